From an optimization exercise on the open Yosys and OpenROAD flow, aimed at small area, a short achievable clock period and few clock cycles per item; shortcuts taken in it are not production practice.
Where RTL was checked, it was by simulation tests only, not by an equivalence proof against the original.
Order is by start time. A run may have started before the one above it ended, and the first run may already hold edits.
Not every run is shown, and edits may drop behaviour that the tests do not exercise.
No functional check of the RTL was part of runs 1 to 4.

===== design.v =====
module shift_add(x_i, y_i, z_i, value, x, y, z);
    parameter STAGE = 16;
    input wire [31:0] x_i, y_i, z_i, value;
    output reg [31:0] x, y, z;
  wire [31:0] x_shift, y_shift;
  assign x_shift = {x_i[31],(x_i[30:0] >> STAGE)};
  assign y_shift = {y_i[31],(y_i[30:0] >> STAGE)};
  reg [31:0] x_p, y_p;
    always @(*) begin
        if (y_i[31]) begin    
            if (x_i[31]) begin 
                x = {1'b1, (x_i[30:0] + y_shift[30:0])};
                y = {1'b1, (y_i[30:0] + x_shift[30:0])}; 
            end else begin
                x = (x_i[29:0] > y_shift[29:0]) ? {2'b00, (x_i[29:0] - y_shift[29:0])} : {2'b10, (y_shift[29:0] - x_i[29:0])};
                y = (y_i[29:0] < x_shift[29:0]) ? {2'b00, (x_shift[29:0] - y_i[29:0])} : {2'b10, (y_i[29:0] - x_shift[29:0])};
            end
        end else begin  
            if (x_i[31]) begin  
              x = {1'b1, (x_i[30:0] + y_shift[30:0])};
              y = {1'b0,(y_i[30:0] + x_shift[30:0]) };
            end else begin
                 x = (x_i[29:0] > y_shift[29:0]) ? {2'b00, (x_i[29:0] - y_shift[29:0])} : {2'b10, (y_shift[29:0] - x_i[29:0])};
                y = (y_i[29:0] > x_shift[29:0]) ? {2'b00, (-x_shift[29:0] + y_i[29:0])} : {2'b10, (-y_i[29:0] + x_shift[29:0])};
            end
        end
    end
    always @(*) begin
        if (y_i[31]) begin
            if (z_i[31]) begin
                z = {1'b1, (z_i[30:0] + value[30:0])};
            end else begin
              z = (z_i[29:0] > value[29:0]) ? (z_i - value) : {1'b1, (value[30:0] - z_i[30:0])};
            end
        end else begin
            if (z_i[31]) begin
                z = (z_i[29:0] > value[29:0]) ? {2'b10, (z_i[29:0] - value[29:0])} : {2'b00, (value[29:0] - z_i[29:0])};
            end else begin
              z = {1'b0, (z_i[30:0] + value[30:0])};
            end
        end
    end
endmodule
module thv_cordic(x,y,clk,x_o,y_o,z_o);
input wire[31:0] x,y;
input wire clk;
output reg [31:0] x_o,y_o,z_o;
wire [31:0] x_1_2_in,x_2_3_in,x_3_4_in,x_4_5_in,x_5_6_in,x_6_7_in,x_7_8_in,x_8_9_in,x_9_10_in,x_10_11_in,x_11_12_in,x_12_13_in,x_13_14_in,x_14_15_in,x_15_16_in,x_16_17_in,x_17_18_in,x_18_out;
reg [31:0] x_0_1_out,x_1_2_out,x_2_3_out,x_3_4_out,x_4_5_out,x_5_6_out,x_6_7_out,x_7_8_out,x_8_9_out,x_9_10_out,x_10_11_out,x_11_12_out,x_12_13_out,x_13_14_out,x_14_15_out,x_15_16_out,x_16_17_out,x_17_18_out;
wire [31:0] y_1_2_in,y_2_3_in,y_3_4_in,y_4_5_in,y_5_6_in,y_6_7_in,y_7_8_in,y_8_9_in,y_9_10_in,y_10_11_in,y_11_12_in,y_12_13_in,y_13_14_in,y_14_15_in,y_15_16_in,y_16_17_in,y_17_18_in,y_18_out;
  reg [31:0] y_0_1_out,y_1_2_out,y_2_3_out,y_3_4_out,y_4_5_out,y_5_6_out,y_6_7_out,y_7_8_out,y_8_9_out,y_9_10_out,y_10_11_out,y_11_12_out,y_12_13_out,y_13_14_out,y_14_15_out,y_15_16_out,y_16_17_out,y_17_18_out;
wire [31:0] z_1_2_in,z_2_3_in,z_3_4_in,z_4_5_in,z_5_6_in,z_6_7_in,z_7_8_in,z_8_9_in,z_9_10_in,z_10_11_in,z_11_12_in,z_12_13_in,z_13_14_in,z_14_15_in,z_15_16_in,z_16_17_in,z_17_18_in,z_18_out;
reg [31:0] z_0_1_out,z_1_2_out,z_2_3_out,z_3_4_out,z_4_5_out,z_5_6_out,z_6_7_out,z_7_8_out,z_8_9_out,z_9_10_out,z_10_11_out,z_11_12_out,z_12_13_out,z_13_14_out,z_14_15_out,z_15_16_out,z_16_17_out,z_17_18_out;
wire [31:0] value_0,value_1,value_2,value_3,value_4,value_5,value_6,value_7,value_8,value_9,value_10,value_11,value_12,value_13,value_14,value_15;
assign value_0 = 32'b00000001100101011100000000100000;
assign value_1 = 32'b00000000101111001010100111000000;
assign value_2 = 32'b00000000010111001101000101100000;
assign value_3 = 32'b00000000001011100011101000000000;
assign value_4 = 32'b00000000000101110001011101000000;
assign value_5 = 32'b00000000000010111000101011100000;
assign value_6 = 32'b00000000000001011100010101100000;
assign value_7 = 32'b00000000000000101110001010100000;
assign value_8 = 32'b00000000000000010111000101100000;
assign value_9 = 32'b00000000000000001011100010100000;
assign value_10= 32'b00000000000000000101110001100000;
assign value_11= 32'b00000000000000000010111000100000;
assign value_12= 32'b00000000000000000001011100100000;
assign value_13= 32'b00000000000000000000101110000000;
assign value_14= 32'b00000000000000000000010111000000;
assign value_15= 32'b00000000000000000000001011100000;
shift_add #(1) stage_1 (.x_i(x_0_1_out), .y_i(y_0_1_out), .z_i(z_0_1_out), .value(value_0), .x(x_1_2_in), .y(y_1_2_in), .z(z_1_2_in));
shift_add #(2) stage_2 (.x_i(x_1_2_out), .y_i(y_1_2_out), .z_i(z_1_2_out), .value(value_1), .x(x_2_3_in), .y(y_2_3_in), .z(z_2_3_in));
shift_add #(3) stage_3 (.x_i(x_2_3_out), .y_i(y_2_3_out), .z_i(z_2_3_out), .value(value_2), .x(x_3_4_in), .y(y_3_4_in), .z(z_3_4_in));
shift_add #(4) stage_4 (.x_i(x_3_4_out), .y_i(y_3_4_out), .z_i(z_3_4_out), .value(value_3), .x(x_4_5_in), .y(y_4_5_in), .z(z_4_5_in));
shift_add #(4) stage_5 (.x_i(x_4_5_out), .y_i(y_4_5_out), .z_i(z_4_5_out), .value(value_3), .x(x_5_6_in), .y(y_5_6_in), .z(z_5_6_in));
shift_add #(5) stage_6 (.x_i(x_5_6_out), .y_i(y_5_6_out), .z_i(z_5_6_out), .value(value_4), .x(x_6_7_in), .y(y_6_7_in), .z(z_6_7_in));
shift_add #(6) stage_7 (.x_i(x_6_7_out), .y_i(y_6_7_out), .z_i(z_6_7_out), .value(value_5), .x(x_7_8_in), .y(y_7_8_in), .z(z_7_8_in));
shift_add #(7) stage_8 (.x_i(x_7_8_out), .y_i(y_7_8_out), .z_i(z_7_8_out), .value(value_6), .x(x_8_9_in), .y(y_8_9_in), .z(z_8_9_in));
shift_add #(8) stage_9 (.x_i(x_8_9_out), .y_i(y_8_9_out), .z_i(z_8_9_out), .value(value_7), .x(x_9_10_in), .y(y_9_10_in), .z(z_9_10_in));
shift_add #(9) stage_10 (.x_i(x_9_10_out), .y_i(y_9_10_out), .z_i(z_9_10_out), .value(value_8), .x(x_10_11_in), .y(y_10_11_in), .z(z_10_11_in));
shift_add #(10) stage_11 (.x_i(x_10_11_out), .y_i(y_10_11_out), .z_i(z_10_11_out), .value(value_9), .x(x_11_12_in), .y(y_11_12_in), .z(z_11_12_in));
shift_add #(11) stage_12 (.x_i(x_11_12_out), .y_i(y_11_12_out), .z_i(z_11_12_out), .value(value_10), .x(x_12_13_in), .y(y_12_13_in), .z(z_12_13_in));
shift_add #(12) stage_13 (.x_i(x_12_13_out), .y_i(y_12_13_out), .z_i(z_12_13_out), .value(value_11), .x(x_13_14_in), .y(y_13_14_in), .z(z_13_14_in));
shift_add #(13) stage_14 (.x_i(x_13_14_out), .y_i(y_13_14_out), .z_i(z_13_14_out), .value(value_12), .x(x_14_15_in), .y(y_14_15_in), .z(z_14_15_in));
shift_add #(13) stage_15 (.x_i(x_14_15_out), .y_i(y_14_15_out), .z_i(z_14_15_out), .value(value_12), .x(x_15_16_in), .y(y_15_16_in), .z(z_15_16_in));
shift_add #(14) stage_16 (.x_i(x_15_16_out), .y_i(y_15_16_out), .z_i(z_15_16_out), .value(value_13), .x(x_16_17_in), .y(y_16_17_in), .z(z_16_17_in));
shift_add #(15) stage_17 (.x_i(x_16_17_out), .y_i(y_16_17_out), .z_i(z_16_17_out), .value(value_14), .x(x_17_18_in), .y(y_17_18_in), .z(z_17_18_in));
shift_add #(16) stage_18 (.x_i(x_17_18_out), .y_i(y_17_18_out), .z_i(z_17_18_out), .value(value_15), .x(x_18_out), .y(y_18_out), .z(z_18_out));
always @(posedge clk)
begin
x_0_1_out <= x;
y_0_1_out <= y;
z_0_1_out <= 32'b0;
x_1_2_out <= x_1_2_in;
y_1_2_out <= y_1_2_in;
z_1_2_out <= z_1_2_in;
x_2_3_out <= x_2_3_in;
y_2_3_out <= y_2_3_in;
z_2_3_out <= z_2_3_in;
x_3_4_out <= x_3_4_in;
y_3_4_out <= y_3_4_in;
z_3_4_out <= z_3_4_in;
x_4_5_out <= x_4_5_in;
y_4_5_out <= y_4_5_in;
z_4_5_out <= z_4_5_in;
x_5_6_out <= x_5_6_in;
y_5_6_out <= y_5_6_in;
z_5_6_out <= z_5_6_in;
x_6_7_out <= x_6_7_in;
y_6_7_out <= y_6_7_in;
z_6_7_out <= z_6_7_in;
x_7_8_out <= x_7_8_in;
y_7_8_out <= y_7_8_in;
z_7_8_out <= z_7_8_in;
x_8_9_out <= x_8_9_in;
y_8_9_out <= y_8_9_in;
z_8_9_out <= z_8_9_in;
x_9_10_out <= x_9_10_in;
y_9_10_out <= y_9_10_in;
z_9_10_out <= z_9_10_in;
x_10_11_out <= x_10_11_in;
y_10_11_out <= y_10_11_in;
z_10_11_out <= z_10_11_in;
x_11_12_out <= x_11_12_in;
y_11_12_out <= y_11_12_in;
z_11_12_out <= z_11_12_in;
x_12_13_out <= x_12_13_in;
y_12_13_out <= y_12_13_in;
z_12_13_out <= z_12_13_in;
x_13_14_out <= x_13_14_in;
y_13_14_out <= y_13_14_in;
z_13_14_out <= z_13_14_in;
x_14_15_out <= x_14_15_in;
y_14_15_out <= y_14_15_in;
z_14_15_out <= z_14_15_in;
x_15_16_out <= x_15_16_in;
y_15_16_out <= y_15_16_in;
z_15_16_out <= z_15_16_in;
x_16_17_out <= x_16_17_in;
y_16_17_out <= y_16_17_in;
z_16_17_out <= z_16_17_in;
x_17_18_out <= x_17_18_in;
y_17_18_out <= y_17_18_in;
z_17_18_out <= z_17_18_in;
x_o <= x_18_out;
y_o <= y_18_out;
z_o <= {z_18_out[31], z_18_out[29:0], 1'b0};
end
endmodule
module is_valid(fp,x,y,exponent,clk,reset,valid);
input wire [31:0] fp;
input wire clk,reset;
output reg [31:0] x,y;
output reg [7:0] exponent;
output reg valid;
always @(posedge clk, posedge reset)
begin
    if(reset)
        begin
        x<= 32'b0;
        y<= 32'b0;
        exponent <= 8'b0;
        valid <= 1'b0;
        end
    else
        begin
        if((fp[31]==0)&&(fp[22:0]!=23'b0)&&(fp[30:23]!=8'd0)&&(fp[30:23]!=8'd255))
            begin
            x <= {(7'b0000010),fp[22:0],2'b0};
            y <= {7'b0,fp[22:0],2'b0};
            exponent <= (fp[30:23]>=7'd127)?(fp[30:23]-7'd127):({1'b1,7'd127-fp[29:23]});
            valid <= 1'b1;
            end
        else
            begin
            x <= x;
            y <= y;
            exponent <= exponent;
            valid <= 1'b0;
            end
        end
end
endmodule
module delay_unit(
    input wire [7:0] exponent,
    input wire valid,
    input wire clk,
    input wire reset,
    output reg [7:0] exponent_out,
    output wire valid_out
);
reg [7:0] exp_0_1_out, exp_1_2_out, exp_2_3_out, exp_3_4_out, exp_4_5_out, 
          exp_5_6_out, exp_6_7_out, exp_7_8_out, exp_8_9_out, exp_9_10_out, 
          exp_10_11_out, exp_11_12_out, exp_12_13_out, exp_13_14_out, 
          exp_14_15_out, exp_15_16_out, exp_16_17_out, exp_17_18_out;
reg [18:0] valid_sr;
assign valid_out = valid_sr[18];
always @(posedge clk, posedge reset) begin
    if (reset)
        valid_sr <= 19'b0;
    else
        valid_sr <= {valid_sr[17:0], valid};
end
always @(posedge clk) begin
    exp_0_1_out  <= exponent;
    exp_1_2_out  <= exp_0_1_out;
    exp_2_3_out  <= exp_1_2_out;
    exp_3_4_out  <= exp_2_3_out;
    exp_4_5_out  <= exp_3_4_out;
    exp_5_6_out  <= exp_4_5_out;
    exp_6_7_out  <= exp_5_6_out;
    exp_7_8_out  <= exp_6_7_out;
    exp_8_9_out  <= exp_7_8_out;
    exp_9_10_out <= exp_8_9_out;
    exp_10_11_out <= exp_9_10_out;
    exp_11_12_out <= exp_10_11_out;
    exp_12_13_out <= exp_11_12_out;
    exp_13_14_out <= exp_12_13_out;
    exp_14_15_out <= exp_13_14_out;
    exp_15_16_out <= exp_14_15_out;
    exp_16_17_out <= exp_15_16_out;
    exp_17_18_out <= exp_16_17_out;
    exponent_out  <= exp_17_18_out;
end
endmodule
module au(clk,value,exponent,log_value,reset,valid_in,valid);
input wire clk,reset;
input wire [7:0] exponent;
input wire [31:0] value;
input wire valid_in;
output reg [32:0] log_value;
output reg valid;
wire [24:0] frac;
assign frac = value[31] ? 25'b0 : ((value[30:25] != 6'b0) ? {25{1'b1}} : value[24:0]);
always @(posedge clk,posedge reset)
begin
   if(reset)
       begin
       log_value <= 33'b0;
       valid <= 1'b0;
       end
   else
       begin
           valid <= valid_in;
           if(exponent[7]==0)
               log_value <= {exponent,frac};
           else
               begin
                log_value <= {1'b1,({exponent[6:0],25'b0}-{7'b0,frac})};
               end
       end
end
endmodule
module thv_top(clk,reset,valid,fp_value,log_value);
input wire clk,reset;
input wire [31:0] fp_value;
output wire [32:0] log_value;
output wire valid;
wire [31:0] x,y;
wire [7:0] exponent_in,exponent_out;
wire [31:0] v_1,v_2,value;
wire valid_in,valid_d;
is_valid is_valid_inst(.fp(fp_value),.clk(clk),.reset(reset),.x(x),.y(y),.exponent(exponent_in),.valid(valid_in));
delay_unit delay_unit_inst(.exponent(exponent_in),.valid(valid_in),.clk(clk),.reset(reset),.exponent_out(exponent_out),.valid_out(valid_d));
thv_cordic thv_cordic_inst(.x(x),.y(y),.clk(clk),.x_o(v_1),.y_o(v_2),.z_o(value));
au au_inst(.clk(clk),.value(value),.reset(reset),.exponent(exponent_out),.log_value(log_value),.valid_in(valid_d),.valid(valid));
endmodule

===== run.sh =====
#!/bin/bash
# synth_recipe.tcl (not shown) runs the flow's synth.tcl, then flattens the netlist and writes it again
# the make line also repeats each setting of config.mk as NAME=value (left out here)
make -C /OpenROAD-flow-scripts/flow DESIGN_CONFIG=/design/flow/config.mk WORK_HOME=/design/flow/orfs CLKGATE_MAP_FILE= SYNTH_SCRIPT=/design/flow/synth_recipe.tcl finish

===== config.mk =====
export PLATFORM = sky130hd
export DESIGN_NAME = thv_top
export DESIGN_NICKNAME = thv_top
export VERILOG_FILES = /design/flow/design.v
export SDC_FILE = /design/flow/constraint.sdc
export NUM_CORES = 8
export LEC_CHECK = 0
export CAP_MARGIN = 20
export CORE_MARGIN = 2
export CORE_UTILIZATION = 40
export SLEW_MARGIN = 20

===== constraint.sdc =====
create_clock -name core_clock -period 5.5 [get_ports {clk}]
set_input_delay 1.1000 -clock core_clock [delete_from_list [all_inputs] [get_ports {clk}]]
set_output_delay 1.1000 -clock core_clock [all_outputs]
set_load 0.01 [all_outputs]

==> summary.txt, run 1 <==
Max Clk Rate=roughly 0.19 GHz; clock transition at the registers of the reported paths=roughly 0.060 ns; gr usage total=approximately 28%; num rows=about 240; Synth Area in Compound Gates=27.62%; #FFs+latches synth=1671; CTS tree=done; aggregate global routing overflow=0; sequential fraction of the synthesis area=20.22%; crit path kind=reg -> reg; global-route wire length before repair=950600 um; HPWL after detailed placement=between 500000 and 600000 um; 1st-iter DRT viols=about 19000; slew margin rel.=between 20% and 30%; Slew @ Worst Pin=between 1 and 1.5 ns; crit end category=register; Clock Skew=~0.11 ns; final WL=630200 um; Ys Warns=20; Hold/Removal Path Class=reg -> reg; DRC=0; # nets final=24270; CTS buffer count=roughly 210; status=no timing/DRC/antenna violations; multi-input logic area=around 120000 sq um; RSZ-0062 raised after global routing=no; Synth Instances=approximately 22000; Syn Area/Cell=approximately 7.5 sq um; largest fanout on the critical path=18; die area=423800 sq um; latest clock arrival within the worst-skew pair=between 0.9 and 1 ns; Post-synth EDFFs=0; crit path time final=a little over 5 ns; routed vias/inst=around 6.0; IO Port Bufs=67; Post-CTS Hold Buffers=0; layout cells sized above 1=between 4 and 5%; Initial DRT Pass Iterations=7; fin crit share=between 90% and 100%; Final GP Congestion=approximately 1.0; Final Hold Viols=0; library cells used by synthesis=~120; antenna violations before repair=25; Max Slew Vio Count=0; Core ar.=roughly 420000 sq um; mapped cell area=between 150000 and 200000 sq um; mux share of post-synthesis cell area=2.438%; Critical Path Start Type=register; Async SR Flop Fraction=4.847%; Antenna Nets Post-Route=0; main combinational cell family by area after synthesis=compound AO/OA/AOI/OAI gates; fillers=around 43000; depth of the CTS H-tree=4; CP Data Required Time=about 6.3 ns; Root Driver=clkbuf_16; max_cap viols=0; sequential cell area=around 34000 sq um; area share of fa/ha/maj cells after synthesis=17.98%; Post-Synth Simple-Gate Area=18.12%; Die Width=between 600 and 700 um; setup TNS=0 ns; routed length per placed instance=22.85 um; endpoints failing setup=0; synthesis-to-layout area growth=8.010%; vias in the first global route=about 150k; Clock Sinks=1671; area share of xor/xnor cells in the synthesized design=between 6 and 7%; largest net degree at the start of global routing=87; io pins=68; vias=165600; initial core utilization=about two fifths; DIE HEIGHT=between 600 and 700 um; Clock Path Buffers=4; Post-CTS Setup Bufs=0; r2r setup slk=roughly 0.33 ns; post-cts sizing count=0; Most used DFF post-synth=dfxtp_1; arrival time worst endpoint=5.94 ns
## worst max-delay path: stages (launching register included)
cell	delay, ns
dfxtp_1	0.74
inv_1	0.20
ha_1	0.57
and3_1	0.27
nand2_1	0.12
nor4_1	0.46
nand3b_1	0.23
nand2_1	0.13
a31oi_1	0.05
nor2_1	0.11
buf_4	0.17
nand2_1	0.52
mux2_2	0.41
o21ai_0	0.10
xnor2_1	0.85
## layout by cell type (no fill, tap or decap), types with 562 or more instances in the layout
cell,instances
a21o_1,562
a21oi_1,2458
dfxtp_1,1576
ha_1,2265
inv_1,1874
nand2_1,1423
nor2_1,2044
nor3_1,579
o21ai_0,1477
xnor2_1,1029
## path summary, 6_finish.rpt
| check | end | cells past startpoint | from |
|---|---|---|---|
| setup reg to reg | thv_cordic_inst.y_13_14_out[13] | 14 | thv_cordic_inst.x_12_13_out[21] |
| min in group asynchronous | is_valid_inst.exponent[0] | 2 | reset |
| hold / removal | delay_unit_inst.exp_1_2_out[3] | 0 | delay_unit_inst.exp_0_1_out[3] |
| max in group asynchronous | au_inst.log_value[6] | 3 | reset |
| hold reg to reg | delay_unit_inst.exp_1_2_out[3] | 0 | delay_unit_inst.exp_0_1_out[3] |
| setup / recovery | thv_cordic_inst.y_13_14_out[13] | 14 | thv_cordic_inst.x_12_13_out[21] |
## per-stage QoR
| stage | setup WS (ns) | instances | instance area (sq um) | utilization [%] | hold WS (ns) |
|---|---|---|---|---|---|
| detailed placement | 0.5712 | 27170 | 173200 | 41.56 | 0.3121 |
| floorplan | 1.715 | 22400 | 167400 | - | 0.3096 |
| global route | 0.1765 | 27570 | 180800 | 43.40 | 0.2451 |
| CTS | 0.5050 | 27560 | 180800 | 43.39 | 0.2435 |
| finish | 0.3259 | 27580 | 180800 | 43.41 | 0.2682 |
| global placement | 0.5429 | 27170 | 173200 | 41.56 | 0.3097 |
## area by class of cell
class	count	share of cell area, %
antenna	12	0.01660
timing repair buffer	379	1.673
tap	5497	3.803
multi-input combinational	17730	67.63
clock buffer	263	3.201
inverter	1892	3.928
clock inverter	132	1.016
sequential	1671	18.73
## kinds of logic after synthesis
family / Yosys count
xor+xnor: 1296
mux: 391
compound gates: 7336
simple gates: 6352
fa+ha+maj: 2354
flops: 1671
other cells: 1
buf+inv: 2999
## metal layers
| metal | GRT usage, % | up-vias | routed length [um] |
|---|---|---|---|
| li1 | - | 78410 | - |
| met1 | 40.51 | 78760 | 291600 |
| met2 | 41.85 | 7371 | 260800 |
| met3 | 5.140 | 1039 | 55800 |
| met4 | 8.885 | 8 | 21990 |
| met5 | 0 | - | 53 |
## Yosys cell counts (72+ instances only)
| master | number | share of area (%) |
|---|---|---|
| a211oi_1 | 287 | 1.3 |
| a21o_1 | 562 | 2.5 |
| a21oi_1 | 2461 | 7.4 |
| a221oi_1 | 76 | 0.40 |
| a311oi_1 | 95 | 0.50 |
| a31oi_1 | 297 | 1.1 |
| and2_1 | 112 | 0.42 |
| and3_1 | 175 | 0.65 |
| buf_2 | 85 | 0.25 |
| clkbuf_1 | 939 | 2.1 |
| dfrtp_1 | 81 | 1.2 |
| dfxtp_1 | 1590 | 19 |
| fa_1 | 88 | 1.1 |
| ha_1 | 2265 | 17 |
| inv_1 | 1877 | 4.2 |
| mux2_2 | 126 | 0.85 |
| mux2i_1 | 256 | 1.5 |
| nand2_1 | 1423 | 3.2 |
| nand2b_1 | 276 | 1.0 |
| nand3_1 | 417 | 1.2 |
| nand4_1 | 292 | 1.1 |
| nor2_1 | 2045 | 4.6 |
| nor2b_1 | 267 | 1.0 |
| nor3_1 | 580 | 1.7 |
| nor4_1 | 190 | 0.71 |
| o211ai_1 | 178 | 0.80 |
| o21a_1 | 155 | 0.69 |
| o21ai_0 | 1478 | 4.4 |
| o21ai_1 | 77 | 0.23 |
| o21bai_1 | 446 | 2.0 |
| o22ai_1 | 91 | 0.34 |
| o31ai_1 | 189 | 0.85 |
| o41ai_1 | 72 | 0.38 |
| or2_2 | 84 | 0.31 |
| or3_1 | 202 | 0.75 |
| or4_1 | 73 | 0.33 |
| xnor2_1 | 1033 | 5.4 |
| xor2_1 | 263 | 1.4 |
Power of run 1 is not shown: default switching activity piles up to over one toggle a cycle in this logic, so the estimate is an artifact.
==> run 2, diff against run 1 <==
==> design.v (replaced) <==
module thv_top(clk, reset, valid, fp_value, log_value);
input  wire        clk, reset;
input  wire [31:0] fp_value;
output wire [32:0] log_value;
output wire        valid;
wire acc_in = ~fp_value[31] & (|fp_value[22:0]) & (|fp_value[30:23]) & ~(&fp_value[30:23]);
reg [8:0] v;             
always @(posedge clk, posedge reset)
    if (reset) v <= {(8+1){1'b0}};
    else       v <= {v[8-1:0], acc_in};
reg [7:0]  e0;
reg [16:0] dl0;
always @(posedge clk) begin
    e0  <= fp_value[30:23];
    dl0 <= ~fp_value[22:6];
end
wire signed [18:0] t1 = $signed({2'b00, dl0}) + $signed({2'b00, dl0 >> 1}) - $signed(19'd131072);
wire acc1 = ~t1[18];
reg [16:0] dl1;
reg [7:0] e1;
reg [0:0] d1;
always @(posedge clk) begin
    dl1 <= acc1 ? t1[16:0] : dl0[16:0];
    e1  <= e0;
    d1  <= acc1;
end
wire signed [18:0] t2 = $signed({2'b00, dl1}) + $signed({2'b00, dl1 >> 2}) - $signed(19'd65536);
wire acc2 = ~t2[18];
reg [15:0] dl2;
reg [7:0] e2;
reg [1:0] d2;
always @(posedge clk) begin
    dl2 <= acc2 ? t2[15:0] : dl1[15:0];
    e2  <= e1;
    d2  <= {d1, acc2};
end
wire signed [17:0] t3 = $signed({2'b00, dl2}) + $signed({2'b00, dl2 >> 3}) - $signed(18'd32768);
wire acc3 = ~t3[17];
reg [14:0] dl3;
reg [7:0] e3;
reg [2:0] d3;
always @(posedge clk) begin
    dl3 <= acc3 ? t3[14:0] : dl2[14:0];
    e3  <= e2;
    d3  <= {d2, acc3};
end
wire signed [16:0] t4 = $signed({2'b00, dl3}) + $signed({2'b00, dl3 >> 4}) - $signed(17'd16384);
wire acc4 = ~t4[16];
reg [13:0] dl4;
reg [7:0] e4;
reg [3:0] d4;
always @(posedge clk) begin
    dl4 <= acc4 ? t4[13:0] : dl3[13:0];
    e4  <= e3;
    d4  <= {d3, acc4};
end
wire signed [15:0] t5 = $signed({2'b00, dl4}) + $signed({2'b00, dl4 >> 5}) - $signed(16'd8192);
wire acc5 = ~t5[15];
reg [12:0] dl5;
reg [7:0] e5;
reg [4:0] d5;
always @(posedge clk) begin
    dl5 <= acc5 ? t5[12:0] : dl4[12:0];
    e5  <= e4;
    d5  <= {d4, acc5};
end
wire signed [14:0] t6 = $signed({2'b00, dl5}) + $signed({2'b00, dl5 >> 6}) - $signed(15'd4096);
wire acc6 = ~t6[14];
reg [11:0] dl6;
reg [7:0] e6;
reg [5:0] d6;
always @(posedge clk) begin
    dl6 <= acc6 ? t6[11:0] : dl5[11:0];
    e6  <= e5;
    d6  <= {d5, acc6};
end
wire signed [13:0] t7 = $signed({2'b00, dl6}) + $signed({2'b00, dl6 >> 7}) - $signed(14'd2048);
wire acc7 = ~t7[13];
reg [10:0] dl7;
reg [7:0] e7;
reg [6:0] d7;
always @(posedge clk) begin
    dl7 <= acc7 ? t7[10:0] : dl6[10:0];
    e7  <= e6;
    d7  <= {d6, acc7};
end
reg [17:0] tab_a, tab_b;
always @(*) begin
    case ({d7[3], d7[4], d7[5], d7[6]})
    4'd0: tab_a = 18'd0;
    4'd1: tab_a = 18'd153344;
    4'd2: tab_a = 18'd84392;
    4'd3: tab_a = 18'd237736;
    4'd4: tab_a = 18'd44545;
    4'd5: tab_a = 18'd197889;
    4'd6: tab_a = 18'd128936;
    4'd7: tab_a = 18'd282281;
    4'd8: tab_a = 18'd22928;
    4'd9: tab_a = 18'd176272;
    4'd10: tab_a = 18'd107319;
    4'd11: tab_a = 18'd260664;
    4'd12: tab_a = 18'd67473;
    4'd13: tab_a = 18'd220817;
    4'd14: tab_a = 18'd151864;
    4'd15: tab_a = 18'd305209;
    endcase
    case ({d7[0], d7[1], d7[2]})
    3'd0: tab_b = 18'd0;
    3'd1: tab_b = 18'd11638;
    3'd2: tab_b = 18'd5864;
    3'd3: tab_b = 18'd17501;
    3'd4: tab_b = 18'd2943;
    3'd5: tab_b = 18'd14581;
    3'd6: tab_b = 18'd8807;
    3'd7: tab_b = 18'd20444;
    endcase
end
wire [20:0] gsum = tab_a + tab_b + (({9'b0, {dl7, 1'b0}} >> 1) + ({9'b0, {dl7, 1'b0}} >> 2) - ({9'b0, {dl7, 1'b0}} >> 5) + ({9'b0, {dl7, 1'b0}} >> 8)) + 21'd5;
wire [17:0] g = gsum[17:0];
wire        neg  = ~e7[7] & ~(&e7[6:0]);           
wire [7:0]  ep1  = e7 + 8'd1;
wire [6:0]  ipart = ep1[6:0] ^ {7{neg}};
reg        o_sign;
reg [6:0]  o_int;
reg [17:0] o_frac;
always @(posedge clk) begin
    o_sign <= neg;
    o_int  <= ipart;
    o_frac <= g ^ {18{~neg}};
end
assign valid = v[8];
assign log_value = {o_sign, o_int, o_frac, 7'd64};
endmodule
==> run 2 against run 1 <==
  * Still clean on timing, DRC and antenna
  * Global-route usage is 15 points lower
  * Synthesized area is 92% lower
  * Clock skew is 0.099 ns lower
  * Via count is 95% lower
  * Critical endpoint is now o_frac[16]
  * Largest cell class unchanged
  * Highest routed layer is now met4
==> summary.txt, run 2 <==
fin area=approximately 15000 sq um; Core ar.=about 32000 sq um; initial core utilization=40.46%; die area=34290 sq um; Slew @ Worst Pin=~0.96 ns; latest clock arrival within the worst-skew pair=about 0.55 ns; layout cells sized above 1=roughly 7.2%; IO Port Bufs=60; library cells used by synthesis=slightly above 70; routed vias/inst=4.758; max_cap viols=0; slew margin rel.=between 30% and 40%; endpoints failing setup=0; #FFs+latches synth=around 270; Die Width=around 190 um; placed cell areas=approximately 14000 sq um; synthesis-to-layout area growth=15.87%; Syn Area/Cell=9.986 sq um; Synth top area share=39.03%; CP peak stage delay=0.48 ns; Final GP Congestion=0.8261; largest fanout on the critical path=5; n_diodes=0; fin crit share=approximately 96%; DIE HEIGHT=approximately 190 um; Post-CTS Hold Buffers=0; crit end category=register; # nets final=between 1500 and 2000; RSZ-0062 raised after global routing=no; Initial DRT Pass Iterations=4; commonest non-fill, non-tap cell in the layout=dfxtp_1; crit path time final=about 5.3 ns; Async SR Flop Fraction=under 10%; Final Hold Viols=0; Max Clk Rate=around 0.19 GHz; Post-synth EDFFs=0; antenna violations before repair=0; global-route wire length before repair=38070 um; final WL=21840 um; cell family with most CP delay=adder cells; commonest non-fill, non-tap cells in the layout=dfxtp_1 (256), ha_1 (155), inv_1 (107), a21oi_1 (90), xnor2_1 (83); largest net degree at the start of global routing=32; mapped cell area=approximately 13000 sq um; hold slack final=approximately 0.32 ns; sequence of cells on the critical path=inv_1, fa_1, buf_4, fa_1, nor2b_1, o2111ai_1, a31oi_1, a21o_1, a21o_1, xnor2_1, fa_1, ha_1, ha_1, ha_4, or2_2, a21oi_1, a31oi_1, a31o_2, a21o_1, a21oi_1, xnor2_1; Synth top cells by count=dfxtp_1 (256), ha_1 (156), inv_1 (107), a21oi_1 (92), xnor2_1 (83); top cells by area, synth=dfxtp_1 (39%), ha_1 (15%), xnor2_1 (5.5%); num rows=between 60 and 70; 1st-iter DRT viols=304; setup TNS=0 ns; Ys Warns=3; depth of the CTS H-tree=1; Critical Path Start Type=register; CP Data Required Time=roughly 6.0 ns; final worst setup slack=approximately 0.24 ns; routed length per placed instance=approximately 12 um; Place WS=-0.04088 ns; vias in the first global route=between 8000 and 9000; Yosys top cell by area=dfxtp_1; register with the most flip-flops=o_frac; CTS tree=done; Most used DFF post-synth=dfxtp_1; aggregate global routing overflow=0; Clock Skew=around 0.011 ns; max reg flops=18; HPWL after detailed placement=between 15000 and 20000 um; sequential fraction of the synthesis area=a little over 40%; slowest CP cell=fa_1; Synth Instances=1315; Max Slew Vio Count=0; io pins=approximately 70; CTS buffer count=29; Hold/Removal Path Class=reg -> reg; Antenna Nets Post-Route=0; clock transition at the registers of the reported paths=~0.060 ns; gr usage total=about an eighth; arrival time worst endpoint=5.74 ns; Worst Path Buf+Inv=2; DRC=0; status=no timing/DRC/antenna violations; crit path kind=reg -> reg; vias=8807; Largest regs=o_frac x18, dl0 x17, dl1 x17; Root Driver=clkbuf_16; Clock Sinks=~270; Clock Path Buffers=3; top-count cell post-synth=dfxtp_1
[run 2: cell count changes after synthesis, moves of 929 or more]
cell / previous run / this run
a21oi_1: 2461 / 92
ha_1: 2265 / 156
nor2_1: 2045 / 77
inv_1: 1877 / 107
o21ai_0: 1478 / 81
nand2_1: 1423 / 78
dfxtp_1: 1590 / 256
xnor2_1: 1033 / 83
clkbuf_1: 939 / 10
[run 2: repair_timing]
action | 4_1_cts | 5_1_grt
setup buffers | 0 | 2
endpoints found under the setup margin | 1 | 4
gates resized for setup | 1 | 5
pin swaps | 0 | 5
[run 2: layout make-up]
class / instances / area, sq um
inverter: 108 / 405.4
fill: 3057 / 17240
clock inverter: 14 / 175.2
timing repair buffer: 65 / 638.1
sequential: 265 / 5350
tap: 442 / 553.0
multi-input combinational: 917 / 7267
clock buffer: 40 / 827.0
[run 2: worst paths after layout]
check                      slack, ns  cells after the start    endpoint    from
max reg2reg                     0.24                     21  o_frac[16]  dl7[2]
max                             0.24                     21  o_frac[16]  dl7[2]
min                             0.32                      0       d2[1]      d1
min reg2reg                     0.32                      0       d2[1]      d1
min in group asynchronous       0.81                      2        v[7]   reset
max in group asynchronous       4.43                      2        v[0]   reset
[run 2: layer usage]
| metal | global-route usage [%] | wire [um] |
|---|---|---|
| met1 | 15.95 | 10240 |
| met2 | 23.91 | 10480 |
| met3 | 2.084 | 631 |
| met4 | 3.556 | 490 |
| met5 | 0 | 0 |
[run 2: logic make-up (layout without fill, tap and decap cells)]
group / Yosys count / after routing / share of synthesized area (%)
xor+xnor: 126 / 126 / 8.404
compound gates: 294 / 294 / 14.11
mux: 28 / 28 / 2.535
simple gates: 274 / 274 / 9.948
buf+inv: 138 / 227 / 4.459
flops: 265 / 265 / 40.74
fa+ha+maj: 188 / 188 / 19.74
other cells: 2 / 7 / 0.05719
[run 2: through the flow]
stage / instances / utilization, %
after floorplan: 1320 / -
after detailed placement: 1795 / 43.61
after CTS: 1849 / 46.72
after global placement: 1795 / 43.61
after global routing: 1851 / 46.88
final: 1851 / 46.88
[run 2: worst reg2reg max path: cells and delay by family (launching register included)]
kind	cells	cell delay [ns]
DFF	1	0.30
buffers and inverters	2	0.23
and+or+nand+nor	2	0.44
AOI/OAI and AO/OA	9	1.67
xor gates and xnor gates	2	0.26
adders and majority gates	6	2.31
Power of run 2 is left out for the same reason.
==> run 3, diff against run 2 <==
==> design.v (replaced) <==
module thv_top(clk, reset, valid, fp_value, log_value);
input  wire        clk, reset;
input  wire [31:0] fp_value;
output wire [32:0] log_value;
output wire        valid;
wire acc_in = ~fp_value[31] & (|fp_value[22:0]) & (|fp_value[30:23]) & ~(&fp_value[30:23]);
reg [9:0] v;
always @(posedge clk, posedge reset)
    if (reset) v <= 10'd0;
    else       v <= {v[8:0], acc_in};
reg [7:0] e0;
reg [16:0] dl0;
always @(posedge clk) begin
    e0  <= fp_value[30:23];
    dl0 <= ~fp_value[22:6];
end
wire [17:0] s1 = dl0 + (dl0 >> 1);
wire acc1 = s1[17];
wire [16:0] nd1 = acc1 ? s1[16:0] : dl0[16:0];
reg [7:0] e1;
reg [16:0] dl1;
reg [0:0] d1;
always @(posedge clk) begin
    e1  <= e0;
    dl1 <= nd1;
    d1  <= acc1;
end
wire [16:0] s2 = dl1 + (dl1 >> 2);
wire acc2 = s2[16];
wire [15:0] nd2 = acc2 ? s2[15:0] : dl1[15:0];
reg [7:0] e2;
reg [15:0] dl2;
reg [1:0] d2;
always @(posedge clk) begin
    e2  <= e1;
    dl2 <= nd2;
    d2  <= {d1, acc2};
end
wire [15:0] s3 = dl2 + (dl2 >> 3);
wire acc3 = s3[15];
wire [14:0] nd3 = acc3 ? s3[14:0] : dl2[14:0];
reg [7:0] e3;
reg [14:0] dl3;
reg [2:0] d3;
always @(posedge clk) begin
    e3  <= e2;
    dl3 <= nd3;
    d3  <= {d2, acc3};
end
wire [14:0] s4 = dl3 + (dl3 >> 4);
wire acc4 = s4[14];
wire [13:0] nd4 = acc4 ? s4[13:0] : dl3[13:0];
reg [7:0] e4;
reg [13:0] dl4;
reg [3:0] d4;
always @(posedge clk) begin
    e4  <= e3;
    dl4 <= nd4;
    d4  <= {d3, acc4};
end
wire [13:0] s5 = dl4 + (dl4 >> 5);
wire acc5 = s5[13];
wire [12:0] nd5 = acc5 ? s5[12:0] : dl4[12:0];
reg [7:0] e5;
reg [12:0] dl5;
reg [4:0] d5;
always @(posedge clk) begin
    e5  <= e4;
    dl5 <= nd5;
    d5  <= {d4, acc5};
end
wire [12:0] s6 = dl5 + (dl5 >> 6);
wire acc6 = s6[12];
wire [11:0] nd6 = acc6 ? s6[11:0] : dl5[11:0];
reg [7:0] e6;
reg [11:0] dl6;
reg [5:0] d6;
always @(posedge clk) begin
    e6  <= e5;
    dl6 <= nd6;
    d6  <= {d5, acc6};
end
wire [11:0] s7 = dl6 + (dl6 >> 7);
wire acc7 = s7[11];
wire [10:0] nd7 = acc7 ? s7[10:0] : dl6[10:0];
reg [7:0] e7;
reg [10:0] dl7;
reg [6:0] d7;
always @(posedge clk) begin
    e7  <= e6;
    dl7 <= nd7;
    d7  <= {d6, acc7};
end
reg [17:0] ta, tb;
always @(*)
    case ({d7[3], d7[4], d7[5], d7[6]})
    4'd0: ta = 18'd5;
    4'd1: ta = 18'd153349;
    4'd2: ta = 18'd84397;
    4'd3: ta = 18'd237741;
    4'd4: ta = 18'd44550;
    4'd5: ta = 18'd197894;
    4'd6: ta = 18'd128941;
    4'd7: ta = 18'd20142;
    4'd8: ta = 18'd22933;
    4'd9: ta = 18'd176277;
    4'd10: ta = 18'd107324;
    4'd11: ta = 18'd260669;
    4'd12: ta = 18'd67478;
    4'd13: ta = 18'd220822;
    4'd14: ta = 18'd151869;
    4'd15: ta = 18'd43070;
    endcase
always @(*)
    case ({d7[0], d7[1], d7[2]})
    3'd0: tb = 18'd0;
    3'd1: tb = 18'd11638;
    3'd2: tb = 18'd5864;
    3'd3: tb = 18'd17501;
    3'd4: tb = 18'd2943;
    3'd5: tb = 18'd14581;
    3'd6: tb = 18'd8807;
    3'd7: tb = 18'd20444;
    endcase
wire [17:0] zs = ta + tb;
wire [11:0] ys = ({dl7, 1'b0} >> 1) + ({dl7, 1'b0} >> 2) - ({dl7, 1'b0} >> 5) + ({dl7, 1'b0} >> 8);
reg [7:0] ea;
reg [17:0] za;
reg [11:0] ya;
always @(posedge clk) begin
    ea <= e7;
    za <= zs;
    ya <= ys;
end
wire [17:0] g = za + ya;
wire        neg   = ~ea[7] & ~(&ea[6:0]);         
wire [7:0]  ep1   = ea + 8'd1;
wire [6:0]  ipart = ep1[6:0] ^ {7{neg}};
reg        o_sign;
reg [6:0]  o_int;
reg [17:0] o_frac;
always @(posedge clk) begin
    o_sign <= neg;
    o_int  <= ipart;
    o_frac <= g ^ {18{~neg}};
end
assign valid = v[9];
assign log_value = {o_sign, o_int, o_frac, 7'd64};
endmodule
--- a/config.mk
+++ b/config.mk
@@ -5,7 +5,9 @@
 export SDC_FILE = /design/flow/constraint.sdc
 export NUM_CORES = 8
 export LEC_CHECK = 0
+export ABC_CLOCK_PERIOD_IN_PS = 2000
 export CAP_MARGIN = 20
 export CORE_MARGIN = 2
-export CORE_UTILIZATION = 40
+export CORE_UTILIZATION = 55
+export SETUP_SLACK_MARGIN = 3.4
 export SLEW_MARGIN = 20
==> run 3 against run 2 <==
  * Still clean
  * Via count grew 21%
  * Sequential share of layout area down 2.5 points
  * Synthesized area is 8.6% higher
  * Critical path depth shrank 7
  * Die area shrank 21%
  * Clock skew hardly changed
  * Global-route usage grew 7.8 points
  * First-iteration DRC count rose by 100%
  * Design area up 26%
  * Setup slack better by 2.3 ns
  * Critical path type unchanged
  * Critical endpoint is now ya[11]
  * Largest cell class unchanged
==> summary.txt, run 3 <==
hold path start=d5[4]; synthesis-to-layout area growth=34.46%; fin crit share=54.19%; arrival time worst endpoint=about 3.5 ns; Root Driver=clkbuf_16; DIE HEIGHT=approximately 170 um; Core ar.=25330 sq um; Clock Skew=0.01118 ns; Most used DFF post-synth=dfxtp_1; Post-Synth Simple-Gate Area=10.48%; Yosys top cell by area=dfxtp_1; global-route wire length before repair=approximately 47000 um; main combinational cell family by area after synthesis=adder cells; Slew @ Worst Pin=between 0.6 and 0.7 ns; sequential fraction of the synthesis area=a little over two fifths; initial core utilization=56.31%; commonest non-fill, non-tap cell in the layout=dfxtp_1; depth of the CTS H-tree=1; crit end category=register; placed cell areas=approximately 15000 sq um; RSZ-0062 raised after global routing=yes; largest fanout on the critical path=2; mux share of post-synthesis cell area=roughly 3.7%; endpoints failing setup=0; fin area=roughly 19000 sq um; vias in the first global route=~10000; Synth Instances=about 1400; routed vias/inst=between 5 and 6; Clock Path Buffers=3; Post-CTS Hold Buffers=0; Synth top cells by count=dfxtp_1 (293), ha_1 (139), inv_1 (109), a21oi_1 (94), xnor2_1 (94); num rows=58; top-count cell post-synth=dfxtp_1; top cells by area, synth=dfxtp_1 (41%), ha_1 (12%), xnor2_1 (5.8%); Critical Path Start Type=register; gr usage total=between 20% and 30%; latest clock arrival within the worst-skew pair=~0.56 ns; area share of fa/ha/maj cells after synthesis=roughly 15%; fillers=1711; #FFs+latches synth=between 300 and 400; setup TNS=0 ns; Antenna Nets Post-Route=0; max_cap viols=0; io pins=68; n_diodes=0; routed length per placed instance=15.21 um; Max Clk Rate=approximately 0.34 GHz; Largest regs=o_frac x18, za x18; Final GP Congestion=~0.8; Syn Area/Cell=~10 sq um; crit path time final=about 3.0 ns; largest net degree at the start of global routing=20; layout cells sized above 1=34.55%; slew margin rel.=a little under 60%; Post-synth EDFFs=0; Synth top area share=a little over 40%; Initial DRT Pass Iterations=5; die area=roughly 27000 sq um; status=no timing/DRC/antenna violations; CTS buffer count=31; CTS tree=done; Ys Warns=1; IO Port Bufs=60; Clock Sinks=about 300; commonest non-fill, non-tap cells in the layout=dfxtp_1 (221), inv_1 (96), ha_1 (94), xnor2_1 (91), buf_4 (86); Die Width=approximately 170 um; DRC=0; CP Data Required Time=between 5 and 6 ns; antenna violations before repair=0; beginning of the critical path=dl7[1]; HPWL after detailed placement=around 18000 um; Max Slew Vio Count=0; Final Hold Viols=0; library cells used by synthesis=80; Synth Area in Compound Gates=between 15 and 20%; Crit Reg-Reg Startpoint=dl7[1]; # nets final=about 1800; mapped cell area=roughly 14000 sq um; vias=10640; clock transition at the registers of the reported paths=approximately 0.070 ns; crit path kind=reg -> reg; area share of xor/xnor cells in the synthesized design=around 8.6%; final WL=about 30000 um; aggregate global routing overflow=0; Hold/Removal Path Class=reg -> reg; Async SR Flop Fraction=around 3.3%; 1st-iter DRT viols=roughly 600
## run 3: changes by cell type in the layout (fill, tap and decap cells not counted), moves of 23 or more
cell	previous run	this run
a21oi_1	90	64
a21oi_2	2	25
buf_4	5	86
buf_6	0	38
clkdlybuf4s50_1	60	33
dfxtp_1	256	221
dfxtp_2	0	48
dfxtp_4	0	24
ha_1	155	94
ha_4	1	38
mux2_4	7	31
o21ai_0	81	37
o21ai_2	1	26
## run 3: worst max-delay path, cell delays in order (launching register included)
cell and delay [ns]:
dfxtp_2 0.33, fa_1 0.53, inv_1 0.05, fa_1 0.47
inv_1 0.05, ha_2 0.17, inv_2 0.05, fa_2 0.20
nor2b_2 0.05, o21ai_2 0.14, a21boi_2 0.08, o21ai_1 0.18
a21oi_1 0.11, or4_1 0.40, o211ai_1 0.10
## run 3: layout make-up
cell class	count	area, sq um	share of cell area, %
multi-input combinational	994	9303	48.51
sequential	303	6266	32.67
timing repair buffer	185	1734	9.043
clock buffer	42	857.1	4.469
inverter	109	426.7	2.225
tap	330	412.9	2.153
clock inverter	16	166.4	0.8678
timing repair inverter	1	11.26	0.05872
## run 3: logic make-up (layout without fill, tap and decap cells)
| family | Yosys count | after routing |
|---|---|---|
| and+or+nand+nor | 303 | 305 |
| other | 2 | 7 |
| AOI/OAI and AO/OA | 338 | 340 |
| adders and majority gates | 160 | 160 |
| muxes | 43 | 43 |
| xor gates and xnor gates | 139 | 139 |
| buffers and inverters | 138 | 353 |
| DFF | 303 | 303 |
## run 3: final timing paths
check	end	slack, ns	cells after the start
setup / recovery	ya[11]	2.52	14
hold / removal	d6[5]	0.32	0
setup reg to reg	ya[11]	2.52	14
hold reg to reg	d6[5]	0.32	0
max in group asynchronous	v[5]	4.42	2
min in group asynchronous	v[1]	0.81	2
## run 3: metal layers
| layer | vias up | global-route usage [%] | routed length, um |
|---|---|---|---|
| met5 | - | 0 | 0 |
| met4 | 0 | 5.731 | 575 |
| met3 | 46 | 2.988 | 972 |
| met2 | 163 | 37.56 | 15180 |
| met1 | 5034 | 26.02 | 13390 |
| li1 | 5392 | - | - |
## run 3: repair_timing
item	4_1_cts	5_1_grt
cloned	7	2
setup buffers	77	43
gates resized for setup	339	196
endpoints found under the setup margin	174	164
pin swaps	100	117
## run 3: metrics by stage
stage                     hold slack (ns)  setup WS [ns]  util, %  std cells
after floorplan                    0.3096          2.550        -       1431
after global routing               0.3258          2.371    75.72       1980
final                              0.3191          2.519    75.72       1980
after CTS                          0.3218          2.537    71.09       1935
after global placement             0.3098          2.458    60.97       1793
after detailed placement           0.3121          2.368    60.97       1793
Power of run 3 is left out for the same reason.
==> run 4, diff against run 3 <==
--- a/design.v
+++ b/design.v
@@ -4,24 +4,19 @@
 output wire [32:0] log_value;
 output wire        valid;
 wire acc_in = ~fp_value[31] & (|fp_value[22:0]) & (|fp_value[30:23]) & ~(&fp_value[30:23]);
-reg [9:0] v;
+reg [8:0] v;
 always @(posedge clk, posedge reset)
-    if (reset) v <= 10'd0;
-    else       v <= {v[8:0], acc_in};
-reg [7:0] e0;
-reg [16:0] dl0;
-always @(posedge clk) begin
-    e0  <= fp_value[30:23];
-    dl0 <= ~fp_value[22:6];
-end
+    if (reset) v <= 9'd0;
+    else       v <= {v[7:0], acc_in};
+wire [16:0] dl0 = ~fp_value[22:6];
 wire [17:0] s1 = dl0 + (dl0 >> 1);
 wire acc1 = s1[17];
 wire [16:0] nd1 = acc1 ? s1[16:0] : dl0[16:0];
 reg [7:0] e1;
 reg [16:0] dl1;
-reg [0:0] d1;
+reg d1;
 always @(posedge clk) begin
-    e1  <= e0;
+    e1  <= fp_value[30:23];
     dl1 <= nd1;
     d1  <= acc1;
 end
@@ -144,6 +139,6 @@
     o_int  <= ipart;
     o_frac <= g ^ {18{~neg}};
 end
-assign valid = v[9];
+assign valid = v[8];
 assign log_value = {o_sign, o_int, o_frac, 7'd64};
 endmodule
==> run 4 against run 3 <==
  * Wire length shrank 7.2%
  * Hold slack gained 0.0012 ns
  * Critical endpoint unchanged
  * Via count shrank 6.2%
  * Synthesized area shrank 5.5%
  * Design area shrank 4.4%
  * Critical path depth grew 1
==> summary.txt, run 4 <==
commonest non-fill, non-tap cell in the layout=dfxtp_1; fin crit share=around 55%; Die Width=160.6 um; largest fanout on the critical path=2; Ys Warns=1; Final GP Congestion=about 0.9; initial core utilization=about 56%; #FFs+latches synth=about 280; Synth top area share=around two fifths; Post-synth EDFFs=0; Yosys top cell by area=dfxtp_1; fillers=1612; routed length per placed instance=roughly 15 um; top cells by area, synth=dfxtp_1 (40%), ha_1 (13%), xnor2_1 (6.7%); clock transition at the registers of the reported paths=~0.060 ns; layout cells sized above 1=roughly 36%; io pins=between 60 and 70; aggregate global routing overflow=0; max_cap viols=0; slew margin rel.=about three fifths; Clock Sinks=around 280; CP Data Required Time=5.92 ns; endpoints failing setup=0; utilization after layout=around 76%; 1st-iter DRT viols=between 400 and 500; die area=25780 sq um; Final Hold Viols=0; Antenna Nets Post-Route=0; RSZ-0062 raised after global routing=yes; latest clock arrival within the worst-skew pair=between 0.5 and 0.6 ns; Most used DFF post-synth=dfxtp_1; DIE HEIGHT=160.6 um; Async SR Flop Fraction=under 10%; crit path kind=reg -> reg; Initial DRT Pass Iterations=4; Clock Path Buffers=3; final worst setup slack=between 2 and 2.5 ns; n_diodes=0; Slew @ Worst Pin=approximately 0.61 ns; largest net degree at the start of global routing=22; CTS buffer count=28; routed vias/inst=a little over 5; arrival time worst endpoint=roughly 3.5 ns; Synth Instances=about 1400; vias in the first global route=roughly 9800; top-count cell post-synth=dfxtp_1; Critical Path Start Type=register; crit end category=register; antenna violations before repair=0; Root Driver=clkbuf_16; mapped cell area=13480 sq um; commonest non-fill, non-tap cells in the layout=dfxtp_1 (220), ha_1 (101), xnor2_1 (95), buf_4 (86), inv_1 (70); HPWL after detailed placement=roughly 17000 um; Largest regs=o_frac x18, za x18, dl1 x17; gr usage total=roughly a fifth; status=no timing/DRC/antenna violations; Syn Area/Cell=9.905 sq um; crit path time final=about 3.0 ns; Core ar.=24180 sq um; IO Port Bufs=60; sequential fraction of the synthesis area=roughly two fifths; num rows=between 50 and 60; Max Slew Vio Count=0; global-route wire length before repair=roughly 45000 um; vias=9972; Place WS=around 1.5 ns; Max Clk Rate=~0.33 GHz; setup TNS=0 ns; # nets final=approximately 1800; CTS tree=done; synthesis-to-layout area growth=35.99%; Hold/Removal Path Class=reg -> reg; final WL=between 20000 and 30000 um; DRC=0; Clock Skew=~0.012 ns; library cells used by synthesis=between 70 and 80; depth of the CTS H-tree=1; Synth top cells by count=dfxtp_1 (268), ha_1 (139), xnor2_1 (103), inv_1 (98), a21oi_1 (96)
[run 4: cell types whose count changed after synthesis, sizes merged, moves of 11 or more]
cell | previous run | this run
xnor2 | 95 | 106
o21ai | 91 | 73
dfxtp | 293 | 268
nand2 | 78 | 91
[run 4: cells by family after synthesis]
group / count (synthesis) / share of synthesized area [%]
DFF: 277 / 41.47
and+or+nand+nor: 307 / 10.92
muxes: 46 / 3.945
AOI/OAI and AO/OA: 300 / 14.15
other: 2 / 0.05571
xor gates and xnor gates: 140 / 9.430
buffers and inverters: 129 / 4.019
adders and majority gates: 160 / 16.02
[run 4: repair_timing]
item / in CTS / in global routing
setup buffers: 100 / 35
hold buffers: 0 / 0
pin swaps: 108 / 103
gates cloned: 10 / 1
endpoints found under the setup margin: 169 / 152
gates resized for setup: 352 / 180
[run 4: path summary, 6_finish.rpt]
path                       slack [ns]     end  startpoint  depth (start not counted)
min in group asynchronous        0.82    v[5]       reset                          2
setup reg to reg                 2.46  ya[11]      dl7[2]                         15
max in group asynchronous        4.44    v[3]       reset                          2
hold reg to reg                  0.32   e5[4]       e4[4]                          0
setup / recovery                 2.46  ya[11]      dl7[2]                         15
hold / removal                   0.32   e5[4]       e4[4]                          0
[run 4: area by class of cell]
type	count	area, sq um	share of cell area (%)
clock buffer	37	764.5	4.170
clock inverter	13	185.2	1.010
inverter	100	412.9	2.252
multi-input combinational	963	9010	49.15
sequential	277	5685	31.01
tap	324	405.4	2.211
timing repair buffer	203	1854	10.11
timing repair inverter	2	15.01	0.08190
[run 4: layer usage]
metal | track usage (%) | part of all wire, % | wire, um | vias to the layer above
li1 | - | - | - | 5140
met1 | 26.56 | 45 | 12560 | 4649
met2 | 37.40 | 50 | 14010 | 138
met3 | 2.634 | 3.0 | 851 | 45
met4 | 5.242 | 1.8 | 512 | 0
met5 | 0 | 0 | 0 | -
[run 4: critical path, cell delays in order, from the launching register on]
cell      delay, ns
dfxtp_4        0.36
fa_1           0.51
inv_2          0.04
fa_1           0.43
inv_1          0.07
ha_2           0.19
inv_2          0.04
fa_2           0.35
nor2b_2        0.14
o21ai_2        0.07
a21boi_2       0.16
o21ai_2        0.08
a21oi_2        0.14
o21ai_1        0.08
mux2i_1        0.15
nand2_1        0.08
[run 4: through the flow]
stage | hold WS (ns) | std cells | instance area, sq um
after floorplan | 0.3096 | 1366 | 13970
after global placement | 0.3098 | 1723 | 14800
after detailed placement | 0.3121 | 1723 | 14800
after CTS | 0.3231 | 1883 | 17380
after global routing | 0.3273 | 1919 | 18330
final | 0.3204 | 1919 | 18330
Power of run 4 is not shown: the default activity estimate is doubtful for this run.
==> run 5, diff against run 4 <==
==> design.v (replaced) <==
module thv_top(clk, reset, valid, fp_value, log_value);
input  wire        clk, reset;
input  wire [31:0] fp_value;
output wire [32:0] log_value;
output wire        valid;
wire acc_in = ~fp_value[31] & (|fp_value[22:0]) & (|fp_value[30:23]) & ~(&fp_value[30:23]);
reg [9:0] v;
always @(posedge clk, posedge reset)
    if (reset) v <= 10'd0;
    else       v <= {v[8:0], acc_in};
reg [7:0] e0;
reg [16:0] dl0;
always @(posedge clk) begin
    e0  <= fp_value[30:23];
    dl0 <= ~fp_value[22:6];
end
wire acc1 = dl0 >= 17'd87382;
wire [16:0] s1 = dl0[16:0] + dl0[16:1];
wire [16:0] nd1 = acc1 ? s1 : dl0[16:0];
reg [7:0] e1;
reg [16:0] dl1;
reg [0:0] d1;
always @(posedge clk) begin
    e1  <= e0;
    dl1 <= nd1;
    d1  <= acc1;
end
wire acc2 = dl1 >= 17'd52429;
wire [15:0] s2 = dl1[15:0] + dl1[16:2];
wire [15:0] nd2 = acc2 ? s2 : dl1[15:0];
reg [7:0] e2;
reg [15:0] dl2;
reg [1:0] d2;
always @(posedge clk) begin
    e2  <= e1;
    dl2 <= nd2;
    d2  <= {d1, acc2};
end
wire acc3 = dl2 >= 16'd29128;
wire [14:0] s3 = dl2[14:0] + dl2[15:3];
wire [14:0] nd3 = acc3 ? s3 : dl2[14:0];
reg [7:0] e3;
reg [14:0] dl3;
reg [2:0] d3;
always @(posedge clk) begin
    e3  <= e2;
    dl3 <= nd3;
    d3  <= {d2, acc3};
end
wire acc4 = dl3 >= 15'd15421;
wire [13:0] s4 = dl3[13:0] + dl3[14:4];
wire [13:0] nd4 = acc4 ? s4 : dl3[13:0];
reg [7:0] e4;
reg [13:0] dl4;
reg [3:0] d4;
always @(posedge clk) begin
    e4  <= e3;
    dl4 <= nd4;
    d4  <= {d3, acc4};
end
wire acc5 = dl4 >= 14'd7944;
wire [12:0] s5 = dl4[12:0] + dl4[13:5];
wire [12:0] nd5 = acc5 ? s5 : dl4[12:0];
reg [7:0] e5;
reg [12:0] dl5;
reg [4:0] d5;
always @(posedge clk) begin
    e5  <= e4;
    dl5 <= nd5;
    d5  <= {d4, acc5};
end
wire acc6 = dl5 >= 13'd4033;
wire [11:0] s6 = dl5[11:0] + dl5[12:6];
wire [11:0] nd6 = acc6 ? s6 : dl5[11:0];
reg [7:0] e6;
reg [11:0] dl6;
reg [5:0] d6;
always @(posedge clk) begin
    e6  <= e5;
    dl6 <= nd6;
    d6  <= {d5, acc6};
end
wire acc7 = dl6 >= 12'd2033;
wire [10:0] s7 = dl6[10:0] + dl6[11:7];
wire [10:0] nd7 = acc7 ? s7 : dl6[10:0];
reg [7:0] e7;
reg [10:0] dl7;
reg [6:0] d7;
always @(posedge clk) begin
    e7  <= e6;
    dl7 <= nd7;
    d7  <= {d6, acc7};
end
reg [17:0] ta, tb;
always @(*)
    case ({d7[3], d7[4], d7[5], d7[6]})
    4'd0: ta = 18'd262021;
    4'd1: ta = 18'd153221;
    4'd2: ta = 18'd84269;
    4'd3: ta = 18'd237613;
    4'd4: ta = 18'd44422;
    4'd5: ta = 18'd197766;
    4'd6: ta = 18'd128813;
    4'd7: ta = 18'd20014;
    4'd8: ta = 18'd22805;
    4'd9: ta = 18'd176149;
    4'd10: ta = 18'd107196;
    4'd11: ta = 18'd260541;
    4'd12: ta = 18'd67350;
    4'd13: ta = 18'd220694;
    4'd14: ta = 18'd151741;
    4'd15: ta = 18'd42942;
    endcase
always @(*)
    case ({d7[0], d7[1], d7[2]})
    3'd0: tb = 18'd0;
    3'd1: tb = 18'd11638;
    3'd2: tb = 18'd5864;
    3'd3: tb = 18'd17501;
    3'd4: tb = 18'd2943;
    3'd5: tb = 18'd14581;
    3'd6: tb = 18'd8807;
    3'd7: tb = 18'd20444;
    endcase
wire [17:0] zs = ta + tb;
wire [11:0] ys = ({dl7, 1'b0} >> 1) + ({dl7, 1'b0} >> 2);
wire [7:0] yr = 8'd128 - ({dl7, 1'b0} >> 5) + ({dl7, 1'b0} >> 8);
reg [7:0] ea;
reg [17:0] za;
reg [11:0] ya;
reg [7:0] yb;
always @(posedge clk) begin
    ea <= e7;
    za <= zs;
    ya <= ys;
    yb <= yr;
end
wire [17:0] g = za + ya + yb;
wire        neg   = ~ea[7] & ~(&ea[6:0]);         
wire [7:0]  ep1   = ea + 8'd1;
wire [6:0]  ipart = ep1[6:0] ^ {7{neg}};
reg        o_sign;
reg [6:0]  o_int;
reg [17:0] o_frac;
always @(posedge clk) begin
    o_sign <= neg;
    o_int  <= ipart;
    o_frac <= g ^ {18{~neg}};
end
assign valid = v[9];
assign log_value = {o_sign, o_int, o_frac, 7'd64};
endmodule
--- a/config.mk
+++ b/config.mk
@@ -5,9 +5,7 @@
 export SDC_FILE = /design/flow/constraint.sdc
 export NUM_CORES = 8
 export LEC_CHECK = 0
-export ABC_CLOCK_PERIOD_IN_PS = 2000
 export CAP_MARGIN = 20
 export CORE_MARGIN = 2
 export CORE_UTILIZATION = 55
-export SETUP_SLACK_MARGIN = 3.4
 export SLEW_MARGIN = 20
==> run 5 against run 4 <==
  * Clock skew up 0.0062 ns
  * Still clean
  * Setup slack lost 0.069 ns
  * Via count is 6.5% higher
  * Synthesized cell count rose by 13%
  * Largest cell class unchanged
  * Hold slack got worse by 0.0014 ns
  * Design area shrank 7.4%
  * Non-clock buffer count shrank 138
  * Synthesized area up 10%
  * Flip-flop and latch count rose by 34
==> summary.txt, run 5 <==
R2R depth=9; hold path start=d5[3]; vias in the first global route=around 10000; Critical Path Start Type=register; crit end category=register; n_diodes=0; HPWL after detailed placement=roughly 20000 um; crit path kind=reg -> reg; Root Driver=clkbuf_16; Largest regs=o_frac x18, za x18; Max Clk Rate=approximately 0.32 GHz; num rows=60; routed length per placed instance=about 14 um; setup TNS=0 ns; Clock Sinks=311; CP Data Required Time=just under 6 ns; antenna violations before repair=0; Die Width=168.2 um; sequential fraction of the synthesis area=42.30%; sequence of cells on the critical path=fa_1, ha_1, fa_1, a21o_1, a21oi_1, o21ai_0, a2111oi_1, nor3_1, xnor2_1; Placed Instances=approximately 1900; beginning of the critical path=za[1]; routed vias/inst=5.362; synthesis-to-layout area growth=14.40%; crit path time final=just over 3 ns; DIE HEIGHT=around 170 um; arrival time worst endpoint=3.50 ns; Clock Skew=approximately 0.018 ns; slowest CP cell=a2111oi_1; Post-Layout Cell Count=1981; die area=~28000 sq um; sequential cell area=~6300 sq um; latest clock arrival within the worst-skew pair=about 0.5 ns; final WL=26840 um; Synth Instances=1538; clock transition at the registers of the reported paths=roughly 0.060 ns; Syn Area/Cell=approximately 9.6 sq um; Post-CTS Hold Buffers=0; gr usage total=19.49%; Yosys top cell by area=dfxtp_1; depth of the CTS H-tree=2; max_cap viols=0; Final Hold Viols=0; fin area=between 15000 and 20000 sq um; Place WS=between 2 and 2.5 ns; #FFs+latches synth=311; Most used DFF post-synth=dfxtp_1; vias=approximately 11000; top cells by area, synth=dfxtp_1 (41%), ha_1 (13%), xnor2_1 (4.4%); CTS tree=done; global-route wire length before repair=roughly 47000 um; CTS buffer count=35; RSZ-0062 raised after global routing=no; Post-synth EDFFs=0; status=no timing/DRC/antenna violations; largest net degree at the start of global routing=27; library cells used by synthesis=80; Hold Path Cell Cnt=0; commonest non-fill, non-tap cell in the layout=dfxtp_1; final worst setup slack=around 2.4 ns; IO Port Bufs=60; post-cts sizing count=0; Core ar.=~27000 sq um; commonest non-fill, non-tap cells in the layout=dfxtp_1 (301), ha_1 (157), nand2_1 (113), inv_1 (110), a21oi_1 (101); Synth top area share=approximately two fifths; Async SR Flop Fraction=3.215%; Hold/Removal Path Class=reg -> reg; Most common cell on crit path=fa_1; Final GP Congestion=around 0.86; layout cells sized above 1=6.037%; placed cell areas=~16000 sq um; fin crit share=between 50% and 60%; fillers=roughly 2300; Max Slew Vio Count=0; Synth top cells by count=dfxtp_1 (301), ha_1 (157), nand2_1 (113), inv_1 (110), a21oi_1 (101); io pins=approximately 70; Antenna Nets Post-Route=0; top-count cell post-synth=dfxtp_1; multi-input logic area=approximately 8000 sq um; # nets final=about 1800; Ys Warns=1; endpoints failing setup=0; Clock Path Buffers=3; DRC=0; Initial DRT Pass Iterations=5; aggregate global routing overflow=0; Crit Reg-Reg Startpoint=za[1]; slew margin rel.=between 30% and 40%; CP peak stage delay=between 0.6 and 0.7 ns; initial core utilization=a little under three fifths; Post-CTS Setup Bufs=0; largest fanout on the critical path=3; Slew @ Worst Pin=roughly 0.93 ns; mapped cell area=14840 sq um; 1st-iter DRT viols=~640
## run 5: cell families (layout without fill, tap and decap cells)
logic type / count (synthesis) / after routing / synth area share [%]
XOR/XNOR: 119 / 119 / 7.076
buffers and inverters: 145 / 242 / 3.888
flip-flops: 311 / 311 / 42.30
multiplexers: 9 / 9 / 0.7337
AND/OR/NAND/NOR: 398 / 398 / 13.15
adder cells (fa/ha/maj): 176 / 176 / 15.80
AO/OA/AOI/OAI: 378 / 378 / 16.99
other: 2 / 7 / 0.05062
## run 5: critical path, delay by kind of cell (launching register included)
family,cells,cell delay [ns]
AOI/OAI and AO/OA,4,1.25
xor gates and xnor gates,1,0.15
adders and majority gates,3,1.12
DFF,1,0.32
and+or+nand+nor,1,0.15
## run 5: final cells by class
type                            count  share of cell area, %
Multi-Input combinational cell   1087                  47.34
Clock inverter                     10                 0.5603
Clock buffer                       53                  6.332
Tap cell                          341                  2.514
Inverter                          114                  2.521
Sequential cell                   311                  36.98
Timing Repair Buffer               65                  3.760
## run 5: per-stage QoR
stage	utilization (%)	hold WS, ns
floorplan	-	0.3096
finish	63.51	0.3190
detailed placement	59.05	0.3121
CTS	63.43	0.3178
global route	63.51	0.3237
global placement	59.05	0.3095
## run 5: path summary, 6_finish.rpt
kind | end | slack, ns
min | d6[4] | 0.32
max in group asynchronous | v[0] | 4.34
max reg2reg | o_frac[17] | 2.40
min reg2reg | d6[4] | 0.32
min in group asynchronous | v[4] | 0.88
max | o_frac[17] | 2.40
## run 5: per-layer routing
metal | vias up | wire length [um] | GRT usage (%)
li1 | 5557 | - | -
met3 | 44 | 917 | 3.268
met4 | 0 | 550 | 5.472
met1 | 4855 | 12810 | 25.30
met2 | 166 | 12570 | 33.57
met5 | - | 0 | 0
Testbench counts for the RTL of run 5, summed over its fixed seeds: cycles 16,072, items 15,013.
Power of run 5 is not shown: the default activity estimate is doubtful for this run.
==> run 6, diff against run 5 <==
--- a/config.mk
+++ b/config.mk
@@ -8,4 +8,5 @@
 export CAP_MARGIN = 20
 export CORE_MARGIN = 2
 export CORE_UTILIZATION = 55
+export SETUP_SLACK_MARGIN = 3.2
 export SLEW_MARGIN = 20
==> run 6 against run 5 <==
  * Maximum frequency up 20%
  * Sequential share of layout area down 1.3 points
  * Via count up 2.7%
  * Die area unchanged
  * Setup slack better by 0.53 ns
  * Design area up 4.3%
  * Critical path depth unchanged
  * Utilization up 2.7 points
  * Hold slack better by 0.0013 ns
  * Wire length up 7.0%
  * Register-to-register slack better by 0.53 ns
  * Global-route usage up 0.67 points
  * Critical endpoint unchanged
==> summary.txt, run 6 <==
Syn Area/Cell=about 9.6 sq um; # nets final=between 1500 and 2000; Yosys top cell by area=dfxtp_1; crit path time final=2.579 ns; library cells used by synthesis=80; mapped cell area=between 10000 and 15000 sq um; Synth Instances=about 1500; arrival time worst endpoint=2.98 ns; RSZ-0062 raised after global routing=yes; top-count cell post-synth=dfxtp_1; Clock Sinks=between 300 and 400; vias in the first global route=roughly 10000; reg2reg end=o_frac[17]; Crit Reg-Reg Startpoint=za[1]; Antenna Nets Post-Route=0; #FFs+latches synth=roughly 310; layout cells sized above 1=between 10% and 20%; sequential fraction of the synthesis area=a little over two fifths; Core ar.=26730 sq um; DIE HEIGHT=around 170 um; die area=between 20000 and 30000 sq um; Final Hold Viols=0; beginning of the critical path=za[1]; Slew @ Worst Pin=0.7209 ns; crit end category=register; fin area=~18000 sq um; 1st-iter DRT viols=between 500 and 600; num rows=60; Max Clk Rate=roughly 0.39 GHz; Most used DFF post-synth=dfxtp_1; Die Width=168.2 um; Largest regs=o_frac x18, za x18; HPWL after detailed placement=roughly 21000 um; Clock Skew=about 0.02 ns; Synth top cells by count=dfxtp_1 (301), ha_1 (157), nand2_1 (113), inv_1 (110), a21oi_1 (101); CTS buffer count=35; final worst setup slack=roughly 2.9 ns; clock transition at the registers of the reported paths=approximately 0.06 ns; largest net degree at the start of global routing=27; slowest CP cell=fa_1; Place WS=2.832 ns; routed vias/inst=5.444; final WL=28720 um; Initial DRT Pass Iterations=5; commonest non-fill, non-tap cells in the layout=dfxtp_1 (285), ha_1 (143), nand2_1 (113), inv_1 (107); Final GP Congestion=0.8505; Post-synth EDFFs=0; fin crit share=about 47%; Synth top area share=between 40 and 50%; utilization after layout=about 66%; top cells by area, synth=dfxtp_1 (41%), ha_1 (13%), xnor2_1 (4.4%); routed length per placed instance=roughly 14 um; global-route wire length before repair=48040 um; IO Port Bufs=60; setup TNS=0 ns; endpoints failing setup=0; Post-CTS Hold Buffers=0; n_diodes=0; r2r setup slk=2.92 ns; io pins=roughly 70; DRC=0; CTS tree=done; max_cap viols=0; crit path kind=reg -> reg; Hold/Removal Path Class=reg -> reg; gr usage total=20.15%; depth of the CTS H-tree=2; sequence of cells on the critical path=fa_1, ha_2, fa_2, a21o_1, a21oi_4, o21ai_4, a2111oi_4, nor3_1, xnor2_1; commonest non-fill, non-tap cell in the layout=dfxtp_1; vias=about 11000; R2R depth=9; Async SR Flop Fraction=~3.2%; antenna violations before repair=0; placed cell areas=between 15000 and 20000 sq um; largest fanout on the critical path=3; Critical Path Start Type=register; Root Driver=clkbuf_16; Hold Path Cell Cnt=0; Ys Warns=1; synthesis-to-layout area growth=19.27%; status=no timing/DRC/antenna violations; CP endpoint=o_frac[17]; initial core utilization=between 50% and 60%; slew margin rel.=roughly half; latest clock arrival within the worst-skew pair=between 0.5 and 0.6 ns; CP peak stage delay=approximately 0.48 ns; Max Slew Vio Count=0; CP Data Required Time=roughly 5.9 ns; Clock Path Buffers=3; aggregate global routing overflow=0
run 6: cell count changes in the layout (fill, tap and decap cells not counted), moves of 13 or more:
cell	delta
dfxtp_1	-16
clkdlybuf4s50_1	-27
a21oi_2	+13
ha_1	-14
buf_4	+15
a21oi_1	-14
dlygate4sd2_1	+26
run 6: per-layer routing:
| metal | part of all wire (%) | routed length (um) | vias to the layer above | GRT usage [%] |
|---|---|---|---|---|
| li1 | - | - | 5622 | - |
| met1 | 47 | 13430 | 5046 | 25.90 |
| met2 | 48 | 13700 | 187 | 35.18 |
| met3 | 3.3 | 959 | 49 | 2.985 |
| met4 | 2.2 | 632 | 0 | 5.960 |
| met5 | 0 | 0 | - | 0 |
run 6: cell families (layout without fill, tap and decap cells):
logic type      after synthesis  after routing  synth area share [%]
xor+xnor                    119            119                 7.076
simple gates                398            398                 13.15
flops                       311            311                 42.30
compound gates              378            379                 16.99
buf+inv                     145            263                 3.888
other cells                   2              7               0.05062
mux                           9              9                0.7337
fa+ha+maj                   176            176                 15.80
run 6: timing repair:
action	in CTS	in global routing
setup endpoints to repair	60	55
setup buffers	7	14
pin swaps	20	36
gates cloned	1	2
resized for setup	77	77
endpoints found under the hold margin	0	0
run 6: per-stage QoR:
step           hold slack (ns)  cells
2_1_floorplan           0.3096   1543
3_3_place_gp            0.3095   1917
3_5_place_dp            0.3121   1917
4_1_cts                 0.3171   1987
5_1_grt                 0.3201   2003
6_report                0.3203   2003
run 6: critical path, delay by kind of cell, from the launching register on:
family | cells | cell delay [ns]
AOI/OAI and AO/OA | 4 | 0.87
xor gates and xnor gates | 1 | 0.15
adders and majority gates | 3 | 1.03
DFF | 1 | 0.32
and+or+nand+nor | 1 | 0.12
run 6: final cells by class:
| type | instances | area, sq um |
|---|---|---|
| tap | 341 | 426.7 |
| fill | 2188 | 9031 |
| timing repair buffer | 87 | 829.5 |
| sequential | 311 | 6309 |
| multi-input combinational | 1088 | 8504 |
| clock buffer | 44 | 939.7 |
| clock inverter | 18 | 244.0 |
| inverter | 114 | 441.7 |
run 6: worst min path at each step:
stage	from	endpoint	slack, ns
floorplan	d1	d2[1]	0.31
global placement	e4[6]	e5[6]	0.31
detailed placement	d3[0]	d4[1]	0.31
CTS	e1[0]	e2[0]	0.32
global route	e1[1]	e2[1]	0.32
finish	e1[0]	e2[0]	0.32
Power of run 6 is not shown: the default activity estimate is doubtful for this run.
==> run 7, diff against run 6 <==
==> design.v (replaced) <==
module thv_top(clk, reset, valid, fp_value, log_value);
input  wire        clk, reset;
input  wire [31:0] fp_value;
output wire [32:0] log_value;
output wire        valid;
wire acc_in = ~fp_value[31] & (|fp_value[22:0]) & (|fp_value[30:23]) & ~(&fp_value[30:23]);
reg [9:0] v;
always @(posedge clk, posedge reset)
    if (reset) v <= 10'd0;
    else       v <= {v[8:0], acc_in};
reg [7:0] e0;
reg [16:0] dl0;
always @(posedge clk) begin
    e0  <= fp_value[30:23];
    dl0 <= ~fp_value[22:6];
end
wire acc1;
wire [16:0] nd1;
log2_stage1 u_stage1 (.dl(dl0), .acc(acc1), .nd(nd1));
reg [7:0] e1;
reg [16:0] dl1;
reg [0:0] d1;
always @(posedge clk) begin
    e1  <= e0;
    dl1 <= nd1;
    d1  <= acc1;
end
wire acc2;
wire [15:0] nd2;
log2_stage2 u_stage2 (.dl(dl1), .acc(acc2), .nd(nd2));
reg [7:0] e2;
reg [15:0] dl2;
reg [1:0] d2;
always @(posedge clk) begin
    e2  <= e1;
    dl2 <= nd2;
    d2  <= {d1, acc2};
end
wire acc3;
wire [14:0] nd3;
log2_stage3 u_stage3 (.dl(dl2), .acc(acc3), .nd(nd3));
reg [7:0] e3;
reg [14:0] dl3;
reg [2:0] d3;
always @(posedge clk) begin
    e3  <= e2;
    dl3 <= nd3;
    d3  <= {d2, acc3};
end
wire acc4;
wire [13:0] nd4;
log2_stage4 u_stage4 (.dl(dl3), .acc(acc4), .nd(nd4));
reg [7:0] e4;
reg [13:0] dl4;
reg [3:0] d4;
always @(posedge clk) begin
    e4  <= e3;
    dl4 <= nd4;
    d4  <= {d3, acc4};
end
wire acc5;
wire [12:0] nd5;
log2_stage5 u_stage5 (.dl(dl4), .acc(acc5), .nd(nd5));
reg [7:0] e5;
reg [12:0] dl5;
reg [4:0] d5;
always @(posedge clk) begin
    e5  <= e4;
    dl5 <= nd5;
    d5  <= {d4, acc5};
end
wire acc6;
wire [11:0] nd6;
log2_stage6 u_stage6 (.dl(dl5), .acc(acc6), .nd(nd6));
reg [7:0] e6;
reg [11:0] dl6;
reg [5:0] d6;
always @(posedge clk) begin
    e6  <= e5;
    dl6 <= nd6;
    d6  <= {d5, acc6};
end
wire acc7;
wire [10:0] nd7;
log2_stage7 u_stage7 (.dl(dl6), .acc(acc7), .nd(nd7));
reg [7:0] e7;
reg [10:0] dl7;
reg [6:0] d7;
always @(posedge clk) begin
    e7  <= e6;
    dl7 <= nd7;
    d7  <= {d6, acc7};
end
wire [17:0] zs;
wire [11:0] ys;
wire [7:0] yr;
log2_sums u_sums (.d(d7), .dl(dl7), .zs(zs), .ys(ys), .yr(yr));
reg [7:0] ea;
reg [17:0] za;
reg [11:0] ya;
reg [7:0] yb;
always @(posedge clk) begin
    ea <= e7;
    za <= zs;
    ya <= ys;
    yb <= yr;
end
wire        neg;
wire [6:0]  ipart;
wire [17:0] frac;
log2_out u_out (.za(za), .ya(ya), .yb(yb), .ea(ea), .neg(neg), .ipart(ipart), .frac(frac));
reg        o_sign;
reg [6:0]  o_int;
reg [17:0] o_frac;
always @(posedge clk) begin
    o_sign <= neg;
    o_int  <= ipart;
    o_frac <= frac;
end
assign valid = v[9];
assign log_value = {o_sign, o_int, o_frac, 7'd64};
endmodule
module log2_stage1(input wire [16:0] dl, output wire acc, output wire [16:0] nd);
assign acc = dl >= 17'd87382;
wire [16:0] s = dl[16:0] + dl[16:1];
assign nd = acc ? s : dl[16:0];
endmodule
module log2_stage2(input wire [16:0] dl, output wire acc, output wire [15:0] nd);
assign acc = dl >= 17'd52429;
wire [15:0] s = dl[15:0] + dl[16:2];
assign nd = acc ? s : dl[15:0];
endmodule
module log2_stage3(input wire [15:0] dl, output wire acc, output wire [14:0] nd);
assign acc = dl >= 16'd29128;
wire [14:0] s = dl[14:0] + dl[15:3];
assign nd = acc ? s : dl[14:0];
endmodule
module log2_stage4(input wire [14:0] dl, output wire acc, output wire [13:0] nd);
assign acc = dl >= 15'd15421;
wire [13:0] s = dl[13:0] + dl[14:4];
assign nd = acc ? s : dl[13:0];
endmodule
module log2_stage5(input wire [13:0] dl, output wire acc, output wire [12:0] nd);
assign acc = dl >= 14'd7944;
wire [12:0] s = dl[12:0] + dl[13:5];
assign nd = acc ? s : dl[12:0];
endmodule
module log2_stage6(input wire [12:0] dl, output wire acc, output wire [11:0] nd);
assign acc = dl >= 13'd4033;
wire [11:0] s = dl[11:0] + dl[12:6];
assign nd = acc ? s : dl[11:0];
endmodule
module log2_stage7(input wire [11:0] dl, output wire acc, output wire [10:0] nd);
assign acc = dl >= 12'd2033;
wire [10:0] s = dl[10:0] + dl[11:7];
assign nd = acc ? s : dl[10:0];
endmodule
module log2_sums(input wire [6:0] d, input wire [10:0] dl,
                 output wire [17:0] zs, output wire [11:0] ys, output wire [7:0] yr);
reg [17:0] ta, tb;
always @(*)
    case ({d[3], d[4], d[5], d[6]})
    4'd0: ta = 18'd262021;
    4'd1: ta = 18'd153221;
    4'd2: ta = 18'd84269;
    4'd3: ta = 18'd237613;
    4'd4: ta = 18'd44422;
    4'd5: ta = 18'd197766;
    4'd6: ta = 18'd128813;
    4'd7: ta = 18'd20014;
    4'd8: ta = 18'd22805;
    4'd9: ta = 18'd176149;
    4'd10: ta = 18'd107196;
    4'd11: ta = 18'd260541;
    4'd12: ta = 18'd67350;
    4'd13: ta = 18'd220694;
    4'd14: ta = 18'd151741;
    4'd15: ta = 18'd42942;
    endcase
always @(*)
    case ({d[0], d[1], d[2]})
    3'd0: tb = 18'd0;
    3'd1: tb = 18'd11638;
    3'd2: tb = 18'd5864;
    3'd3: tb = 18'd17501;
    3'd4: tb = 18'd2943;
    3'd5: tb = 18'd14581;
    3'd6: tb = 18'd8807;
    3'd7: tb = 18'd20444;
    endcase
assign zs = ta + tb;
assign ys = ({dl, 1'b0} >> 1) + ({dl, 1'b0} >> 2);
assign yr = 8'd128 - ({dl, 1'b0} >> 5) + ({dl, 1'b0} >> 8);
endmodule
module log2_out(input wire [17:0] za, input wire [11:0] ya, input wire [7:0] yb,
                input wire [7:0] ea, output wire neg, output wire [6:0] ipart, output wire [17:0] frac);
wire [17:0] g = za + ya + yb;
assign neg = ~ea[7] & ~(&ea[6:0]);         
wire [7:0] ep1 = ea + 8'd1;
assign ipart = ep1[6:0] ^ {7{neg}};
assign frac = g ^ {18{~neg}};
endmodule
--- a/config.mk
+++ b/config.mk
@@ -10,3 +10,4 @@
 export CORE_UTILIZATION = 55
 export SETUP_SLACK_MARGIN = 3.2
 export SLEW_MARGIN = 20
+export SYNTH_HIERARCHICAL = 1
==> run 7 against run 6 <==
  * Still clean on timing, DRC and antenna
  * Non-clock buffer count is 4 higher
  * Global-route usage is 0.14 points lower
  * First-iteration DRC count is 12% higher
==> summary.txt, run 7 <==
sequential cell area=~5900 sq um; placed cell areas=between 15000 and 20000 sq um; met2 capacity usage during global routing=a little over a third; fillers=between 2000 and 2500; antenna violations before repair=0; largest net degree at the start of global routing=31; Yosys top cell by area=dfxtp_1; largest fanout on the critical path=5; CTS tree=done; Clock Skew=approximately 0.0052 ns; crit path time final=around 2.5 ns; Max Clk Rate=~0.39 GHz; # nets final=1800; depth of the CTS H-tree=1; status=no timing/DRC/antenna violations; arrival time worst endpoint=just over 3 ns; DIE HEIGHT=167.6 um; Largest regs=o_frac x18, za x18; crit end category=register; layer with the highest usage=met2; Synth Instances=around 1500; clock transition at the registers of the reported paths=~0.060 ns; mapped cell area=between 10000 and 15000 sq um; routed vias/inst=about 5.4; die area=between 20000 and 30000 sq um; routed length per placed instance=approximately 14 um; met3 Resource Use GR=2.411%; Slew @ Worst Pin=around 0.63 ns; gr usage total=between 20% and 30%; Post-synth EDFFs=0; Hold/Removal Path Class=reg -> reg; n_diodes=0; DRC=0; Antenna Nets Post-Route=0; layout cells sized above 1=around 15%; Clock Path Buffers=3; Async SR Flop Fraction=between 3 and 4%; #FFs+latches synth=roughly 290; vias=about 10000; fin area=about 17000 sq um; library cells used by synthesis=roughly 110; commonest non-fill, non-tap cells in the layout=dfxtp_1 (268), ha_1 (135), nand2_1 (116), a21oi_1 (96), xnor2_1 (93); synthesis-to-layout area growth=17.91%; Max Slew Vio Count=0; fin crit share=46.18%; commonest non-fill, non-tap cell in the layout=dfxtp_1; Root Driver=clkbuf_16; RSZ-0062 raised after global routing=yes; top-count cell post-synth=dfxtp_1; CP Data Required Time=approximately 6.0 ns; sequential fraction of the synthesis area=around 40%; Critical Path Start Type=register; num rows=a little under 60; Core ar.=26210 sq um; latest clock arrival within the worst-skew pair=between 0.5 and 0.6 ns; R2R depth=12; Ys Warns=8; global-route wire length before repair=~48000 um; max_cap viols=0; Most used DFF post-synth=dfxtp_1; Final Hold Viols=0; r2r setup slk=slightly below 3 ns; vias in the first global route=roughly 10000; slew margin rel.=between 50% and 60%; initial core utilization=between 50% and 60%; CTS buffer count=29; 1st-iter DRT viols=between 600 and 700; Syn Area/Cell=between 9 and 10 sq um; Initial DRT Pass Iterations=5; final WL=approximately 28000 um; multi-input logic area=between 8000 and 9000 sq um; Synth top area share=between 30% and 40%; IO Port Bufs=60; top cells by area, synth=dfxtp_1 (38%), ha_1 (13%), xnor2_1 (5.6%); Clock Sinks=between 200 and 300; met1 usage=a little over a quarter; setup TNS=0 ns; Hold Path Cell Cnt=0; Synth top cells by count=dfxtp_1 (279), ha_1 (155), nand2_1 (120), a21oi_1 (107), inv_1 (96); endpoints failing setup=0; aggregate global routing overflow=0; HPWL after detailed placement=between 20000 and 25000 um; Die Width=167.6 um; io pins=68; crit path kind=reg -> reg; Final GP Congestion=between 0.8 and 0.9
==> run 7: cell count changes in the layout (fill, tap and decap cells not counted), sizes merged, moves of 9 or more <==
cell     change
a2111oi      -9
a21oi       +11
xnor2       +20
inv         -15
mux2        +16
dfxtp       -22
nor3        -23
==> run 7: path summary, 6_finish.rpt <==
kind	end	startpoint
hold / removal	e2[7]	e1[7]
setup reg to reg	za[12]	d7[5]
min in group asynchronous	v[0]	reset
setup / recovery	za[12]	d7[5]
hold reg to reg	e2[7]	e1[7]
max in group asynchronous	v[3]	reset
==> run 7: per-layer routing <==
metal	up-vias	wire length, um
li1	5431	-
met1	4845	13360
met2	157	13180
met3	47	918
met4	0	531
met5	-	0
==> run 7: timing repair <==
item / 4_1_cts / 5_1_grt
pin swaps: 34 / 31
hold endpoints to repair: 0 / 0
setup buffers: 17 / 11
resized for setup: 78 / 59
hold buffers: 0 / 0
setup endpoints to repair: 49 / 38
==> run 7: cell families after synthesis <==
logic type               share of synthesized area, %
flip-flops                                      39.62
other                                         0.05099
buffers and inverters                           4.214
AND/OR/NAND/NOR                                 13.05
adder cells (fa/ha/maj)                         15.89
XOR/XNOR                                        8.300
AO/OA/AOI/OAI                                   16.17
multiplexers                                    2.710
==> run 7: worst max-delay path, cell delays in order, from the launching register on <==
cell	delay, ns
dfxtp_4	0.42
inv_6	0.05
ha_4	0.16
nor2_4	0.09
nor2_2	0.06
a21oi_2	0.11
o21ai_2	0.08
ha_1	0.34
a21o_4	0.25
o311a_4	0.39
o41ai_4	0.25
buf_4	0.18
xnor2_2	0.10
==> run 7: modules after synthesis (local to each module, per instance) <==
module	cells inside	cell area, sq um	times used
thv_top	332	6082	1
log2_sums	277	2053	1
log2_stage1	181	1310	1
log2_out	135	1189	1
log2_stage2	127	968.4	1
log2_stage3	122	869.6	1
log2_stage4	117	744.5	1
log2_stage5	82	588.1	1
log2_stage6	73	523.0	1
log2_stage7	52	400.4	1
==> run 7: final cells by class <==
class,count,area share (%)
Clock buffer,42,5.044
Inverter,100,2.320
Clock inverter,11,0.8862
Multi-Input combinational cell,1080,50.82
Timing Repair Buffer,91,4.719
Tap cell,335,2.414
Sequential cell,289,33.80
==> run 7: metrics by stage <==
| step | cells | hold slack, ns | setup slack, ns | utilization, % |
|---|---|---|---|---|
| CTS | 1937 | 0.3232 | 2.970 | 65.00 |
| global placement | 1867 | 0.3095 | 2.755 | 59.84 |
| floorplan | 1503 | 0.3089 | 2.930 | - |
| detailed placement | 1867 | 0.3121 | 2.741 | 59.84 |
| global route | 1948 | 0.3278 | 2.833 | 66.26 |
| finish | 1948 | 0.3225 | 2.960 | 66.26 |
Power of run 7 is not shown: the default activity estimate is doubtful for this run.

[afterwards: timing with drivers on the ports]
No port has a modelled driver above. Below, the same layouts with a new extraction and two added sets of constraints. Step 1, drivers: a clkbuf_16 drives clk and a buf_2 each remaining input, both assumed. Step 2 times the ports against the registers' clock, not the clock port: input delays grow and output delays shrink by t, the midpoint of the rising clock arrivals with the driver on. Slacks: ideal ports / drivers / drivers and shift; pairs: ideal ports / drivers.
run | t (ns) | slack for setup (ns) | worst data-port slew with drivers (ns)
run 1 | 1.035 | 0.326 / 0.326 / 0.326 | 0.07
run 2 | 0.594 | 0.239 / 0.239 / 0.239 | 0.04
run 3 | 0.611 | 2.519 / 2.519 / 2.519 | 0.04
run 4 | 0.584 | 2.465 / 2.465 / 2.172 | 0.05
run 5 | 0.548 | 2.396 / 2.396 / 2.396 | 0.04
run 6 | 0.566 | 2.921 / 2.921 / 2.921 | 0.04
run 7 | 0.601 | 2.960 / 2.960 / 2.942 | 0.03
After both steps setup and hold are still met in every run listed. The setup slack of run 4, which loses most, moves by 0.000 ns with the drivers and by -0.293 ns with both steps.
